This design comes from an exercise in tuning for small area on the open sky130 flow, not from production work. Where RTL was checked, it was by simulation tests only, not by an equivalence proof against the original. Runs are listed by start time; runs that overlapped did not see each other's results, and the first one shown may already differ from the original design. Not every run is shown, and edits may drop behaviour that the tests do not exercise. Only the layout flow was run in run 6; the RTL was not checked for function there. The clock cells of runs 8 and 9 come from the design's own scripts or RTL, not from TritonCTS. The flow treats the clock pin as an ideal source. Dropping or thinning the clock tree relies on that and would not hold on a real chip. Power is estimated from default activity; no workload was simulated.

==> design.v <==
module ButtonFilter (
    input wire clk,
    input wire rst,
    input wire ce,
    input wire btn_i,
    output wire press
);
reg [3:0] sr;
reg [9:0] cnt;
reg lvl;
reg lvl_d;
wire newest = sr[0];
wire stable = (&sr) | ~(|sr);
wire at_top = &(cnt | ~10'd999);
wire at_bot = ~(|cnt);
wire done = newest ? at_top : at_bot;
always @(posedge clk) begin
    if (rst) begin
        sr <= 4'b1111;
        cnt <= 10'd999;
        lvl <= 1'b1;
        lvl_d <= 1'b1;
    end else if (ce) begin
        sr <= {sr[2:0], btn_i};
        if (!done)
            cnt <= newest ? cnt + 1'b1 : cnt - 1'b1;
        lvl_d <= lvl;
        if (done && stable)
            lvl <= newest;
    end
end
assign press = lvl_d & ~lvl;
endmodule
module SquareWave (
    input wire clk_100M,
    input wire rst,          
    input wire btn_a_i,      
    input wire btn_b_i,      
    output wire io_b3a
);
reg [3:0] sc;
always @(posedge clk_100M) begin
    if (rst)
        sc <= 4'd0;
    else
        sc <= sc + 1'b1;
end
wire ce = (sc == 4'd7);
wire press_a;
wire press_b;
ButtonFilter buttonFilter_a (.clk(clk_100M), .rst(rst), .ce(ce), .btn_i(btn_a_i), .press(press_a));
ButtonFilter buttonFilter_b (.clk(clk_100M), .rst(rst), .ce(ce), .btn_i(btn_b_i), .press(press_b));
reg [4:0] idx;
reg [4:0] ridx;
always @(posedge clk_100M) begin
    if (rst) begin
        idx <= 5'd21;
        ridx <= 5'd21;
    end else if (ce) begin
        ridx <= idx;
        if (press_a && idx != 5'd0)
            idx <= idx - 1'b1;
        else if (press_b && idx != 5'd24)
            idx <= idx + 1'b1;
    end
end
wire [28:0] lim =
    (ridx == 5'd0) ? 29'd4 :
    (ridx == 5'd1) ? 29'd9 :
    (ridx == 5'd2) ? 29'd24 :
    (ridx == 5'd3) ? 29'd49 :
    (ridx == 5'd4) ? 29'd99 :
    (ridx == 5'd5) ? 29'd249 :
    (ridx == 5'd6) ? 29'd499 :
    (ridx == 5'd7) ? 29'd999 :
    (ridx == 5'd8) ? 29'd2499 :
    (ridx == 5'd9) ? 29'd4999 :
    (ridx == 5'd10) ? 29'd9999 :
    (ridx == 5'd11) ? 29'd24999 :
    (ridx == 5'd12) ? 29'd49999 :
    (ridx == 5'd13) ? 29'd99999 :
    (ridx == 5'd14) ? 29'd249999 :
    (ridx == 5'd15) ? 29'd499999 :
    (ridx == 5'd16) ? 29'd999999 :
    (ridx == 5'd17) ? 29'd2499999 :
    (ridx == 5'd18) ? 29'd4999999 :
    (ridx == 5'd19) ? 29'd9999999 :
    (ridx == 5'd20) ? 29'd24999999 :
    (ridx == 5'd21) ? 29'd49999999 :
    (ridx == 5'd22) ? 29'd99999999 :
    (ridx == 5'd23) ? 29'd249999999 :
    29'd499999999;
reg [28:0] cnt;
reg wave;
wire hit = &(cnt | ~lim);
wire past = (ridx == 5'd0 && cnt[4:0] > 5'd4) || (ridx == 5'd1 && cnt[4:0] > 5'd9);
always @(posedge clk_100M) begin
    if (rst) begin
        cnt <= 29'd0;
        wave <= 1'b0;
    end else if (press_a | press_b) begin
        cnt <= 29'd0;
    end else if (past) begin
        cnt <= 29'd0;
    end else if (hit) begin
        cnt <= 29'd0;
        wave <= ~wave;
    end else begin
        cnt <= cnt + 1'b1;
    end
end
assign io_b3a = wave;
endmodule
==> run.sh <==
#!/bin/bash
# synth_recipe.tcl (not shown) runs the flow's synth.tcl, then flattens the netlist and writes it again
# the make line also repeats each setting of config.mk as NAME=value (left out here)
make -C /OpenROAD-flow-scripts/flow DESIGN_CONFIG=/design/flow/config.mk WORK_HOME=/design/flow/orfs CLKGATE_MAP_FILE= SYNTH_SCRIPT=/design/flow/synth_recipe.tcl finish
==> config.mk <==
export PLATFORM = sky130hd
export DESIGN_NAME = SquareWave
export DESIGN_NICKNAME = SquareWave
export VERILOG_FILES = /design/flow/design.v
export SDC_FILE = /design/flow/constraint.sdc
export NUM_CORES = 4
export LEC_CHECK = 0
export CAP_MARGIN = 20
export CORE_MARGIN = 2
export CORE_UTILIZATION = 40
export SLEW_MARGIN = 20
==> constraint.sdc <==
create_clock -name core_clock -period 12.0 [get_ports {clk_100M}]
set_input_delay 2.4000 -clock core_clock [delete_from_list [all_inputs] [get_ports {clk_100M}]]
set_output_delay 2.4000 -clock core_clock [all_outputs]
set_load 0.01 [all_outputs]
==> flow_summary.yaml, run 1 <==
status:
  status: "timing/DRC/antenna clean"
placed_design:
  io_buffer_count: 4
  gp_congestion: 0.845
  placed_cells: 739
  dpl.hpwl_um: 7430
  dpl_cell_area_mm2: 0.00493
cells_and_area:
  drive_above_1_share_pct: 6.23
  antennaDiodeCount: 0
  fill_cells: 1213
  area_delta_synth_final_pct: 8.36
  postLayoutCellArea_mm2: 0.00524
  instances_no_fill: 757
  nNetsFinal: 635
clocking:
  clk_pin_slew_ns: 0.06
  clk_latency_ns: 0.34
  ctsHoldBuffers: 0
  htree_levels: 3
  cts_tree: "built"
  cts_buffers: 9
  clock_sinks: 76
  cts_root_buffer: "clkbuf_16"
  cts_buffer_depth: 2
  post-cts-setup-buffers: 0
  cts_resized: 0
logic_synthesis:
  synth_area_mm2: 0.00483
  syn_nets: 647
  synth-async-reset-ratio_pct: 0
  synth_warnings: 2
  synthCells: 617
  ys_ff_latch: 76
  synth_ff_type: "dfxtp_1"
  syn_area_per_cell_um2: 7.83
  synth_area_leaders: "dfxtp_1 (31%), ha_1 (6.0%), nand2_1 (5.5%), xnor2_1 (5.4%), nor2_1 (4.7%)"
  yosysSeqAreaShare_pct: 31.5
  yosysTopAreaCell: "dfxtp_1"
  synth_top_area_share_pct: 31.5
  yosysUniqueCellTypes: 64
  yosysMostFrequentCell: "dfxtp_1"
  synth_commonest_cells: "dfxtp_1 (76), nand2_1 (71), nor2_1 (60)"
  synth_edf_count: 0
grt:
  grt_overflow: 0
  grtUsageMet3_pct: 3.40
  grt_busiest_layer: "met2"
  met2_usage_pct: 29.7
  grt_max_degree: 40
  grt_first_pass_wirelength_um: 18900
  track_usage_pct: 17.5
  antenna_found_initial: 0
  grt_pass1_vias: 4042
  grtUsageMet1_pct: 22.2
critical_path:
  critPathMaxFanout: 30
  cpPeakStageDelay_ns: 0.70
  critPathCaptureType: "register"
  cp.required_ns: 12.17
  path_cells: "clkdlybuf4s50_1, buf_4, inv_1, o211ai_1"
  worstSetupStartpointType: "primary input"
  crit_arrival_ns: 3.92
  startpoint: "rst"
  cp_slowest_cell: "inv_1"
  timing.rr.start: "ridx[3]"
  criticalPathCategory: "in -> reg"
flow_run:
  cap_violations: 0
sta:
  hold_viol_final: 0
  slew_viol_final: 0
  fmax_mhz: 266
  relSlewSlack_pct: 37.0
  fin_crit_ns: 3.76
  setup_viol: 0
  worst_slew_pin_slew_ns: 0.944
  tns_ns: 0
  rsz0062_at_grt: "false"
  timing.final.crit_share_pct: 31.3
  fin_skew_ns: 0.00619
floorplan:
  die-area_mm2: 0.0130
  die_w_um: 114
  rows: 40
  initial_core_util_pct: 40.6
  fp.dieH_um: 114
  core_area_mm2: 0.0119
  num_io_pins: 5
routing:
  viasPerCell: 5.58
  wire_per_inst_um: 14.1
  drt_iter0_drc: 213
  drt_first_pass_iters: 5
  ant_nets: 0
  drc: 0
  vias: 4224
  wl_um: 10700
power_and_ir_drop:
  powerDensity_mw_per_mm2: 102
  p_leak_nw: 2.04
  p_total_mw: 0.535
  vdd_drop_max_uv: 76.1
min_path:
  worstHoldPathType: "reg -> reg"
  min-delay-start: "sc[0]"
==> where the power goes <==
| part | switching [mW] | leakage (nW) | total [mW] | internal (mW) |
|---|---|---|---|---|
| Combinational | 0.0115 | 1.29 | 0.0196 | 0.00814 |
| Clock | 0.115 | 0.139 | 0.259 | 0.144 |
| Sequential | 0.00286 | 0.615 | 0.257 | 0.254 |
==> metal layers <==
metal | share of wire (%) | wire length, um | vias to the layer above
met5 | 0 | 0 | -
met4 | 2.1 | 228 | 0
met3 | 3.2 | 346 | 19
met1 | 46 | 4940 | 1987
li1 | - | - | 2148
met2 | 48 | 5160 | 70
==> placed cells by master (no fill, tap or decap), types with 6 or more instances in the layout <==
master / instances
a21o_1: 9
a21oi_1: 37
a31oi_1: 6
and3_1: 6
buf_4: 6
clkbuf_16: 9
dfxtp_1: 76
ha_1: 23
inv_1: 22
nand2_1: 71
nand2b_1: 14
nand3_1: 29
nand4_1: 13
nor2_1: 60
nor2b_1: 16
nor3_1: 21
nor4_1: 9
o211ai_1: 16
o21ai_0: 22
or2_2: 7
or3_1: 6
xnor2_1: 30
xor2_1: 23
==> state kept, by name, summed over array words and instances (netlist names) <==
signal                cells
buttonFilter_b.cnt       10
wave                      1
buttonFilter_b.lvl        1
cnt                      29
sc                        4
idx                       5
buttonFilter_a.sr         4
buttonFilter_a.cnt       10
buttonFilter_a.lvl_d      1
buttonFilter_b.lvl_d      1
buttonFilter_b.sr         4
ridx                      5
buttonFilter_a.lvl        1
==> cells by family (layout without fill, tap and decap cells) <==
family | after synthesis | in the layout | synth area share (%)
buffers and inverters | 57 | 50 | 5.44
and+or+nand+nor | 269 | 269 | 27.3
AOI/OAI and AO/OA | 132 | 132 | 18.1
xor gates and xnor gates | 53 | 53 | 9.60
muxes | 4 | 4 | 0.854
DFF | 76 | 76 | 31.5
adders and majority gates | 26 | 26 | 7.20
==> path summary, 6_finish.rpt <==
check | cells after the start | end | slack, ns
setup reg to reg | 9 | cnt[17] | 8.57
hold reg to reg | 1 | sc[0] | 0.45
setup / recovery | 4 | buttonFilter_a.sr[0] | 8.24
hold / removal | 1 | sc[0] | 0.45
==> critical path, delay by kind of cell <==
family	cells	cell delay [ns]
compound gates	1	0.20
buf+inv	3	1.31
==> per-stage QoR <==
step	hold WS [ns]	setup WS [ns]	utilization, %
after floorplan	0.418	8.82	-
after global placement	0.434	7.93	41.4
after detailed placement	0.448	7.88	41.4
after CTS	0.462	8.23	43.8
after global routing	0.486	8.08	44.0
final	0.454	8.24	44.0
==> cell type report <==
cell class | instances | area [um^2] | area share, %
Clock buffer | 9 | 225 | 4.30
Clock inverter | 7 | 58.8 | 1.12
Inverter | 22 | 82.6 | 1.58
Multi-Input combinational cell | 484 | 3060 | 58.4
Sequential cell | 76 | 1520 | 29.0
Tap cell | 147 | 184 | 3.51
Timing Repair Buffer | 12 | 108 | 2.05
==> run 2, diff against run 1 <==
==> design.v (replaced) <==
module ButtonFilter (
    input wire clk,
    input wire rst,
    input wire ce,
    input wire btn_i,
    output wire press
);
reg newest;
reg [1:0] run;
reg [9:0] cnt;
reg lvl;
reg lvl_d;
wire stable = (run == 2'd3);
reg [10:0] eq;
integer i;
always @(*) begin
    eq[0] = 1'b1;
    for (i = 1; i < 11; i = i + 1)
        eq[i] = eq[i-1] & ~(cnt[i-1] ^ newest);
end
wire at_top = &(cnt | ~10'd999);
wire done = newest ? at_top : eq[10];
wire step = ce & ~done;
always @(posedge clk) begin
    if (rst)
        cnt <= 10'd999;
    else if (step)
        cnt <= cnt ^ eq[9:0];
end
always @(posedge clk) begin
    if (rst) begin
        newest <= 1'b1;
        run <= 2'd3;
        lvl <= 1'b1;
        lvl_d <= 1'b1;
    end else if (ce) begin
        newest <= btn_i;
        if (btn_i != newest)
            run <= 2'd0;
        else if (run != 2'd3)
            run <= run + 1'b1;
        lvl_d <= lvl;
        if (done && stable)
            lvl <= newest;
    end
end
assign press = lvl_d & ~lvl;
endmodule
module SquareWave (
    input wire clk_100M,
    input wire rst,          
    input wire btn_a_i,      
    input wire btn_b_i,      
    output wire io_b3a
);
reg [3:0] sc;
always @(posedge clk_100M) begin
    if (rst)
        sc <= 4'd0;
    else
        sc <= sc + 1'b1;
end
wire ce = (sc == 4'd7);
wire press_a;
wire press_b;
ButtonFilter buttonFilter_a (.clk(clk_100M), .rst(rst), .ce(ce), .btn_i(btn_a_i), .press(press_a));
ButtonFilter buttonFilter_b (.clk(clk_100M), .rst(rst), .ce(ce), .btn_i(btn_b_i), .press(press_b));
reg [3:0] rk;
reg [1:0] rt;
reg pend_up;
reg pend_dn;
reg [3:0] ck;
reg [1:0] ct;
always @(*) begin
    ck = rk;
    ct = rt;
    if (pend_up) begin
        if (rt == 2'd2) begin
            ck = rk + 1'b1;
            ct = 2'd0;
        end else begin
            ct = rt + 1'b1;
        end
    end else if (pend_dn) begin
        if (rt == 2'd0) begin
            ck = rk - 1'b1;
            ct = 2'd2;
        end else begin
            ct = rt - 1'b1;
        end
    end
end
wire at_min = (ck == 4'd0) && (ct == 2'd0);
wire at_max = (ck == 4'd8) && (ct == 2'd0);
wire go_dn = press_a && !at_min;
wire go_up = !go_dn && press_b && !at_max;
always @(posedge clk_100M) begin
    if (rst) begin
        rk <= 4'd7;
        rt <= 2'd0;
        pend_up <= 1'b0;
        pend_dn <= 1'b0;
    end else if (ce) begin
        rk <= ck;
        rt <= ct;
        pend_up <= go_up;
        pend_dn <= go_dn;
    end
end
reg [2:0] m5 [0:8];
reg [7:0] m2;
reg [8:0] ign_e;    
reg [8:0] ge2_e;    
reg [7:0] ign_o;    
integer i;
always @(*) begin
    for (i = 0; i < 9; i = i + 1) begin
        ge2_e[i] = (rt == 2'd2) && (i == rk + 1);
        ign_e[i] = (i > rk) && !ge2_e[i];
    end
    for (i = 0; i < 8; i = i + 1)
        ign_o[i] = (i > rk) || ((i == rk) && (rt != 2'd1));
end
reg hit;
always @(*) begin
    hit = 1'b1;
    for (i = 0; i < 9; i = i + 1)
        hit = hit & (m5[i][2] | ign_e[i] | (ge2_e[i] & m5[i][1]));
    for (i = 0; i < 8; i = i + 1)
        hit = hit & (m2[i] | ign_o[i]);
end
wire past = (rk == 4'd0) && (((rt == 2'd0) && (m2[0] || (|m5[1]))) ||
                             ((rt == 2'd1) && (|m5[1])));
wire clr = press_a | press_b | past | hit;
reg wave;
reg c;
always @(posedge clk_100M) begin
    if (rst) begin
        for (i = 0; i < 9; i = i + 1)
            m5[i] <= 3'd0;
        m2 <= 8'd0;
        wave <= 1'b0;
    end else begin
        if (clr) begin
            for (i = 0; i < 9; i = i + 1)
                m5[i] <= 3'd0;
            m2 <= 8'd0;
        end else begin
            c = 1'b1;
            for (i = 0; i < 9; i = i + 1) begin
                if (c)
                    m5[i] <= m5[i][2] ? 3'd0 : m5[i] + 1'b1;
                c = c & m5[i][2];
                if (i < 8) begin
                    if (c)
                        m2[i] <= ~m2[i];
                    c = c & m2[i];
                end
            end
        end
        if (!press_a && !press_b && !past && hit)
            wave <= ~wave;
    end
end
assign io_b3a = wave;
endmodule
==> flow/run.sh (new file) <==
#!/bin/bash
# Standard layout, with the synthesis's ABC run given an area-oriented
# script (flow/area.abc) in place of ORFS's delay-oriented one. Everything
# else, including the synthesis script itself, is the standard flow's.
set -euo pipefail
W=$(pwd)
cat > "$W/my_synth.tcl" <<EOT
proc abc {args} {
  set i [lsearch -exact \$args -script]
  if {\$i >= 0} { lset args [expr {\$i + 1}] $W/flow/area.abc }
  yosys abc {*}\$args
}
source $W/synth_recipe.tcl
EOT
sed "s#SYNTH_SCRIPT=[^ ]*#SYNTH_SCRIPT=$W/my_synth.tcl#" standard.sh > my_standard.sh
grep -q "SYNTH_SCRIPT=$W/my_synth.tcl" my_standard.sh
bash my_standard.sh "$@" > flow_make.log 2>&1
==> flow/area.abc (new file) <==
strash
&get -n
&fraig -x
&put
dc2
strash
&get -n
&dch -f
&nf -R 1000
&put
==> standard.sh (new file) <==
#!/bin/bash
# synth_recipe.tcl (not shown) runs the flow's synth.tcl, then flattens the netlist and writes it again
# the make line also repeats each setting of config.mk as NAME=value (left out here)
make -C /OpenROAD-flow-scripts/flow DESIGN_CONFIG=/design/flow/config.mk WORK_HOME=/design/flow/orfs CLKGATE_MAP_FILE= SYNTH_SCRIPT=/design/flow/synth_recipe.tcl "${@:-finish}"
removed: run.sh
==> run 2 against run 1 <==
  * First-iteration DRC count shrank 47%
  * Largest cell class unchanged
  * Sequential cell count grew 2
  * Maximum frequency shrank 9.1%
  * Clock skew grew 0.00093 ns
  * Core utilization grew 1.9 points
==> flow_summary.yaml, run 2 <==
status:
  status: "timing/DRC/antenna clean"
cells_and_area:
  area_delta_synth_final_pct: 10.4
  largest_reg_flops: 27
  drive_above_1_share_pct: 3.48
  instances_no_fill: 617
  antennaDiodeCount: 0
  final_cell_mix: "dfxtp_1 (78), a21oi_1 (60), nor2_1 (57), nand2_1 (44), o21ai_0 (34)"
  multi_input_area_mm2: 0.00224
  final_common_cell: "dfxtp_1"
  largest_registers: "m5 x27, buttonFilter_a.cnt x10, buttonFilter_b.cnt x10"
  top_register: "m5"
  regArea_mm2: 0.00156
  nNetsFinal: 512
  fill_cells: 958
logic_synthesis:
  synth_area_mm2: 0.00386
  synth_area_leaders: "dfxtp_1 (40%), a21oi_1 (7.8%), ha_1 (7.5%), nor2_1 (5.5%), o21ai_0 (4.4%)"
  syn_area_per_cell_um2: 8.26
  syn_nets: 494
  synth_warnings: 3
  synth_top_area_share_pct: 40.5
  synth_ff_type: "dfxtp_1"
  yosysTopAreaCell: "dfxtp_1"
  ys_ff_latch: 78
  yosysSeqAreaShare_pct: 40.5
  synth_commonest_cells: "dfxtp_1 (78), a21oi_1 (60), nor2_1 (57)"
  synth-async-reset-ratio_pct: 0
  yosysUniqueCellTypes: 42
  yosysMostFrequentCell: "dfxtp_1"
  synthCells: 467
  synth_edf_count: 0
critical_path:
  critPathMaxFanout: 44
  criticalPathCategory: "in -> reg"
  cp.required_ns: 12.20
  critPathCaptureType: "register"
  cpPeakStageDelay_ns: 0.70
  path_cells: "clkdlybuf4s50_1, buf_4, nor2_1, nand2_1, nor2_1, nand2_1, o21ai_0"
  cp_slowest_cell: "nand2_1"
  crit_arrival_ns: 4.33
  crit_family: "simple AND/OR/NAND/NOR gates"
  worstSetupStartpointType: "primary input"
  crit_buf_inv: 2
  r2r_slack_ns: 8.05
power_and_ir_drop:
  p_leak_nw: 1.57
  p_total_mw: 0.463
  vdd_drop_max_uv: 80.0
  powerDensity_mw_per_mm2: 109
grt:
  grt_first_pass_wirelength_um: 13300
  grt_pass1_vias: 2961
  grt_max_degree: 45
  track_usage_pct: 15.8
  grt_overflow: 0
  antenna_found_initial: 0
routing:
  vias: 3274
  wl_met2_um: 3350
  drt_iter0_drc: 113
  drc: 0
  viasPerCell: 5.31
  routedLengthMet1_um: 3990
  wire_per_inst_um: 12.4
  drt_first_pass_iters: 6
  wl_um: 7670
  dr.max_layer_used: "met4"
  wl_met3_um: 213
  ant_nets: 0
sta:
  fin_ws_ns: 7.87
  slew_viol_final: 0
  fmax_mhz: 242
  hold_viol_final: 0
  fin_skew_ns: 0.00712
  setup_viol: 0
  relSlewSlack_pct: 37.7
  worst_slew_pin_slew_ns: 0.932
  tns_ns: 0
  timing.final.crit_share_pct: 34.4
  rsz0062_at_grt: "false"
  fin_crit_ns: 4.13
placed_design:
  pre_cts_ws_ns: 7.43
  placed_cells: 603
  io_buffer_count: 4
  gp_congestion: 0.875
  dpl.hpwl_um: 5360
clocking:
  clk_latency_ns: 0.35
  htree_levels: 3
  cts_buffer_depth: 2
  cts_buffers: 9
  ctsHoldBuffers: 0
  cts_root_buffer: "clkbuf_8"
  clock_sinks: 78
  cts_tree: "built"
  post-cts-setup-buffers: 0
  clk_pin_slew_ns: 0.07
  cts_resized: 0
floorplan:
  core_area_mm2: 0.00928
  num_io_pins: 5
  initial_core_util_pct: 41.5
  fp.dieH_um: 102
  die_w_um: 102
  rows: 35
  die-area_mm2: 0.0104
min_path:
  worstHoldPathType: "reg -> reg"
flow_run:
  cap_violations: 0
## run 2: routing by layer
| metal | track usage (%) | up-vias |
|---|---|---|
| met5 | 0 | - |
| met4 | 6.56 | 0 |
| met3 | 2.87 | 7 |
| met2 | 25.2 | 43 |
| met1 | 21.1 | 1497 |
| li1 | - | 1727 |
## run 2: path summary, 6_finish.rpt
kind | startpoint | end | depth (start not counted)
max | rst | m5[3][1] | 7
min | m5[0][0] | m5[0][0] | 1
max reg2reg | rk[0] | m5[3][1] | 13
min reg2reg | m5[0][0] | m5[0][0] | 1
## run 2: worst reg2reg max path: cells and delay by family (launching register included)
| kind | cells | cell delay, ns |
|---|---|---|
| buf+inv | 1 | 0.24 |
| compound gates | 3 | 0.33 |
| simple gates | 8 | 2.38 |
| fa+ha+maj | 1 | 0.32 |
| flops | 1 | 0.52 |
## run 2: logic make-up after synthesis
group / after synthesis / share of synthesized area (%)
and+or+nand+nor: 184 / 22.3
AOI/OAI and AO/OA: 134 / 20.4
DFF: 78 / 40.5
adders and majority gates: 23 / 7.46
xor gates and xnor gates: 19 / 4.31
buffers and inverters: 16 / 1.56
muxes: 13 / 3.54
## run 2: stage by stage
step	hold slack, ns	area (um^2)	utilization, %
floorplan	0.402	3860	-
global placement	0.415	4080	44.0
detailed placement	0.426	4080	44.0
CTS	0.437	4260	45.9
global route	0.460	4260	45.9
finish	0.434	4260	45.9
## run 2: power by group
part	total [mW]	switching, mW	internal (mW)
Clock	0.186	0.0929	0.0926
Sequential	0.263	0.00228	0.261
Combinational	0.0142	0.00875	0.00546
## run 2: area by class of cell
cell class | instances | area share (%)
Tap cell | 129 | 3.79
Multi-Input combinational cell | 373 | 52.5
Timing Repair Buffer | 7 | 1.47
Inverter | 16 | 1.41
Clock inverter | 5 | 1.23
Clock buffer | 9 | 2.91
Sequential cell | 78 | 36.7
==> run 3, diff against run 2 <==
==> flow/run.sh (replaced) <==
#!/bin/bash
# Standard layout, with the synthesis's ABC run given an area-oriented
# script (flow/area.abc) in place of ORFS's delay-oriented one, adders left
# to ABC rather than mapped to adder cells, and the clock tree built with
# the options in flow/cts_args.txt. Everything else, including the
# synthesis script itself, is the standard flow's.
set -euo pipefail
W=$(pwd)
cat > "$W/my_synth.tcl" <<EOT
proc abc {args} {
  set i [lsearch -exact \$args -script]
  if {\$i >= 0} { lset args [expr {\$i + 1}] $W/flow/area.abc }
  yosys abc {*}\$args
}
source $W/synth_recipe.tcl
EOT
sed "s#SYNTH_SCRIPT=[^ ]*#SYNTH_SCRIPT=$W/my_synth.tcl ADDER_MAP_FILE=#" standard.sh > my_standard.sh
grep -q "SYNTH_SCRIPT=$W/my_synth.tcl" my_standard.sh
CTS="$(tr '\n' ' ' < "$W/flow/cts_args.txt")"
if [[ $# -eq 0 ]]; then set -- finish; fi
bash my_standard.sh "CTS_ARGS=$CTS" "$@" > flow_make.log 2>&1
==> flow/cts_args.txt (new file) <==
-sink_clustering_enable -repair_clock_nets -dont_use_dummy_load -buf_list sky130_fd_sc_hd__clkbuf_16 -root_buf sky130_fd_sc_hd__clkbuf_16 -sink_clustering_size 100 -sink_clustering_max_diameter 500
==> run 3 against run 2 <==
  * Routed wire length decreased by 8.4%
  * Core utilization about the same
  * Sequential power about the same
  * Combinational power decreased by 14%
  * Critical path type unchanged
  * Largest cell class unchanged
==> flow_summary.yaml, run 3 <==
logic_synthesis:
  yosysUniqueCellTypes: 39
  syn_area_per_cell_um2: 7.93
  synth_area_mm2: 0.00354
  synth_commonest_cells: "dfxtp_1 (78), nor2_1 (66), nand2_1 (53)"
  ys_ff_latch: 78
  yosysTopAreaCell: "dfxtp_1"
  synth_edf_count: 0
  yosysSeqAreaShare_pct: 44.1
  synth_top_area_share_pct: 44.1
  synth-async-reset-ratio_pct: 0
  synth_warnings: 3
  synth_area_leaders: "dfxtp_1 (44%), a21oi_1 (7.1%), nor2_1 (7.0%), nand2_1 (5.6%), o21ai_0 (4.4%)"
  synthCells: 446
  syn_nets: 450
  yosysMostFrequentCell: "dfxtp_1"
  synth_ff_type: "dfxtp_1"
min_path:
  worstHoldPathType: "reg -> reg"
  min-delay-start: "m5[0][1]"
  hold_path_depth: 1
power_and_ir_drop:
  power_frac_seq_pct: 53.2
  p_leak_nw: 1.43
  p_switching_mw: 0.0980
  switching_share_pct: 19.8
  pwr-share-clk_pct: 44.3
  vdd_drop_max_uv: 59.8
  powerDensity_mw_per_mm2: 125
  combPwrFrac_pct: 2.5
  p_int_mw: 0.397
critical_path:
  critPathCaptureType: "register"
  cp_slowest_cell: "or3b_1"
  crit_arrival_ns: 4.37
  path_cells: "clkdlybuf4s50_1, buf_4, or3b_1, a21o_1, a311oi_1"
  critPathMaxFanout: 44
  reg2regPathDepth: 11
  worstSetupStartpointType: "primary input"
  cp.required_ns: 12.23
  crit_buf_inv: 2
  timing.rr.start: "m5[0][2]"
  crit_family: "simple AND/OR/NAND/NOR gates"
  startpoint: "rst"
  cpPeakStageDelay_ns: 0.75
  criticalPathCategory: "in -> reg"
  cp_num_cells: 5
flow_run:
  cap_violations: 0
sta:
  slew_viol_final: 0
  worst_slew_pin_slew_ns: 0.777
  rsz0062_at_grt: "false"
  timing.final.crit_share_pct: 34.5
  fin_skew_ns: 0.0131
  hold_viol_final: 0
  fmax_mhz: 241
  tns_ns: 0
  setup_viol: 0
  fin_crit_ns: 4.14
  relSlewSlack_pct: 48.2
placed_design:
  dpl.hpwl_um: 4870
  gp_congestion: 0.818
  io_buffer_count: 4
  dpl_cell_area_mm2: 0.00374
clocking:
  cts_tree: "built"
  cts_buffer_depth: 2
  ctsHoldBuffers: 0
  cts_resized: 0
  cts_buffers: 9
  clock_sinks: 78
  post-cts-setup-buffers: 0
  htree_levels: 3
  clk_pin_slew_ns: 0.06
  cts_root_buffer: "clkbuf_16"
  clk_latency_ns: 0.33
cells_and_area:
  postLayoutCellArea_mm2: 0.00396
  area_delta_synth_final_pct: 12.0
  top_register: "m5"
  drive_above_1_share_pct: 2.60
  largest_reg_flops: 27
  antennaDiodeCount: 0
  final_common_cell: "dfxtp_1"
  largest_registers: "m5 x27, buttonFilter_a.cnt x10, buttonFilter_b.cnt x10"
  nNetsFinal: 468
  fin_util_pct: 45.9
  final_cell_mix: "dfxtp_1 (78), nor2_1 (66), nand2_1 (53), a21oi_1 (50), o21ai_0 (31)"
routing:
  vias: 3128
  ant_nets: 0
  wl_um: 7020
  drt_first_pass_iters: 4
  drc: 0
  wire_per_inst_um: 12.3
  drt_iter0_drc: 145
  viasPerCell: 5.49
grt:
  grt_max_degree: 45
  antenna_found_initial: 0
  grt_pass1_vias: 2826
  track_usage_pct: 15.5
  grt_first_pass_wirelength_um: 12400
  grt_overflow: 0
status:
  status: "timing/DRC/antenna clean"
floorplan:
  num_io_pins: 5
  fp.dieH_um: 98.1
  die-area_mm2: 0.00961
  core_area_mm2: 0.00864
  rows: 34
  initial_core_util_pct: 41.0
  die_w_um: 98.1
-- run 3: changes by cell type after synthesis, sizes merged, moves of 4 or more --
cell,change
nor2,+9
ha,-23
mux2i,-8
a21oi,-10
a31oi,+6
nand3,-7
nand2b,+5
nand2,+9
nor3,+10
clkinv,-10
a211oi,-6
a21o,+4
xor2,+5
-- run 3: cell families after synthesis --
logic type | count (synthesis) | share of synthesized area, %
DFF | 78 | 44.1
and+or+nand+nor | 212 | 28.0
muxes | 3 | 0.955
buffers and inverters | 6 | 0.636
AOI/OAI and AO/OA | 126 | 21.1
xor gates and xnor gates | 21 | 5.20
-- run 3: final cells by class --
cell class | instances | area (um^2)
repair buffers | 7 | 62.6
multi-input cells | 362 | 1950
clock buffers | 9 | 225
fillers | 865 | 4670
inverters | 6 | 22.5
well taps | 108 | 135
flip-flops and latches | 78 | 1560
-- run 3: power by group through the flow --
stage / clock network, mW / registers, mW / logic, mW
after floorplan: 0 / 0.268 / 0.00738
after detailed placement: 0 / 0.269 / 0.0125
after global placement: 0 / 0.269 / 0.0123
final: 0.220 / 0.264 / 0.0122
after CTS: 0.228 / 0.264 / 0.0124
after global routing: 0.239 / 0.264 / 0.0138
-- run 3: worst paths after layout --
check        endpoint  slack [ns]
max          m5[6][1]        7.86
min          m5[0][1]        0.44
max reg2reg  m5[8][1]        8.37
min reg2reg  m5[0][1]        0.44
-- run 3: routing by layer --
metal	track usage (%)	share of wire (%)
met1	21.2	50
met2	23.9	45
met3	3.44	3.1
met4	6.20	1.8
met5	0	0
-- run 3: worst register-to-register path, stage by stage (launching register included) --
cell and delay (ns):
dfxtp_1 0.43, and2_0 0.31, and3_1 0.33, and3_1 0.32, and3_1 0.32, and3_1 0.33, and3_1 0.36, and3_1 0.38
nand3_1 0.28, nor4b_1 0.35, a21oi_1 0.07, nor2_1 0.08
-- run 3: through the flow --
stage / power [mW] / instances / worst slack (ns) / hold slack (ns)
after global routing: 0.516 / 570 / 7.71 / 0.478
final: 0.495 / 570 / 7.86 / 0.442
after floorplan: 0.276 / 446 / 8.45 / 0.414
after CTS: 0.504 / 570 / 7.83 / 0.446
after detailed placement: 0.281 / 561 / 7.47 / 0.435
after global placement: 0.281 / 561 / 7.52 / 0.427
==> run 4, diff against run 3 <==
==> flow/cts_args.txt (replaced) <==
-sink_clustering_enable -repair_clock_nets -dont_use_dummy_load -buf_list sky130_fd_sc_hd__clkbuf_8 -root_buf sky130_fd_sc_hd__clkbuf_8 -sink_clustering_size 30
==> run 4 against run 3 <==
  * Clock skew increased by 0.0067 ns
  * Sequential cell count unchanged
  * Synthesized cell count unchanged
==> flow_summary.yaml, run 4 <==
critical_path:
  critPathCaptureType: "register"
  worstSetupStartpointType: "primary input"
  cpPeakStageDelay_ns: 0.74
  crit_arrival_ns: 4.36
  timing.rr.start: "m5[0][2]"
  reg2reg_to: "m5[8][1]"
  path_cells: "clkdlybuf4s50_1, buf_4, or3b_1, a21o_1, a311oi_1"
  crit_buf_inv: 2
  cp_slowest_cell: "or3b_1"
  crit_family: "simple AND/OR/NAND/NOR gates"
  reg2regPathDepth: 11
  critPathMaxFanout: 44
  criticalPathCategory: "in -> reg"
  r2r_slack_ns: 8.36
  cp.required_ns: 12.24
cells_and_area:
  largest_reg_flops: 27
  antennaDiodeCount: 0
  top_register: "m5"
  nNetsFinal: 468
  final_common_cell: "dfxtp_1"
  largest_registers: "m5 x27, buttonFilter_a.cnt x10, buttonFilter_b.cnt x10"
  area_delta_synth_final_pct: 9.09
  drive_above_1_share_pct: 2.60
  instances_no_fill: 570
  fill_cells: 875
  regArea_mm2: 0.00156
  final_cell_mix: "dfxtp_1 (78), nor2_1 (66), nand2_1 (53), a21oi_1 (50), o21ai_0 (31)"
  multi_input_area_mm2: 0.00195
  postLayoutCellArea_mm2: 0.00386
  fin_util_pct: 44.7
logic_synthesis:
  yosysSeqAreaShare_pct: 44.1
  synth_area_leaders: "dfxtp_1 (44%), a21oi_1 (7.1%), nor2_1 (7.0%), nand2_1 (5.6%), o21ai_0 (4.4%)"
  yosysTopAreaCell: "dfxtp_1"
  synthCells: 446
  synth_edf_count: 0
  synth_top_area_share_pct: 44.1
  synth_area_mm2: 0.00354
  synth_commonest_cells: "dfxtp_1 (78), nor2_1 (66), nand2_1 (53)"
  synth_ff_type: "dfxtp_1"
  syn_area_per_cell_um2: 7.93
  synth-async-reset-ratio_pct: 0
  yosysUniqueCellTypes: 39
  yosysMostFrequentCell: "dfxtp_1"
  synth_warnings: 3
  syn_nets: 450
  ys_ff_latch: 78
power_and_ir_drop:
  powerDensity_mw_per_mm2: 109
  p_int_mw: 0.333
  combPwrFrac_pct: 2.9
  p_leak_nw: 1.38
  power_frac_seq_pct: 62.3
  vdd_drop_max_uv: 58.7
  pwr-share-clk_pct: 34.8
  switching_share_pct: 21.2
  p_switching_mw: 0.0897
sta:
  slew_viol_final: 0
  rsz0062_at_grt: "false"
  fin_crit_ns: 4.13
  timing.final.crit_share_pct: 34.4
  fin_skew_ns: 0.0198
  setup_viol: 0
  worst_hold_slack_ns: 0.445
  hold_viol_final: 0
  fmax_mhz: 242
  worst_slew_pin_slew_ns: 0.764
  tns_ns: 0
  relSlewSlack_pct: 49.1
floorplan:
  num_io_pins: 5
  die_w_um: 98.1
  fp.dieH_um: 98.1
  core_area_mm2: 0.00864
  die-area_mm2: 0.00961
  rows: 34
  initial_core_util_pct: 41.0
clocking:
  post-cts-setup-buffers: 0
  cts_buffers: 9
  cts_tree: "built"
  clk_pin_slew_ns: 0.08
  ctsHoldBuffers: 0
  htree_levels: 3
  clk_latency_ns: 0.34
  cts_root_buffer: "clkbuf_8"
  clock_sinks: 78
  cts_buffer_depth: 2
  cts_resized: 0
grt:
  grt_max_degree: 45
  grt_overflow: 0
  antenna_found_initial: 0
  grt_first_pass_wirelength_um: 12400
  track_usage_pct: 15.5
  grt_pass1_vias: 2830
placed_design:
  gp_congestion: 0.818
  io_buffer_count: 4
  dpl.hpwl_um: 4870
  dpl_cell_area_mm2: 0.00374
  placed_cells: 561
routing:
  wire_per_inst_um: 12.3
  drt_iter0_drc: 145
  viasPerCell: 5.45
  ant_nets: 0
  vias: 3104
  drt_first_pass_iters: 4
  drc: 0
  wl_um: 7020
flow_run:
  cap_violations: 0
min_path:
  min-delay-start: "m5[0][1]"
  holdPathEnd: "m5[0][1]"
  hold_path_depth: 1
  worstHoldPathType: "reg -> reg"
status:
  status: "timing/DRC/antenna clean"
[run 4: changes by cell type in the layout (fill, tap and decap cells not counted)]
cell,previous run,this run
clkbuf_16,9,0
clkbuf_8,0,9
[run 4: logic make-up after synthesis]
| group | count (synthesis) | synth area share [%] |
|---|---|---|
| AOI/OAI and AO/OA | 126 | 21.1 |
| xor gates and xnor gates | 21 | 5.20 |
| buffers and inverters | 6 | 0.636 |
| DFF | 78 | 44.1 |
| muxes | 3 | 0.955 |
| and+or+nand+nor | 212 | 28.0 |
[run 4: layer usage]
layer / global-route usage (%) / wire length (um) / vias up
li1: - / - / 1648
met1: 21.0 / 3560 / 1415
met2: 23.9 / 3200 / 33
met3: 4.51 / 185 / 8
met4: 4.59 / 81 / 0
met5: 0 / 0 / -
[run 4: worst register-to-register path: stages, from the launching register on]
cell	delay, ns
dfxtp_1	0.44
and2_0	0.31
and3_1	0.33
and3_1	0.32
and3_1	0.32
and3_1	0.33
and3_1	0.36
and3_1	0.37
nand3_1	0.28
nor4b_1	0.35
a21oi_1	0.07
nor2_1	0.08
[run 4: layout make-up]
class	count	share of cell area, %
Clock buffer	9	3.21
Timing Repair Buffer	7	1.62
Sequential cell	78	40.5
Tap cell	108	3.50
Inverter	6	0.583
Multi-Input combinational cell	362	50.6
[run 4: stage by stage]
step	power (mW)	worst slack (ns)
after detailed placement	0.281	7.47
after global placement	0.281	7.52
final	0.422	7.87
after global routing	0.442	7.73
after CTS	0.431	7.85
after floorplan	0.276	8.45
[run 4: power by group through the flow]
stage               sequential (mW)  combinational [mW]  clock [mW]
floorplan                     0.268             0.00738           0
global placement              0.269              0.0123           0
detailed placement            0.269              0.0125           0
CTS                           0.263              0.0124       0.156
global route                  0.264              0.0138       0.165
finish                        0.263              0.0122       0.147
[run 4: how the worst max path moves through the flow]
| stage | startpoint | end | cells past startpoint |
|---|---|---|---|
| finish | rst | m5[6][1] | 5 |
| floorplan | rst | m5[6][1] | 3 |
| CTS | rst | m5[6][1] | 5 |
| detailed placement | rst | m5[6][1] | 5 |
| global route | rst | m5[6][1] | 5 |
| global placement | rst | m5[7][1] | 5 |
==> run 5, diff against run 4 <==
--- a/flow/run.sh
+++ b/flow/run.sh
@@ -2,7 +2,8 @@
 # Standard layout, with the synthesis's ABC run given an area-oriented
 # script (flow/area.abc) in place of ORFS's delay-oriented one, adders left
 # to ABC rather than mapped to adder cells, and the clock tree built with
-# the options in flow/cts_args.txt. Everything else, including the
+# the options in flow/cts_args.txt, and any make settings in
+# flow/make_args.txt (one per line). Everything else, including the
 # synthesis script itself, is the standard flow's.
 set -euo pipefail
 W=$(pwd)
@@ -18,4 +19,6 @@
 grep -q "SYNTH_SCRIPT=$W/my_synth.tcl" my_standard.sh
 CTS="$(tr '\n' ' ' < "$W/flow/cts_args.txt")"
 if [[ $# -eq 0 ]]; then set -- finish; fi
-bash my_standard.sh "CTS_ARGS=$CTS" "$@" > flow_make.log 2>&1
+EXTRA=()
+if [[ -f "$W/flow/make_args.txt" ]]; then mapfile -t EXTRA < <(grep -v '^\s*$' "$W/flow/make_args.txt"); fi
+bash my_standard.sh "CTS_ARGS=$CTS" "${EXTRA[@]}" "$@" > flow_make.log 2>&1
==> flow/cts_args.txt (replaced) <==
-sink_clustering_enable -repair_clock_nets -dont_use_dummy_load -buf_list sky130_fd_sc_hd__clkbuf_8 -root_buf sky130_fd_sc_hd__clkbuf_4
==> flow/make_args.txt (new file) <==
BUFFER_PORTS_ARGS=-buffer_cell sky130_fd_sc_hd__buf_1
--- a/config.mk
+++ b/config.mk
@@ -5,7 +5,7 @@
 export SDC_FILE = /design/flow/constraint.sdc
 export NUM_CORES = 4
 export LEC_CHECK = 0
-export CAP_MARGIN = 20
+export CAP_MARGIN = 0
 export CORE_MARGIN = 2
-export CORE_UTILIZATION = 40
-export SLEW_MARGIN = 20
+export CORE_UTILIZATION = 65
+export SLEW_MARGIN = 0
==> run 5 against run 4 <==
  * Sequential power about the same
  * Core utilization grew 27 points
  * Die area decreased by 37%
  * Global-route usage increased by 9.0 points
  * Non-clock buffer count down 1
  * First-iteration DRC count up 12%
  * Sequential share of layout area is 1.5 points higher
  * Power decreased by 9.0%
==> flow_summary.yaml, run 5 <==
status:
  status: "timing/DRC/antenna clean"
clocking:
  cts_buffer_depth: 2
  cts_root_buffer: "clkbuf_4"
  cts_buffers: 9
  clk_pin_slew_ns: 0.12
  post-cts-setup-buffers: 0
  ctsHoldBuffers: 0
  htree_levels: 3
  clock_sinks: 78
  clk_latency_ns: 0.42
  cts_tree: "built"
  cts_resized: 0
placed_design:
  gp_congestion: 0.862
  pre_cts_ws_ns: 7.85
  io_buffer_count: 4
  dpl.hpwl_um: 4770
critical_path:
  worstSetupStartpointType: "primary input"
  cp.required_ns: 12.32
  critPathCaptureType: "register"
  crit_arrival_ns: 4.06
  critPathMaxFanout: 44
  criticalPathCategory: "in -> reg"
  reg2regPathDepth: 11
flow_run:
  cap_violations: 0
power_and_ir_drop:
  p_leak_nw: 1.35
  powerDensity_mw_per_mm2: 103
  vdd_drop_max_uv: 105
sta:
  timing.final.crit_share_pct: 31.1
  setup_viol: 0
  rsz0062_at_grt: "false"
  fin_crit_ns: 3.74
  fin_skew_ns: 0.0260
  fin_ws_ns: 8.26
  fmax_mhz: 268
  hold_viol_final: 0
  relSlewSlack_pct: 47.8
  worst_slew_pin_slew_ns: 0.783
  slew_viol_final: 0
  tns_ns: 0
  worst_hold_slack_ns: 0.450
cells_and_area:
  top_register: "m5"
  final_cell_mix: "dfxtp_1 (78), nor2_1 (66), nand2_1 (53), a21oi_1 (50), o21ai_0 (31)"
  antennaDiodeCount: 0
  drive_above_1_share_pct: 2.60
  area_delta_synth_final_pct: 5.27
  final_common_cell: "dfxtp_1"
  largest_registers: "m5 x27, buttonFilter_a.cnt x10, buttonFilter_b.cnt x10"
  fill_cells: 416
  nNetsFinal: 467
  largest_reg_flops: 27
logic_synthesis:
  yosysMostFrequentCell: "dfxtp_1"
  synth_warnings: 3
  ys_ff_latch: 78
  yosysTopAreaCell: "dfxtp_1"
  synthCells: 446
  yosysSeqAreaShare_pct: 44.1
  yosysUniqueCellTypes: 39
  synth_edf_count: 0
  synth_commonest_cells: "dfxtp_1 (78), nor2_1 (66), nand2_1 (53)"
  synth_top_area_share_pct: 44.1
  synth_ff_type: "dfxtp_1"
  syn_nets: 450
  synth_area_leaders: "dfxtp_1 (44%), a21oi_1 (7.1%), nor2_1 (7.0%), nand2_1 (5.6%), o21ai_0 (4.4%)"
  synth_area_mm2: 0.00354
  synth-async-reset-ratio_pct: 0
  syn_area_per_cell_um2: 7.93
routing:
  drt_iter0_drc: 162
  wire_per_inst_um: 13.0
  vias: 3169
  drc: 0
  drt_first_pass_iters: 5
  viasPerCell: 5.97
  wl_um: 6880
  ant_nets: 0
floorplan:
  fp.dieH_um: 77.8
  initial_core_util_pct: 68.4
  die-area_mm2: 0.00605
  die_w_um: 77.8
  core_area_mm2: 0.00517
  num_io_pins: 5
  rows: 26
grt:
  grt_first_pass_wirelength_um: 12100
  track_usage_pct: 24.5
  grt_max_degree: 45
  grt_overflow: 0
  grt_pass1_vias: 2887
  antenna_found_initial: 0
min_path:
  worstHoldPathType: "reg -> reg"
  hold_path_depth: 1
==> run 5: final timing paths <==
kind | from | slack (ns) | end
min | m5[0][1] | 0.45 | m5[0][1]
max | rst | 8.26 | m5[6][1]
min reg2reg | m5[0][1] | 0.45 | m5[0][1]
max reg2reg | m5[0][2] | 8.33 | m5[8][1]
==> run 5: through the flow <==
| stage | util, % | instance area [um^2] | power, mW | std cells |
|---|---|---|---|---|
| 2_1_floorplan | - | 3540 | 0.276 | 446 |
| 3_3_place_gp | 70.7 | 3660 | 0.280 | 522 |
| 3_5_place_dp | 70.7 | 3660 | 0.281 | 522 |
| 4_1_cts | 72.0 | 3720 | 0.388 | 531 |
| 5_1_grt | 72.0 | 3720 | 0.400 | 531 |
| 6_report | 72.0 | 3720 | 0.384 | 531 |
==> run 5: final cells by class <==
cell class | count | area [um^2] | share of cell area (%)
well taps | 70 | 87.6 | 2.35
inverters | 6 | 22.5 | 0.605
multi-input cells | 362 | 1950 | 52.5
flip-flops and latches | 78 | 1560 | 41.9
repair buffers | 6 | 31.3 | 0.840
clock buffers | 9 | 67.6 | 1.81
==> run 5: cell families (layout without fill, tap and decap cells) <==
kind of cell | Yosys count | count (layout) | synth area share (%)
AND/OR/NAND/NOR | 212 | 212 | 28.0
multiplexers | 3 | 3 | 0.955
flip-flops | 78 | 78 | 44.1
XOR/XNOR | 21 | 21 | 5.20
buffers and inverters | 6 | 21 | 0.636
AO/OA/AOI/OAI | 126 | 126 | 21.1
==> run 5: critical path: stages <==
cell      delay (ns)
clkbuf_2        0.08
buf_4           0.25
or3b_1          0.75
a21o_1          0.31
a311oi_1        0.25
==> run 5: metal layers <==
layer | part of all wire, % | track usage [%] | routed length (um) | up-vias
li1 | - | - | - | 1642
met2 | 48 | 41.6 | 3290 | 49
met3 | 3.7 | 8.02 | 253 | 15
met4 | 1.8 | 7.86 | 125 | 0
met1 | 47 | 29.2 | 3210 | 1463
met5 | 0 | 0 | 0 | -
==> run 5: where the power goes <==
| part | leakage [nW] | internal, mW | switching [mW] |
|---|---|---|---|
| sequential | 0.631 | 0.261 | 0.00234 |
| clock | 0.0414 | 0.0349 | 0.0744 |
| combinational | 0.676 | 0.00420 | 0.00760 |
| total | 1.35 | 0.300 | 0.0843 |
==> run 6, diff against run 5 <==
==> design.v (replaced) <==
module DivCtl (input wire clk_100M, input wire rst, input wire ce, input wire press_a, input wire press_b, output reg [3:0] rk, output reg [1:0] rt);
reg pend_up;
reg pend_dn;
reg [3:0] ck;
reg [1:0] ct;
always @(*) begin
    ck = rk;
    ct = rt;
    if (pend_up) begin
        if (rt == 2'd2) begin
            ck = rk + 1'b1;
            ct = 2'd0;
        end else begin
            ct = rt + 1'b1;
        end
    end else if (pend_dn) begin
        if (rt == 2'd0) begin
            ck = rk - 1'b1;
            ct = 2'd2;
        end else begin
            ct = rt - 1'b1;
        end
    end
end
wire at_min = (ck == 4'd0) && (ct == 2'd0);
wire at_max = ck[3];
wire go_dn = press_a && !at_min;
wire go_up = !go_dn && press_b && !at_max;
always @(posedge clk_100M) begin
    if (rst) begin
        rk <= 4'd7;
        rt <= 2'd0;
        pend_up <= 1'b0;
        pend_dn <= 1'b0;
    end else if (ce) begin
        rk <= ck;
        rt <= ct;
        pend_up <= go_up;
        pend_dn <= go_dn;
    end
end
endmodule
module WaveGen (input wire clk_100M, input wire rst, input wire hold, input wire [3:0] rk, input wire [1:0] rt, output reg wave);
reg [2:0] m5 [0:8];
reg [7:0] m2;
reg [8:0] ign_e;    
reg [8:0] ge2_e;    
reg [7:0] ign_o;    
integer i;
always @(*) begin
    for (i = 0; i < 9; i = i + 1) begin
        ge2_e[i] = (rt == 2'd2) && (i == rk + 1);
        ign_e[i] = (i > rk) && !ge2_e[i];
    end
    for (i = 0; i < 8; i = i + 1)
        ign_o[i] = (i > rk) || ((i == rk) && (rt != 2'd1));
end
reg hit;
always @(*) begin
    hit = 1'b1;
    for (i = 0; i < 9; i = i + 1)
        hit = hit & (m5[i][2] | ign_e[i] | (ge2_e[i] & m5[i][1]));
    for (i = 0; i < 8; i = i + 1)
        hit = hit & (m2[i] | ign_o[i]);
end
wire past = (rk == 4'd0) && (((rt == 2'd0) && (m2[0] || (|m5[1]))) ||
                             ((rt == 2'd1) && (|m5[1])));
wire clr = hold | past | hit;
reg c;
always @(posedge clk_100M) begin
    if (rst) begin
        for (i = 0; i < 9; i = i + 1)
            m5[i] <= 3'd0;
        m2 <= 8'd0;
        wave <= 1'b0;
    end else begin
        if (clr) begin
            for (i = 0; i < 9; i = i + 1)
                m5[i] <= 3'd0;
            m2 <= 8'd0;
        end else begin
            c = 1'b1;
            for (i = 0; i < 9; i = i + 1) begin
                if (c)
                    m5[i] <= m5[i][2] ? 3'd0 : m5[i] + 1'b1;
                c = c & m5[i][2];
                if (i < 8) begin
                    if (c)
                        m2[i] <= ~m2[i];
                    c = c & m2[i];
                end
            end
        end
        if (!hold && !past && hit)
            wave <= ~wave;
    end
end
endmodule
module ButtonFilter (
    input wire clk,
    input wire rst,
    input wire ce,
    input wire btn_i,
    output wire press
);
reg newest;
reg [1:0] run;
reg [9:0] cnt;
reg lvl;
reg lvl_d;
wire stable = (run == 2'd3);
reg [10:0] eq;
integer i;
always @(*) begin
    eq[0] = 1'b1;
    for (i = 1; i < 11; i = i + 1)
        eq[i] = eq[i-1] & ~(cnt[i-1] ^ newest);
end
wire at_top = &(cnt | ~10'd999);
wire done = newest ? at_top : eq[10];
wire step = ce & ~done;
always @(posedge clk) begin
    if (rst)
        cnt <= 10'd999;
    else if (step)
        cnt <= cnt ^ eq[9:0];
end
always @(posedge clk) begin
    if (rst) begin
        newest <= 1'b1;
        run <= 2'd3;
        lvl <= 1'b1;
        lvl_d <= 1'b1;
    end else if (ce) begin
        newest <= btn_i;
        if (btn_i != newest)
            run <= 2'd0;
        else if (run != 2'd3)
            run <= run + 1'b1;
        lvl_d <= lvl;
        if (done && stable)
            lvl <= newest;
    end
end
assign press = lvl_d & ~lvl;
endmodule
module SquareWave (
    input wire clk_100M,
    input wire rst,          
    input wire btn_a_i,      
    input wire btn_b_i,      
    output wire io_b3a
);
reg [3:0] sc;
always @(posedge clk_100M) begin
    if (rst)
        sc <= 4'd0;
    else
        sc <= sc + 1'b1;
end
wire ce = (sc == 4'd7);
wire press_a;
wire press_b;
ButtonFilter buttonFilter_a (.clk(clk_100M), .rst(rst), .ce(ce), .btn_i(btn_a_i), .press(press_a));
ButtonFilter buttonFilter_b (.clk(clk_100M), .rst(rst), .ce(ce), .btn_i(btn_b_i), .press(press_b));
wire [3:0] rk;
wire [1:0] rt;
DivCtl divctl (.clk_100M(clk_100M), .rst(rst), .ce(ce), .press_a(press_a), .press_b(press_b), .rk(rk), .rt(rt));
WaveGen wavegen (.clk_100M(clk_100M), .rst(rst), .hold(press_a | press_b), .rk(rk), .rt(rt), .wave(io_b3a));
endmodule
--- a/config.mk
+++ b/config.mk
@@ -7,5 +7,5 @@
 export LEC_CHECK = 0
 export CAP_MARGIN = 0
 export CORE_MARGIN = 2
-export CORE_UTILIZATION = 65
+export CORE_UTILIZATION = 80
 export SLEW_MARGIN = 0
==> run 6 against run 5 <==
  * Sequential cell count unchanged
  * Combinational power increased by 7%
  * Power grew 0.56%
==> flow_summary.yaml, run 6 <==
status:
  status: "timing/DRC/antenna clean"
cells_and_area:
  largest_reg_flops: 27
  top_register: "wavegen.m5"
  final_common_cell: "dfxtp_1"
  largest_registers: "wavegen.m5 x27, buttonFilter_a.cnt x10, buttonFilter_b.cnt x10"
  nNetsFinal: 459
  fill_cells: 276
  drive_above_1_share_pct: 2.43
  final_cell_mix: "dfxtp_1 (78), nor2_1 (58), a21oi_1 (50), nand2_1 (45), nor3_1 (33)"
  area_delta_synth_final_pct: 4.61
  antennaDiodeCount: 0
logic_synthesis:
  synth_commonest_cells: "dfxtp_1 (78), nor2_1 (58), a21oi_1 (50)"
  yosysMostFrequentCell: "dfxtp_1"
  syn_nets: 442
  synth_warnings: 5
  yosysSeqAreaShare_pct: 44.3
  syn_area_per_cell_um2: 8.06
  synth-async-reset-ratio_pct: 0
  ys_ff_latch: 78
  synth_ff_type: "dfxtp_1"
  yosysUniqueCellTypes: 41
  synth_area_mm2: 0.00353
  synth_edf_count: 0
  synthCells: 438
  yosysTopAreaCell: "dfxtp_1"
  synth_area_leaders: "dfxtp_1 (44%), a21oi_1 (7.1%), nor2_1 (6.2%), nand2_1 (4.8%), nor3_1 (4.7%)"
  synth_top_area_share_pct: 44.3
sta:
  setup_viol: 0
  fmax_mhz: 268
  timing.final.crit_share_pct: 31.1
  rsz0062_at_grt: "false"
  worst_slew_pin_slew_ns: 0.987
  tns_ns: 0
  fin_skew_ns: 0.0290
  fin_crit_ns: 3.73
  hold_viol_final: 0
  slew_viol_final: 0
  relSlewSlack_pct: 34.2
critical_path:
  crit_arrival_ns: 4.04
  worstSetupStartpointType: "primary input"
  criticalPathCategory: "in -> reg"
  reg2regPathDepth: 11
  critPathCaptureType: "register"
  cp.required_ns: 12.31
  reg2reg_to: "wavegen.m5[8][0]"
  r2r_slack_ns: 8.46
  timing.rr.start: "wavegen.m5[0][2]"
  critPathMaxFanout: 44
routing:
  drt_iter0_drc: 360
  wire_per_inst_um: 15.0
  drt_first_pass_iters: 6
  wl_um: 7560
  viasPerCell: 6.56
  ant_nets: 0
  drc: 0
  vias: 3311
flow_run:
  cap_violations: 0
placed_design:
  gp_congestion: 0.868
  io_buffer_count: 4
  dpl.hpwl_um: 5110
grt:
  grt_max_degree: 45
  grt_pass1_vias: 3055
  track_usage_pct: 32.1
  grt_overflow: 0
  antenna_found_initial: 0
  grt_first_pass_wirelength_um: 12900
min_path:
  holdPathEnd: "wavegen.m5[0][0]"
  min-delay-start: "wavegen.m5[0][0]"
  hold_path_depth: 1
  worstHoldPathType: "reg -> reg"
clocking:
  cts_tree: "built"
  cts_buffers: 9
  post-cts-setup-buffers: 0
  cts_buffer_depth: 2
  clk_pin_slew_ns: 0.11
  htree_levels: 3
  clock_sinks: 78
  cts_root_buffer: "clkbuf_4"
  clk_latency_ns: 0.41
  ctsHoldBuffers: 0
  cts_resized: 0
floorplan:
  core_area_mm2: 0.00429
  die-area_mm2: 0.00496
  num_io_pins: 5
  initial_core_util_pct: 82.2
  rows: 24
  fp.dieH_um: 70.4
  die_w_um: 70.4
power_and_ir_drop:
  powerDensity_mw_per_mm2: 105
  p_total_mw: 0.386
  vdd_drop_max_uv: 82.7
  p_leak_nw: 1.32
[run 6: per-layer routing]
metal | global-route usage, % | vias up | share of wire [%]
li1 | - | 1628 | -
met3 | 6.06 | 32 | 5.9
met1 | 37.5 | 1522 | 41
met2 | 54.6 | 129 | 50
met4 | 18.2 | 0 | 3.1
met5 | 0 | - | 0
[run 6: cell type report]
| cell class | instances | area [um^2] | area share (%) |
|---|---|---|---|
| Multi-Input combinational cell | 355 | 1950 | 52.8 |
| Sequential cell | 78 | 1560 | 42.3 |
| Clock buffer | 9 | 67.6 | 1.83 |
| Tap cell | 52 | 65.1 | 1.76 |
| Timing Repair Buffer | 6 | 30.0 | 0.814 |
| Inverter | 5 | 18.8 | 0.508 |
[run 6: how the worst max path moves through the flow]
stage / start / to / slack, ns / cells after the start
after floorplan: rst / wavegen.m5[6][1] / 8.44 / 3
after global placement: rst / wavegen.m5[7][1] / 7.92 / 5
after detailed placement: rst / wavegen.m5[6][1] / 7.86 / 5
after CTS: rst / wavegen.m5[4][0] / 8.29 / 5
after global routing: rst / wavegen.m5[4][0] / 8.17 / 5
final: rst / wavegen.m5[4][0] / 8.27 / 5
[run 6: critical path: stages]
cell     delay, ns
buf_1         0.07
buf_4         0.25
or3b_1        0.75
a21o_1        0.32
nor3b_1       0.23
[run 6: stage by stage]
stage / setup WS [ns] / util (%) / hold slack [ns] / area (um^2) / instances
final: 8.27 / 86.0 / 0.452 / 3690 / 505
after floorplan: 8.44 / - / 0.421 / 3530 / 438
after global routing: 8.17 / 86.0 / 0.481 / 3690 / 505
after detailed placement: 7.86 / 84.4 / 0.442 / 3620 / 496
after global placement: 7.92 / 84.4 / 0.431 / 3620 / 496
after CTS: 8.29 / 86.0 / 0.457 / 3690 / 505
[run 6: cell families after synthesis]
group | Yosys count | synth area share, %
AND/OR/NAND/NOR | 204 | 27.6
flip-flops | 78 | 44.3
XOR/XNOR | 21 | 5.21
multiplexers | 3 | 0.922
buffers and inverters | 5 | 0.532
AO/OA/AOI/OAI | 127 | 21.5
[run 6: where the power goes]
group	internal, mW	total (mW)	switching, mW
combinational	0.00454	0.0126	0.00806
sequential	0.261	0.263	0.00233
clock	0.0349	0.111	0.0757
==> run 7, diff against run 6 <==
==> design.v (replaced) <==
module WaveGen (
    input wire clk,
    input wire rst,
    input wire hold,
    input wire [3:0] rk,
    input wire [1:0] rt,
    output reg wave
);
reg [26:0] m5;
reg [7:0] m2;
reg [8:0] ign_e;    
reg [8:0] ge2_e;    
reg [7:0] ign_o;    
integer i;
always @(*) begin
    for (i = 0; i < 9; i = i + 1) begin
        ge2_e[i] = (rt == 2'd2) && (i == rk + 1);
        ign_e[i] = (i > rk) && !ge2_e[i];
    end
    for (i = 0; i < 8; i = i + 1)
        ign_o[i] = (i > rk) || ((i == rk) && (rt != 2'd1));
end
reg hit;
always @(*) begin
    hit = 1'b1;
    for (i = 0; i < 9; i = i + 1)
        hit = hit & (m5[3*i+2] | ign_e[i] | (ge2_e[i] & m5[3*i+1]));
    for (i = 0; i < 8; i = i + 1)
        hit = hit & (m2[i] | ign_o[i]);
end
wire past = (rk == 4'd0) && (((rt == 2'd0) && (m2[0] || (|m5[5:3]))) ||
                             ((rt == 2'd1) && (|m5[5:3])));
wire clr = rst | hold | past | hit;
reg [26:0] m5_inc;
reg [7:0] m2_inc;
reg c;
always @(*) begin
    c = 1'b1;
    m5_inc = m5;
    m2_inc = m2;
    for (i = 0; i < 9; i = i + 1) begin
        if (c)
            m5_inc[3*i +: 3] = m5[3*i+2] ? 3'd0 : m5[3*i +: 3] + 1'b1;
        c = c & m5[3*i+2];
        if (i < 8) begin
            if (c)
                m2_inc[i] = ~m2[i];
            c = c & m2[i];
        end
    end
end
always @(posedge clk) begin
    if (clr) begin
        m5 <= 27'd0;
        m2 <= 8'd0;
    end else begin
        m5 <= m5_inc;
        m2 <= m2_inc;
    end
    if (rst)
        wave <= 1'b0;
    else if (!hold && !past && hit)
        wave <= ~wave;
end
endmodule
module SlowClock (
    input wire clk,
    input wire rst,
    output wire tick
);
reg [3:0] sc;
always @(posedge clk) begin
    if (rst)
        sc <= 4'd0;
    else
        sc <= sc + 1'b1;
end
assign tick = (sc == 4'd7);
endmodule
module ButtonFilter (
    input wire clk,
    input wire rst,
    input wire ce,
    input wire btn_i,
    output wire press
);
reg newest;
reg [1:0] run;
reg [9:0] cnt;
reg lvl;
reg lvl_d;
wire stable = (run == 2'd3);
reg [10:0] eq;
integer i;
always @(*) begin
    eq[0] = 1'b1;
    for (i = 1; i < 11; i = i + 1)
        eq[i] = eq[i-1] & ~(cnt[i-1] ^ newest);
end
wire at_top = &(cnt | ~10'd999);
wire done = newest ? at_top : eq[10];
wire step = ce & ~done;
always @(posedge clk) begin
    if (rst)
        cnt <= 10'd999;
    else if (step)
        cnt <= cnt ^ eq[9:0];
end
always @(posedge clk) begin
    if (rst) begin
        newest <= 1'b1;
        run <= 2'd3;
        lvl <= 1'b1;
        lvl_d <= 1'b1;
    end else if (ce) begin
        newest <= btn_i;
        if (btn_i != newest)
            run <= 2'd0;
        else if (run != 2'd3)
            run <= run + 1'b1;
        lvl_d <= lvl;
        if (done && stable)
            lvl <= newest;
    end
end
assign press = lvl_d & ~lvl;
endmodule
module SquareWave (
    input wire clk_100M,
    input wire rst,          
    input wire btn_a_i,      
    input wire btn_b_i,      
    output wire io_b3a
);
wire ce;
SlowClock clock_100K (.clk(clk_100M), .rst(rst), .tick(ce));
wire press_a;
wire press_b;
ButtonFilter buttonFilter_a (.clk(clk_100M), .rst(rst), .ce(ce), .btn_i(btn_a_i), .press(press_a));
ButtonFilter buttonFilter_b (.clk(clk_100M), .rst(rst), .ce(ce), .btn_i(btn_b_i), .press(press_b));
wire [3:0] rk;
wire [1:0] rt;
DivCtl divctl (.clk(clk_100M), .rst(rst), .ce(ce), .press_a(press_a), .press_b(press_b), .rk(rk), .rt(rt));
WaveGen wavegen (.clk(clk_100M), .rst(rst), .hold(press_a | press_b), .rk(rk), .rt(rt), .wave(io_b3a));
endmodule
module DivCtl (
    input wire clk,
    input wire rst,
    input wire ce,
    input wire press_a,
    input wire press_b,
    output reg [3:0] rk,
    output reg [1:0] rt
);
reg pend_up;
reg pend_dn;
reg [3:0] ck;
reg [1:0] ct;
always @(*) begin
    ck = rk;
    ct = rt;
    if (pend_up) begin
        if (rt == 2'd2) begin
            ck = rk + 1'b1;
            ct = 2'd0;
        end else begin
            ct = rt + 1'b1;
        end
    end else if (pend_dn) begin
        if (rt == 2'd0) begin
            ck = rk - 1'b1;
            ct = 2'd2;
        end else begin
            ct = rt - 1'b1;
        end
    end
end
wire at_min = (ck == 4'd0) && (ct == 2'd0);
wire at_max = ck[3];     
wire go_dn = press_a && !at_min;
wire go_up = !go_dn && press_b && !at_max;
always @(posedge clk) begin
    if (rst) begin
        rk <= 4'd7;      
        rt <= 2'd0;
        pend_up <= 1'b0;
        pend_dn <= 1'b0;
    end else if (ce) begin
        rk <= ck;
        rt <= ct;
        pend_up <= go_up;
        pend_dn <= go_dn;
    end
end
endmodule
==> flow/cts_args.txt (replaced) <==
-sink_clustering_enable -repair_clock_nets -dont_use_dummy_load -buf_list sky130_fd_sc_hd__clkbuf_8 -root_buf sky130_fd_sc_hd__clkbuf_8
--- a/config.mk
+++ b/config.mk
@@ -7,5 +7,5 @@
 export LEC_CHECK = 0
 export CAP_MARGIN = 0
 export CORE_MARGIN = 2
-export CORE_UTILIZATION = 80
+export CORE_UTILIZATION = 65
 export SLEW_MARGIN = 0
==> run 7 against run 6 <==
  * Still clean
  * Routed wire length shrank 9.6%
  * Via count shrank 5.6%
  * Non-clock buffer count shrank 1
  * Cell count grew 3.4%
  * Critical path type unchanged
==> flow_summary.yaml, run 7 <==
logic_synthesis:
  syn_nets: 442
  yosysUniqueCellTypes: 43
  synth_edf_count: 0
  synth_area_leaders: "dfxtp_1 (44%), nor2_1 (7.2%), a21oi_1 (6.9%), o21ai_0 (4.4%), nand2_1 (4.1%)"
  synth_ff_type: "dfxtp_1"
  synth_commonest_cells: "dfxtp_1 (78), nor2_1 (68), a21oi_1 (49)"
  ys_ff_latch: 78
  yosysTopAreaCell: "dfxtp_1"
  syn_area_per_cell_um2: 8.06
  synth_warnings: 4
  synth_area_mm2: 0.00353
  yosysMostFrequentCell: "dfxtp_1"
  synth_top_area_share_pct: 44.2
  yosysSeqAreaShare_pct: 44.2
  synth-async-reset-ratio_pct: 0
  synthCells: 438
clocking:
  cts_buffers: 9
  clock_sinks: 78
  cts_root_buffer: "clkbuf_8"
  cts_tree: "built"
  clk_pin_slew_ns: 0.07
  cts_buffer_depth: 2
  clk_latency_ns: 0.35
  htree_levels: 3
  ctsHoldBuffers: 0
  cts_resized: 0
  post-cts-setup-buffers: 0
cells_and_area:
  postLayoutCellArea_mm2: 0.00377
  top_register: "wavegen.m5"
  largest_registers: "wavegen.m5 x27, buttonFilter_a.cnt x10, buttonFilter_b.cnt x10"
  nNetsFinal: 458
  area_delta_synth_final_pct: 6.66
  final_cell_mix: "dfxtp_1 (78), nor2_1 (68), a21oi_1 (49), nand2_1 (39), o21ai_0 (31)"
  final_common_cell: "dfxtp_1"
  fin_util_pct: 72.8
  drive_above_1_share_pct: 2.43
  antennaDiodeCount: 0
  largest_reg_flops: 27
power_and_ir_drop:
  pwr-share-clk_pct: 34.8
  vdd_drop_max_uv: 104
  p_switching_mw: 0.0895
  switching_share_pct: 21.2
  p_int_mw: 0.332
  p_leak_nw: 1.36
  combPwrFrac_pct: 2.9
  powerDensity_mw_per_mm2: 112
  power_frac_seq_pct: 62.4
sta:
  timing.final.crit_share_pct: 34.2
  fin_crit_ns: 4.10
  relSlewSlack_pct: 37.5
  rsz0062_at_grt: "false"
  slew_viol_final: 0
  setup_viol: 0
  hold_viol_final: 0
  worst_slew_pin_slew_ns: 0.934
  fin_skew_ns: 0.0168
  fmax_mhz: 244
  tns_ns: 0
placed_design:
  gp_congestion: 0.888
  io_buffer_count: 4
  dpl_cell_area_mm2: 0.00364
  dpl.hpwl_um: 4760
critical_path:
  critPathMaxFanout: 44
  cp.required_ns: 12.24
  criticalPathCategory: "in -> reg"
  cp_slowest_cell: "or3b_1"
  crit_arrival_ns: 4.34
  crit_buf_inv: 1
  cpPeakStageDelay_ns: 0.88
  worstSetupStartpointType: "primary input"
  critPathCaptureType: "register"
  path_cells: "clkbuf_2, or3b_1, a21o_1, a311oi_1"
  crit_family: "simple AND/OR/NAND/NOR gates"
grt:
  track_usage_pct: 25.1
  grt_first_pass_wirelength_um: 12400
  grt_overflow: 0
  grt_pass1_vias: 2855
  antenna_found_initial: 0
  grt_max_degree: 45
floorplan:
  fp.dieH_um: 77.7
  initial_core_util_pct: 68.3
  core_area_mm2: 0.00517
  die-area_mm2: 0.00604
  die_w_um: 77.7
  rows: 26
  num_io_pins: 5
routing:
  vias: 3127
  routedLengthMet1_um: 3170
  ant_nets: 0
  drt_first_pass_iters: 6
  wl_met3_um: 270
  drc: 0
  wire_per_inst_um: 13.1
  wl_met2_um: 3290
  viasPerCell: 5.99
  wl_um: 6830
  dr.max_layer_used: "met4"
  drt_iter0_drc: 216
flow_run:
  cap_violations: 0
status:
  status: "timing/DRC/antenna clean"
min_path:
  worstHoldPathType: "reg -> reg"
-- run 7: cell families after synthesis --
logic type	Yosys count	synth area share, %
compound gates	124	20.9
xor+xnor	20	4.96
buf+inv	10	1.06
flops	78	44.2
mux	5	1.59
simple gates	201	27.3
-- run 7: per-stage QoR --
step,setup slack [ns],power [mW],hold slack (ns),std cells
after detailed placement,7.56,0.281,0.443,513
after global placement,7.66,0.280,0.438,513
after floorplan,8.43,0.276,0.421,438
after CTS,7.90,0.426,0.446,522
final,7.90,0.422,0.448,522
after global routing,7.73,0.437,0.466,522
-- run 7: area by class of cell --
type | count | area, um^2
Multi-Input combinational cell | 350 | 1930
Sequential cell | 78 | 1560
Fill cell | 411 | 1410
Clock buffer | 9 | 124
Tap cell | 70 | 87.6
Inverter | 10 | 37.5
Timing Repair Buffer | 5 | 23.8
-- run 7: final timing paths --
check                                    from             end  slack, ns  cells past startpoint
worst max-delay path                      rst  wavegen.m5[22]       7.90                      4
worst min-delay path            wavegen.m5[0]   wavegen.m5[0]       0.45                      1
worst min register to register  wavegen.m5[0]   wavegen.m5[0]       0.45                      1
worst max register to register   divctl.rk[2]  wavegen.m5[22]       8.47                     12
-- run 7: per-layer routing --
metal,GRT usage (%),vias to the layer above
li1,-,1617
met1,30.5,1439
met2,42.7,61
met3,6.74,10
met4,9.11,0
met5,0,-
-- run 7: power groups by stage --
stage | Clock [mW] | Sequential, mW | Combinational, mW
after floorplan | 0 | 0.268 | 0.00788
after global placement | 0 | 0.269 | 0.0116
after detailed placement | 0 | 0.269 | 0.0121
after CTS | 0.151 | 0.263 | 0.0122
after global routing | 0.160 | 0.263 | 0.0138
final | 0.147 | 0.263 | 0.0121
==> run 8, diff against run 7 <==
==> flow/run.sh (replaced) <==
#!/bin/bash
# The standard layout (standard.sh) with three changes:
# - synthesis: the standard flow's own script, but Yosys's ABC run gets the
#   area-oriented script flow/area.abc instead of ORFS's delay-oriented
#   one, and adders are left to ABC instead of being mapped to adder cells;
# - clock tree: flow/cts_hook.tcl replaces TritonCTS with a small
#   hand-built tree (a root buffer driving a grid of leaf buffers);
# - the make settings in flow/make_args.txt (one per line).
# Every tool's output goes to flow_make.log and ORFS's logs under orfs/.
set -euo pipefail
W=$(pwd)
cat > "$W/my_synth.tcl" <<EOT
proc abc {args} {
  set i [lsearch -exact \$args -script]
  if {\$i >= 0} { lset args [expr {\$i + 1}] $W/flow/area.abc }
  yosys abc {*}\$args
}
source $W/synth_recipe.tcl
EOT
sed "s#SYNTH_SCRIPT=[^ ]*#SYNTH_SCRIPT=$W/my_synth.tcl ADDER_MAP_FILE=#" standard.sh > my_standard.sh
grep -q "SYNTH_SCRIPT=$W/my_synth.tcl" my_standard.sh
if [[ $# -eq 0 ]]; then set -- finish; fi
EXTRA=()
if [[ -f "$W/flow/make_args.txt" ]]; then mapfile -t EXTRA < <(grep -v '^\s*$' "$W/flow/make_args.txt"); fi
bash my_standard.sh "PRE_CTS_TCL=$W/flow/cts_hook.tcl" "${EXTRA[@]}" "$@" > flow_make.log 2>&1
==> flow/area.abc (replaced) <==
strash
&get -n
&fraig -x
&st
&dc2
&dch -f
&nf -R 1000
&put
==> flow/cts_hook.tcl (new file) <==
# Clock tree by hand, in place of TritonCTS: one leaf buffer for each cell
# of an nx by ny grid over the flip-flops (split by x, then each column by
# y, into equal counts), placed at its flip-flops' centre, and, when
# HAND_CTS_ROOT is set, one root buffer between the clock port and the
# leaves. Every flip-flop is two buffers from the clock port.
proc clock_tree_synthesis {args} {
  set clk_net [get_nets clk_100M]
  set block [ord::get_db_block]
  set dbu [$block getDbUnitsPerMicron]
  set items {}
  foreach p [get_pins -of_objects $clk_net] {
    if {[get_property $p direction] ne "input"} { continue }
    set inst [sta::sta_to_db_inst [get_cells -of_objects $p]]
    set loc [$inst getLocation]
    lappend items [list [lindex $loc 0] [lindex $loc 1] $p]
  }
  set nx 2
  set ny 2
  set cell sky130_fd_sc_hd__clkbuf_8
  if {[info exists ::env(HAND_CTS_NX)]} { set nx $::env(HAND_CTS_NX) }
  if {[info exists ::env(HAND_CTS_NY)]} { set ny $::env(HAND_CTS_NY) }
  set root ""
  if {[info exists ::env(HAND_CTS_CELL)]} { set cell $::env(HAND_CTS_CELL) }
  if {[info exists ::env(HAND_CTS_ROOT)]} { set root $::env(HAND_CTS_ROOT) }
  set items [lsort -integer -index 0 $items]
  set n [llength $items]
  puts "hand CTS: $n sinks, $nx x $ny buffers of $cell"
  set b 0
  set leaves {}
  for {set i 0} {$i < $nx} {incr i} {
    set col [lrange $items [expr {($n * $i) / $nx}] [expr {($n * ($i + 1)) / $nx - 1}]]
    set col [lsort -integer -index 1 $col]
    set m [llength $col]
    for {set j 0} {$j < $ny} {incr j} {
      set grp [lrange $col [expr {($m * $j) / $ny}] [expr {($m * ($j + 1)) / $ny - 1}]]
      set sx 0.0
      set sy 0.0
      set pins {}
      foreach it $grp {
        set sx [expr {$sx + [lindex $it 0]}]
        set sy [expr {$sy + [lindex $it 1]}]
        lappend pins [lindex $it 2]
      }
      set cx [expr {$sx / [llength $grp] / $dbu}]
      set cy [expr {$sy / [llength $grp] / $dbu}]
      puts "hand CTS: buffer $b drives [llength $pins] sinks at ($cx, $cy)"
      insert_buffer -buffer_cell $cell -net $clk_net -load_pins $pins \
        -location [list $cx $cy] -buffer_name hand_clkbuf_$b -net_name hand_clknet_$b
      lappend leaves [list $cx $cy]
      incr b
    }
  }
  if {$root ne ""} {
    # one root buffer between the clock port and the leaf buffers
    set sx 0.0
    set sy 0.0
    foreach l $leaves {
      set sx [expr {$sx + [lindex $l 0]}]
      set sy [expr {$sy + [lindex $l 1]}]
    }
    set pins [get_pins -of_objects $clk_net -filter "direction == input"]
    puts "hand CTS: root $root drives [llength $pins] leaf buffers"
    insert_buffer -buffer_cell $root -net $clk_net -load_pins $pins \
      -location [list [expr {$sx / [llength $leaves]}] [expr {$sy / [llength $leaves]}]] \
      -buffer_name hand_clkroot -net_name hand_clkroot_net
  }
  set_propagated_clock [all_clocks]
}
==> flow/make_args.txt (replaced) <==
BUFFER_PORTS_ARGS=-buffer_cell sky130_fd_sc_hd__buf_1
HAND_CTS_NX=3
HAND_CTS_NY=2
HAND_CTS_CELL=sky130_fd_sc_hd__clkbuf_8
HAND_CTS_ROOT=sky130_fd_sc_hd__clkbuf_2
removed: flow/cts_args.txt
==> run 8 against run 7 <==
  * Cell count down 0.38%
  * Via count down 2.2%
  * Largest cell class unchanged
  * Combinational power about the same
  * Clock skew down 0.012 ns
  * Still clean on timing, DRC and antenna
  * Sequential cell count unchanged
  * Highest routed layer unchanged
==> flow_summary.yaml, run 8 <==
status:
  status: "timing/DRC/antenna clean"
placed_design:
  gp_congestion: 0.887
  dpl_cell_area_mm2: 0.00361
  pre_cts_ws_ns: 7.91
  io_buffer_count: 4
  placed_cells: 513
  dpl.hpwl_um: 4840
sta:
  fmax_mhz: 263
  slew_viol_final: 0
  fin_skew_ns: 0.00526
  rsz0062_at_grt: "false"
  setup_viol: 0
  fin_crit_ns: 3.80
  worst_slew_pin_slew_ns: 1.10
  timing.final.crit_share_pct: 31.7
  fin_ws_ns: 8.20
  hold_viol_final: 0
  worst_hold_slack_ns: 0.436
  relSlewSlack_pct: 26.7
  tns_ns: 0
critical_path:
  cpPeakStageDelay_ns: 0.65
  path_cells: "nand2_1, nor3_1, and3_1, and3_1, and3_1, and3_1, and3_1, nand3_1, nor4b_1, a21oi_1, nor2_1"
  crit_arrival_ns: 4.23
  timing.rr.start: "wavegen.m5[2]"
  r2r_slack_ns: 8.20
  cpMostUsedCell: "and3_1"
  cp.required_ns: 12.42
  reg2regPathDepth: 11
  criticalPathCategory: "reg -> reg"
  crit_family: "simple AND/OR/NAND/NOR gates"
  critPathCaptureType: "register"
  crit_buf_inv: 0
  cp_slowest_cell: "nor3_1"
  worstSetupStartpointType: "register"
  critPathMaxFanout: 8
  reg2reg_to: "wavegen.m5[25]"
logic_synthesis:
  syn_area_per_cell_um2: 8.00
  yosysTopAreaCell: "dfxtp_1"
  synth_top_family_by_area: "simple AND/OR/NAND/NOR gates"
  ys_ff_latch: 78
  synth_ff_type: "dfxtp_1"
  synth-async-reset-ratio_pct: 0
  synthCells: 438
  yosysMostFrequentCell: "dfxtp_1"
  synth-simple-area-share_pct: 25.7
  synth_edf_count: 0
  synth_top_area_share_pct: 44.6
  synth_area_mm2: 0.00350
  synthAdderAreaFrac_pct: 0
  synth_area_leaders: "dfxtp_1 (45%), a21oi_1 (8.4%), nor2_1 (6.4%), o21ai_0 (5.3%), nand2_1 (4.1%)"
  synth_compound_area_share_pct: 22.2
  synth_commonest_cells: "dfxtp_1 (78), nor2_1 (60), a21oi_1 (59)"
  synth.area.mux_share_pct: 0.964
  syn_nets: 442
  synth_xor_xnor_area_share_pct: 5.50
  yosysUniqueCellTypes: 37
  yosysSeqAreaShare_pct: 44.6
  synth_warnings: 4
cells_and_area:
  area_delta_synth_final_pct: 5.64
  final_common_cell: "dfxtp_1"
  fill_cells: 459
  instances_no_fill: 520
  largest_reg_flops: 27
  top_register: "wavegen.m5"
  multi_input_area_mm2: 0.00190
  drive_above_1_share_pct: 1.78
  largest_registers: "wavegen.m5 x27, buttonFilter_a.cnt x10, buttonFilter_b.cnt x10"
  antennaDiodeCount: 0
  final_cell_mix: "dfxtp_1 (78), nor2_1 (60), a21oi_1 (59), nand2_1 (38), o21ai_0 (37)"
  nNetsFinal: 456
  postLayoutCellArea_mm2: 0.00370
  regArea_mm2: 0.00156
floorplan:
  fp.dieH_um: 77.4
  rows: 26
  initial_core_util_pct: 68.2
  num_io_pins: 5
  core_area_mm2: 0.00514
  die-area_mm2: 0.00599
  die_w_um: 77.4
min_path:
  worstHoldPathType: "reg -> reg"
  min-delay-start: "buttonFilter_b.lvl_d"
  hold_path_depth: 2
  holdPathEnd: "buttonFilter_b.lvl_d"
routing:
  drt_iter0_drc: 183
  drc: 0
  wl_um: 7000
  drt_first_pass_iters: 4
  wire_per_inst_um: 13.5
  vias: 3057
  viasPerCell: 5.88
  ant_nets: 0
clocking:
  clk_pin_slew_ns: 0.08
  cts_resized: 0
  post-cts-setup-buffers: 0
  clk_latency_ns: 0.49
  ctsHoldBuffers: 0
power_and_ir_drop:
  p_switching_mw: 0.0870
  vdd_drop_max_uv: 96.2
  combPwrFrac_pct: 3.0
  p_leak_nw: 1.29
  powerDensity_mw_per_mm2: 107
  p_int_mw: 0.311
  pwr-share-clk_pct: 30.9
  switching_share_pct: 21.9
  power_frac_seq_pct: 66.1
grt:
  grt_pass1_vias: 2768
  grt_max_degree: 30
  grt_first_pass_wirelength_um: 12200
  track_usage_pct: 23.4
  grt_overflow: 0
  antenna_found_initial: 0
flow_run:
  cap_violations: 0
[run 8: changes by cell type in the layout (fill, tap and decap cells not counted), moves of 3 or more]
cell      change
o31ai_1       +4
a21oi_1      +10
o21bai_1      -3
nor2_1        -8
clkbuf_8      -3
nor2b_1       -3
a31oi_1       +3
o21ai_0       +6
and3_1        -3
nand3_1       +6
[run 8: worst max path at each step]
stage,startpoint,end,cells after the start
floorplan,rst,wavegen.m5[22],3
global placement,rst,wavegen.m5[22],5
detailed placement,rst,wavegen.m5[22],5
CTS,wavegen.m5[2],wavegen.m5[25],11
global route,wavegen.m5[2],wavegen.m5[25],11
finish,wavegen.m5[2],wavegen.m5[25],11
[run 8: cells by family (layout without fill, tap and decap cells)]
kind of cell,count (synthesis),in the layout
and+or+nand+nor,189,189
AOI/OAI and AO/OA,136,136
DFF,78,78
xor gates and xnor gates,22,22
buffers and inverters,10,22
muxes,3,3
[run 8: layer usage]
metal,vias to the layer above,GRT usage (%),share of wire (%)
met3,11,1.86,2.4
met5,-,0,0
met1,1401,32.1,48
met4,0,4.82,1.6
met2,27,40.8,48
li1,1618,-,-
[run 8: worst min-delay path: stages, from the launching register on]
cell and delay (ns):
dfxtp_1 0.31, nand2_1 0.05, nand2_1 0.04
[run 8: final cells by class, clock buffers not listed]
type	instances	share of cell area [%]
multi-input combinational	350	51.5
inverter	10	1.01
sequential	78	42.2
timing repair buffer	5	0.609
tap	70	2.37
[run 8: through the flow]
stage | util [%] | power [mW]
after global routing | 72.0 | 0.410
after global placement | 70.3 | 0.280
after detailed placement | 70.3 | 0.281
after CTS | 72.0 | 0.401
final | 72.0 | 0.398
after floorplan | - | 0.276
[run 8: power groups by stage]
stage / combinational (mW) / clock, mW / sequential [mW]
detailed placement: 0.0119 / 0 / 0.269
floorplan: 0.00789 / 0 / 0.268
global placement: 0.0116 / 0 / 0.269
finish: 0.0120 / 0.123 / 0.263
CTS: 0.0119 / 0.126 / 0.263
global route: 0.0136 / 0.133 / 0.263
==> run 9, diff against run 8 <==
==> flow/make_args.txt (replaced) <==
BUFFER_PORTS_ARGS=-buffer_cell sky130_fd_sc_hd__buf_1
HAND_CTS_NX=3
HAND_CTS_NY=3
HAND_CTS_CELL=sky130_fd_sc_hd__clkbuf_4
HAND_CTS_ROOT=sky130_fd_sc_hd__clkbuf_2
==> run 9 against run 8 <==
  * Critical endpoint unchanged
  * Worst setup slack gained 0.027 ns
  * Clock power shrank 7%
  * Final area decreased by 0.41%
  * First-iteration DRC count rose by 8.2%
  * Highest routed layer unchanged
  * Sequential share of layout area up 0.17 points
  * Routed wire length decreased by 0.63%
  * Register-to-register slack improved by 0.03 ns
  * Clock skew up 0.014 ns
  * Worst hold slack gained 0.0038 ns
  * Combinational power about the same
  * Core utilization decreased by 0.29 points
  * Synthesized area is the same
==> flow_summary.yaml, run 9 <==
critical_path:
  cp.required_ns: 12.45
  cp_slowest_cell: "nor3_1"
  crit_arrival_ns: 4.22
  path_cells: "nand2_1, nor3_1, and3_1, and3_1, and3_1, and3_1, and3_1, nand3_1, nor4b_1, a21oi_1, nor2_1"
  crit_family: "simple AND/OR/NAND/NOR gates"
  critPathCaptureType: "register"
  crit_buf_inv: 0
  cpMostUsedCell: "and3_1"
  worstSetupStartpointType: "register"
  critPathMaxFanout: 8
  criticalPathCategory: "reg -> reg"
  cpPeakStageDelay_ns: 0.64
power_and_ir_drop:
  p_int_mw: 0.301
  powerDensity_mw_per_mm2: 105
  switching_share_pct: 22.6
  p_total_mw: 0.389
  power_frac_seq_pct: 67.6
  combPwrFrac_pct: 3.1
  p_leak_nw: 1.29
  vdd_drop_max_uv: 79.2
  p_switching_mw: 0.0877
  pwr-share-clk_pct: 29.3
sta:
  hold_viol_final: 0
  worst_hold_slack_ns: 0.439
  relSlewSlack_pct: 27.7
  fin_skew_ns: 0.0189
  setup_viol: 0
  fin_ws_ns: 8.23
  tns_ns: 0
  rsz0062_at_grt: "false"
  fmax_mhz: 265
  timing.final.crit_share_pct: 31.5
  slew_viol_final: 0
  worst_slew_pin_slew_ns: 1.08
  fin_crit_ns: 3.77
placed_design:
  pre_cts_ws_ns: 7.91
  dpl.hpwl_um: 4840
  io_buffer_count: 4
  gp_congestion: 0.887
  dpl_cell_area_mm2: 0.00361
  placed_cells: 513
logic_synthesis:
  yosysUniqueCellTypes: 37
  ys_ff_latch: 78
  syn_nets: 442
  synth_top_area_share_pct: 44.6
  synth_ff_type: "dfxtp_1"
  synth_commonest_cells: "dfxtp_1 (78), nor2_1 (60), a21oi_1 (59)"
  yosysMostFrequentCell: "dfxtp_1"
  synth-async-reset-ratio_pct: 0
  syn_area_per_cell_um2: 8.00
  yosysSeqAreaShare_pct: 44.6
  synth_warnings: 4
  synth_edf_count: 0
  synth_area_mm2: 0.00350
  synth_area_leaders: "dfxtp_1 (45%), a21oi_1 (8.4%), nor2_1 (6.4%), o21ai_0 (5.3%), nand2_1 (4.1%)"
  yosysTopAreaCell: "dfxtp_1"
  synthCells: 438
routing:
  ant_nets: 0
  vias: 3056
  drt_iter0_drc: 198
  wire_per_inst_um: 13.3
  drc: 0
  wl_um: 6960
  drt_first_pass_iters: 4
  viasPerCell: 5.84
cells_and_area:
  top_register: "wavegen.m5"
  fin_util_pct: 71.7
  final_cell_mix: "dfxtp_1 (78), nor2_1 (60), a21oi_1 (59), nand2_1 (38), o21ai_0 (37)"
  antennaDiodeCount: 0
  postLayoutCellArea_mm2: 0.00369
  area_delta_synth_final_pct: 5.21
  drive_above_1_share_pct: 2.43
  largest_reg_flops: 27
  nNetsFinal: 459
  final_common_cell: "dfxtp_1"
  instances_no_fill: 523
  largest_registers: "wavegen.m5 x27, buttonFilter_a.cnt x10, buttonFilter_b.cnt x10"
clocking:
  ctsHoldBuffers: 0
  clk_pin_slew_ns: 0.09
  post-cts-setup-buffers: 0
  clk_latency_ns: 0.52
  cts_resized: 0
grt:
  antenna_found_initial: 0
  track_usage_pct: 23.6
  grt_max_degree: 30
  grt_overflow: 0
  grt_first_pass_wirelength_um: 12200
  grt_pass1_vias: 2771
min_path:
  worstHoldPathType: "reg -> reg"
floorplan:
  die_w_um: 77.4
  die-area_mm2: 0.00599
  initial_core_util_pct: 68.2
  core_area_mm2: 0.00514
  num_io_pins: 5
  rows: 26
  fp.dieH_um: 77.4
status:
  status: "timing/DRC/antenna clean"
flow_run:
  cap_violations: 0
run 9: cell types whose count changed in the layout (fill, tap and decap cells not counted), sizes merged:
cell / delta
clkbuf: +3
run 9: worst paths after layout:
| check | start | to | slack [ns] | depth (start not counted) |
|---|---|---|---|---|
| hold / removal | buttonFilter_b.lvl_d | buttonFilter_b.lvl_d | 0.44 | 2 |
| hold reg to reg | buttonFilter_b.lvl_d | buttonFilter_b.lvl_d | 0.44 | 2 |
| setup reg to reg | wavegen.m5[2] | wavegen.m5[25] | 8.23 | 11 |
| setup / recovery | wavegen.m5[2] | wavegen.m5[25] | 8.23 | 11 |
run 9: worst min-delay path, cell delays in order, from the launching register on:
cell     delay, ns
dfxtp_1       0.32
nand2_1       0.05
nand2_1       0.04
run 9: layer usage:
metal,part of all wire [%],vias up,wire length (um),track usage (%)
met1,48,1383,3360,32.6
met4,1.8,0,126,5.18
li1,-,1630,-,-
met2,47,32,3260,40.3
met3,3.0,11,211,2.33
met5,0,-,0,0
run 9: cell families after synthesis:
family	count (synthesis)	share of synthesized area, %
and+or+nand+nor	189	25.7
AOI/OAI and AO/OA	136	22.2
DFF	78	44.6
xor gates and xnor gates	22	5.50
buffers and inverters	10	1.07
muxes	3	0.964
run 9: final cells by class, clock buffers not listed:
cell class / instances / area [um^2]
Tap cell: 70 / 87.6
Fill cell: 460 / 1450
Multi-Input combinational cell: 350 / 1900
Timing Repair Buffer: 5 / 22.5
Inverter: 10 / 37.5
Sequential cell: 78 / 1560
run 9: power groups by stage:
stage | Sequential (mW) | Combinational [mW] | Clock, mW
3_5_place_dp | 0.269 | 0.0119 | 0
4_1_cts | 0.263 | 0.0119 | 0.117
5_1_grt | 0.263 | 0.0135 | 0.126
3_3_place_gp | 0.269 | 0.0116 | 0
6_report | 0.263 | 0.0119 | 0.114
2_1_floorplan | 0.268 | 0.00789 | 0

## static timing again, ports no longer ideal
The results above use ideal ports. As a check the final layouts listed here were re-extracted and re-timed, cells and wires unchanged.
Step 1 assumes that a clkbuf_16 drives the clock port and a buf_2 every other input.
Step 2 adds t to the input delays and takes it off the output delays; t is the mean of the earliest and latest rising clock arrival at the registers after step 1. Input paths then give back, and output paths get back, about the clock's delay inside the block.
Three values: ideal ports, drivers, drivers and shift; two values: the first two.
run | t, ns | setup slack, ns | worst hold slack (ns) | worst setup path after step 2 | worst register clock-pin slew, ns
run 1 | 0.374 | 8.244 / 8.260 / 7.886 | 0.454 / 0.454 / 0.454 | input to register | 0.06 / 0.06
run 2 | 0.378 | 7.867 / 7.878 / 7.500 | 0.434 / 0.434 / 0.434 | input to register | 0.08 / 0.08
run 3 | 0.355 | 7.857 / 7.871 / 7.515 | 0.442 / 0.442 / 0.442 | input to register | 0.06 / 0.06
run 4 | 0.364 | 7.875 / 7.885 / 7.520 | 0.445 / 0.445 / 0.445 | input to register | 0.08 / 0.08
run 5 | 0.431 | 8.265 / 8.270 / 7.839 | 0.450 / 0.450 / 0.450 | input to register | 0.12 / 0.12
run 6 | 0.426 | 8.274 / 8.281 / 7.854 | 0.452 / 0.452 / 0.452 | input to register | 0.12 / 0.12
run 7 | 0.370 | 7.897 / 7.907 / 7.537 | 0.448 / 0.448 / 0.448 | input to register | 0.08 / 0.08
run 8 | 0.516 | 8.198 / 8.198 / 7.872 | 0.436 / 0.436 / 0.436 | input to register | 0.08 / 0.08
run 9 | 0.536 | 8.226 / 8.226 / 7.899 | 0.439 / 0.439 / 0.439 | input to register | 0.11 / 0.11
After both steps setup and hold are still met in every run listed. For run 5, which loses most, drivers alone change the setup slack by +0.005 ns; drivers and shift together by -0.426 ns.
